Background: an optimization exercise with open tools, aiming at small area. Do not read the settings as production practice.
Where RTL was checked, it was by simulation tests only, not by an equivalence proof against the original.
Runs are listed by start time; runs that overlapped did not see each other's results, and the first one shown may already differ from the original design.
Not every run is shown, and edits may drop behaviour that the tests do not exercise.
For runs 9 and 11, only the layout was checked, not whether the RTL still works.
No driver is modelled on the clock port, so clock power and skew are understated where the tree is cut down; a real chip needs a root buffer or a tree.

==> design.v <==
`timescale 1ns / 1ps
module clk_psc(
    input  logic clk,
    input  logic reset,
    output logic tick
);
    localparam int PSC_BIT = 6;
    logic [PSC_BIT:0] myreg;
    always_ff @(posedge clk)
        if (reset) myreg <= '0;
        else       myreg <= myreg + 1;
    assign tick = (myreg == {1'b0, {PSC_BIT{1'b1}}});
endmodule
`timescale 1ns / 1ps
module clock(
    input  logic       clk, reset,
    output logic [3:0] hora_d, hora_u, min_d, min_u
);
    localparam int TICKS_PER_SEC = 40;
    logic [5:0]  contador;    
    logic [5:0]  segundos;    
    logic [3:0]  mins_u;
    logic [3:0]  mins_d;
    logic [3:0]  horas_u;
    logic [3:0]  horas_d;
    always_ff @(posedge clk) begin
        if (reset) begin
            contador <= '0; segundos <= '0;
            mins_u <= '0; mins_d <= '0;
            horas_u <= '0; horas_d <= '0;
        end else begin
            if (contador == TICKS_PER_SEC - 1) begin
                contador <= '0;
                if (segundos == 59) begin
                    segundos <= 0;
                    if (mins_u == 9) begin
                        mins_u <= 0;
                        if (mins_d == 5) begin
                            mins_d <= 0;
                            if (horas_d == 2 && horas_u == 3) begin
                                horas_d <= 0; horas_u <= 0;  
                            end else if (horas_u == 9) begin
                                horas_u <= 0; horas_d <= horas_d + 1;
                            end else begin
                                horas_u <= horas_u + 1;
                            end
                        end else begin
                            mins_d <= mins_d + 1;
                        end
                    end else begin
                        mins_u <= mins_u + 1;
                    end
                end else begin
                    segundos <= segundos + 1;
                end
            end else begin
                contador <= contador + 1;
            end
        end
    end
    assign min_u  = mins_u;
    assign min_d  = mins_d;
    assign hora_u = horas_u;
    assign hora_d = horas_d;
endmodule
`timescale 1ns / 1ps
module debouncer(
  input  logic clk,
  input  logic reset,
  input  logic btn_raw,
  output logic btn_stable
);
  logic [5:0] cnt;
  logic sync0, sync1;
  always_ff @(posedge clk) begin
    if (reset) begin
      sync0 <= 1'b0;
      sync1 <= 1'b0;
      cnt <= '0;
      btn_stable <= 1'b0;
    end else begin
      sync0 <= btn_raw;
      sync1 <= sync0;
      if (sync1) begin
        if (&cnt) btn_stable <= 1'b1;
        else      cnt <= cnt + 1;
      end else begin
        if (&cnt) btn_stable <= 1'b0;
        else      cnt <= cnt + 1;
      end
    end
  end
endmodule
`timescale 1ns / 1ps
module one_pulse(
  input  logic clk,
  input  logic reset,
  input  logic din,
  output logic pulse
);
  logic d_ff;
  always_ff @(posedge clk) begin
    if (reset) begin
      pulse <= 1'b0;
      d_ff  <= 1'b0;
    end else begin
      pulse <= din & ~d_ff;
      d_ff  <= din;
    end
  end
endmodule
`timescale 1ns / 1ps
module display_7segments(
    input  logic       clk,
    input  logic       reset,
    input  logic [3:0] d3, d2, d1, d0,    
    output logic [3:0] enabled,      
    output logic [6:0] ag            
);
    localparam int REFRESH = 5;
    logic [2:0]  conteo;   
    logic [1:0]  fsm;
    logic [3:0]  display_number;
    always_ff @(posedge clk) begin
        if (reset) begin
            conteo <= '0;
            fsm    <= '0;
        end else if (conteo == REFRESH - 1) begin
            conteo <= 0;
            fsm    <= fsm + 1;
        end else begin
            conteo <= conteo + 1;
        end
    end
    always_comb begin
        case (fsm)
            2'b00: begin enabled = 4'b1110; display_number = d0; end  
            2'b01: begin enabled = 4'b1101; display_number = d1; end  
            2'b10: begin enabled = 4'b1011; display_number = d2; end  
            2'b11: begin enabled = 4'b0111; display_number = d3; end  
        endcase
    end
    always_comb begin
        unique case (display_number)
            4'd0: ag = 7'b1000000;
            4'd1: ag = 7'b1111001;
            4'd2: ag = 7'b0100100;
            4'd3: ag = 7'b0110000;
            4'd4: ag = 7'b0011001;
            4'd5: ag = 7'b0010010;
            4'd6: ag = 7'b0000010;
            4'd7: ag = 7'b1111000;
            4'd8: ag = 7'b0000000;
            4'd9: ag = 7'b0010000;
            default: ag = 7'b1111111;  
        endcase
    end
endmodule
`timescale 1ns / 1ps
module M1_Moore(
    input  logic clk,
    input  logic en,
    input  logic iT,
    input  logic iM,
    input  logic R,
    output logic T, V,
    output logic [1:0] D
);
    typedef enum logic [2:0] {S0, S1, S2, S3} statetype;
    statetype state, nextstate;
    always_ff @(posedge clk)
        if (R)       state <= S0;
        else if (en) state <= nextstate;
    always_comb begin
        nextstate = state;
        case (state)
            S0: if (iT) nextstate = S1;
            S1: if (iM) nextstate = S2;
            S2: if (iM) nextstate = S3;
            S3: if (R)  nextstate = S0;
        endcase
    end
    always_comb begin
        T=0; V=0; D=2'b00;
        case (state)
            S0: begin T=0; V=0; D=2'b00; end
            S1: begin T=1; V=0; D=2'b00; end
            S2: begin T=1; V=0; D=2'b01; end
            S3: begin T=1; V=1; D=2'b10; end
        endcase
    end
endmodule
`timescale 1ns / 1ps
module M2_Mealy(
    input  logic clk,
    input  logic en,
    input  logic R,     
    input  logic T,     
    input  logic V,     
    input  logic C,     
    output logic [1:0] TAL
);
    typedef enum logic [1:0] {S0, S1, S2, S3} statetype;
    statetype state, nextstate;
    typedef enum logic [1:0] {DOWN, UP_START, UP, DOWN_START} outtype;
    outtype tal;
    always_ff @(posedge clk) begin
        if (R)       state <= S0;
        else if (en) state <= nextstate;
    end
    always_comb begin
        nextstate = state;
        case (state)
            S0: if (T & V & C) nextstate = S1;
            S1: if (T & V & C) nextstate = S2;
            S2: if (!C)        nextstate = S3;
            S3: if (!C)        nextstate = S0;
        endcase
    end
    always_comb begin
        tal = DOWN;
        case (state)
            S0: tal = (T & V & C) ? UP_START : DOWN;
            S1: tal = (T & V & C) ? UP       : UP_START;
            S2: tal = (!C)        ? DOWN_START : UP;
            S3: tal = (!C)        ? DOWN       : DOWN_START;
        endcase
    end
    assign TAL = tal;
endmodule
`timescale 1ns / 1ps
module Top_FSM(
    input  logic clk,
    input  logic en,    
    input  logic R,
    input  logic iT,    
    input  logic iM,    
    input  logic C,     
    output logic T1, V1,            
    output logic [1:0] D1,          
    output logic [1:0] TAL2         
);
    logic V2;
    typedef enum logic [1:0] {DOWN, UP_START, UP, DOWN_START} tal_state_t;
    tal_state_t TAL_text;
    M1_Moore Maquina_sellado (
        .clk(clk),
        .en(en),
        .iT(iT),
        .iM(iM),
        .R(R),
        .T(T1),
        .V(V1),
        .D(D1)
    );
    assign V2 = V1;
    M2_Mealy Talanquera (
        .clk(clk),
        .en(en),
        .R(R),
        .T(~iT),
        .V(V2),
        .C(C),
        .TAL(TAL2)
    );
    always_comb begin
        case(TAL2)
            2'b00: TAL_text = DOWN;
            2'b01: TAL_text = UP_START;
            2'b10: TAL_text = UP;
            2'b11: TAL_text = DOWN_START;
            default: TAL_text = DOWN;
        endcase
    end
endmodule
`timescale 1ns / 1ps
module Top_basys3(
  input  logic        clk,       
  input  logic        btnC,      
  input  logic        btnU,      
  input  logic [2:0]  sw,        
  output logic [3:0]  an,        
  output logic [6:0]  seg,       
  output logic        dp         
);
  logic fsm_tick;
  clk_psc clock_div (
    .clk(clk),
    .reset(btnC),
    .tick(fsm_tick)          
  );
  logic T1, V1;
  logic [1:0] D1, TAL2;
  Top_FSM sistema (
    .clk(clk),
    .en(fsm_tick),
    .R(btnC),
    .iT(sw[0]),
    .iM(sw[1]),
    .C(sw[2]),
    .T1(T1),
    .V1(V1),
    .D1(D1),
    .TAL2(TAL2)
  );
  logic [3:0] hora_d, hora_u, min_d, min_u;
  clock reloj_inst(
    .clk   (clk),
    .reset (btnC),
    .hora_d(hora_d),
    .hora_u(hora_u),
    .min_d (min_d),
    .min_u (min_u)
  );
  logic btn_db, btn_pulse;
  logic show_clock;          
  debouncer db(.clk(clk), .reset(btnC), .btn_raw(btnU), .btn_stable(btn_db));
  one_pulse  op(.clk(clk), .reset(btnC), .din(btn_db), .pulse(btn_pulse));
  always_ff @(posedge clk) begin
    if (btnC) show_clock <= 1'b0;   
    else if (btn_pulse) show_clock <= ~show_clock;
  end
  logic [3:0] d3, d2, d1_bcd, d0_bcd;
  always_comb begin
    if (show_clock) begin
      d3 = hora_d;             
      d2 = hora_u;             
      d1_bcd = min_d;          
      d0_bcd = min_u;          
    end else begin
      d3 = {2'b00, TAL2};      
      d2 = 4'hF;               
      d1_bcd = 4'hF;           
      d0_bcd = {2'b00, D1};    
    end
  end
  display_7segments disp(
    .clk(clk),
    .reset(btnC),
    .d3 (d3),
    .d2 (d2),
    .d1 (d1_bcd),
    .d0 (d0_bcd),
    .enabled(an),
    .ag(seg)
  );
  assign dp = 1'b1;  
endmodule
==> run.sh <==
#!/bin/bash
# synth_recipe.tcl (not shown) runs the flow's synth.tcl, then flattens the netlist and writes it again
# the make line also repeats each setting of config.mk as NAME=value (left out here)
make -C /OpenROAD-flow-scripts/flow DESIGN_CONFIG=/design/flow/config.mk WORK_HOME=/design/flow/orfs CLKGATE_MAP_FILE= SYNTH_SCRIPT=/design/flow/synth_recipe.tcl finish
==> config.mk <==
export PLATFORM = sky130hd
export DESIGN_NAME = Top_basys3
export DESIGN_NICKNAME = Top_basys3
export VERILOG_FILES = /design/flow/design.v
export SDC_FILE = /design/flow/constraint.sdc
export NUM_CORES = 4
export LEC_CHECK = 0
export CAP_MARGIN = 20
export CORE_MARGIN = 2
export CORE_UTILIZATION = 40
export PLACE_DENSITY = 0.6
export SLEW_MARGIN = 20
==> constraint.sdc <==
create_clock -name core_clock -period 6.0 [get_ports {clk}]
set_input_delay 1.2000 -clock core_clock [delete_from_list [all_inputs] [get_ports {clk}]]
set_output_delay 1.2000 -clock core_clock [all_outputs]
set_load 0.01 [all_outputs]
==> impl_metrics.tcl, run 1 <==
set metrics [dict create \
    status "no timing/DRC/antenna violations" \
    vias_per_cell 5.07 \
    firstDrtPassIters 4 \
    totalWireLength_mm 5.43 \
    fill_cells 766 \
    dp_hpwl_mm 3.85 \
    syn_inst 358 \
    use_met1_pct 18.2 \
    worst_path_most_repeated_cell "clkdlybuf4s50_1" \
    gr-usage-all-layers_pct 13.5 \
    yosysSeqAreaShare_pct 36.4 \
    cts_buffers 5 \
    hp-class "reg2reg" \
    clk_latency_ns 0.30 \
    yosysWarnings 9 \
    drv_slew 0 \
    tns_ns 0 \
    diodes 0 \
    syn_area_um2 3080 \
    critical_path_required_ns 4.80 \
    start_kind "primary input" \
    yosys-top-cells-area "dfxtp_1, ha_1, nor2_1" \
    post-route-min-period_ns 5.27 \
    antenna_found_initial 0 \
    maxCapViolCount 0 \
    grt_max_degree 56 \
    drt-wirelength-per-cell_um 11.6 \
    nNetsFinal 402 \
    setup_violations 0 \
    rows 32 \
    place_congestion 0.751 \
    grt_util_met2_pct 22.5 \
    fp.dieArea_um2 8430 \
    cpPeakStageDelay_ns 0.55 \
    first_global_vias 2198 \
    busiest_layer "met2" \
    crit_start "sw[2]" \
    port_buffers 16 \
    worstMarginPinSlew_ns 0.990 \
    reg2reg_from "reloj_inst.contador[0]$_SDFF_PP0_" \
    drc_errors 0 \
    synth_flop_cell "dfxtp_1" \
    clk_pin_slew_ns 0.10 \
    core_area_um2 7610 \
    worstPathArrival_ns 4.07 \
    endpoint_kind "output port" \
    final.setup_skew_ns 0.00266 \
    hold_path.startpoint "op.d_ff$_SDFF_PP0_" \
    crit_type "in2out" \
    dieWidth_um 91.8 \
    cts_htree_levels 2 \
    ant_nets 0 \
    grt_pass1_wl_mm 9.68 \
    synth.largest_area_cell "dfxtp_1" \
    cts_buffer_depth 2 \
    drive_above_1_share_pct 4.09 \
    synth_edf_count 0 \
    rsz0062_at_grt "false" \
    avgSynthCellArea_um2 8.61 \
    area_delta_synth_final_pct 9.62 \
    ys_types 53 \
    clkSinkCount 56 \
    synth_top_area_share_pct 36.4 \
    synth-seq-cells 56 \
    cts_hold_buffers 0 \
    route.vias.total 2377 \
    cts_tree "built" \
    ios 18 \
    cts-root-buf "clkbuf_8" \
    overflow 0 \
    synth_fp_nets 394 \
    grt_util_met3_pct 2.96 \
    worstPathCellList "clkdlybuf4s50_1, mux2_2, a211oi_1, o2111ai_1, and2_1, inv_1, ha_1, nor3_1, nor2_1, a311o_1, clkdlybuf4s50_1" \
    maxSlewHeadroom_pct 34.0 \
    fin_crit_sh_pct 87.9 \
    hold_viol 0 \
    async_reset_ff_share_pct 0 \
    initial_utilization_pct 40.5 \
    fp.dieH_um 91.8 \
    max_freq_mhz 190 \
    slowest_stage "clkdlybuf4s50_1" \
    cp_max_fo 5 \
    post_cts_buffers 0 \
    drtIter0Drc 129 \
    post_cts_resized 0 \
    rrSetupSlack_ns 3.71 \
]
-- final timing paths --
path	cells past startpoint	end
worst max-delay path	11	seg[3]
worst min-delay path	1	op.pulse$_SDFF_PP0_
worst max register to register	6	reloj_inst.horas_d[3]$_SDFFE_PP0P_
worst min register to register	1	op.pulse$_SDFF_PP0_
-- metal layers --
metal | vias up | wire (um)
li1 | 1262 | -
met1 | 1087 | 2760
met2 | 26 | 2490
met3 | 2 | 162
met4 | 0 | 15
met5 | - | 0
-- cells in the final DEF (no fill, tap or decap), types with 5 or more instances in the layout --
| cell | n |
|---|---|
| xnor2_1 | 10 |
| xor2_1 | 8 |
| clkbuf_8 | 5 |
| or3_1 | 8 |
| ha_1 | 30 |
| mux2i_1 | 10 |
| nor2_1 | 39 |
| a21oi_1 | 24 |
| nor3_1 | 11 |
| nor2b_1 | 9 |
| nand3_1 | 16 |
| nand2_1 | 18 |
| clkdlybuf4s50_1 | 15 |
| dfxtp_1 | 56 |
| inv_1 | 21 |
| o21ai_0 | 17 |
| nand3b_1 | 5 |
| and3_1 | 5 |
-- critical path: cells and delay by family --
kind                       cells  cell delay (ns)
muxes                          1             0.35
adders and majority gates      1             0.24
and+or+nand+nor                3             0.47
AOI/OAI and AO/OA              3             0.70
buffers and inverters          3             1.11
-- synthesized netlist by cell type, types with 8 or more instances --
cell      count
inv_1        21
nor3_1       11
xor2_1        8
clkbuf_1      9
xnor2_1      10
nor2_1       39
or3_1         8
nand3_1      16
nand2_1      18
a21oi_1      24
o21ai_0      17
ha_1         30
dfxtp_1      56
mux2i_1      10
nor2b_1       9
-- kinds of logic after synthesis --
group	after synthesis	synth area share (%)
AND/OR/NAND/NOR	138	24.0
buffers and inverters	36	4.99
AO/OA/AOI/OAI	68	13.6
XOR/XNOR	18	5.11
flip-flops	56	36.4
multiplexers	11	3.61
adder cells (fa/ha/maj)	30	12.2
other	1	0.122
-- layout make-up --
type                            instances  area (um2)  area share (%)
Sequential cell                        56        1120            33.2
Clock buffer                            6        72.6            2.15
Tap cell                              102         128            3.78
Timing Repair Buffer                   16         155            4.59
Inverter                               21        78.8            2.33
Multi-Input combinational cell        266        1810            53.5
Clock inverter                          2        16.3           0.481
-- metrics by stage --
step	hold slack [ns]	util (%)	setup WS, ns	std cells	area (um2)
6_report	0.390	44.4	0.725	469	3380
5_1_grt	0.415	44.4	0.574	469	3380
4_1_cts	0.396	44.4	0.732	469	3380
3_5_place_dp	0.381	43.3	0.757	461	3290
3_3_place_gp	0.372	43.3	0.785	461	3290
2_1_floorplan	0.367	-	1.82	358	3080
-- flip-flops by register name, summed over array words and instances, names as in the netlist, 2 cells and up --
name                           count
reloj_inst.mins_d                  4
sistema.Maquina_sellado.state      2
disp.fsm                           2
disp.conteo                        3
clock_div.myreg                    7
reloj_inst.contador                6
db.cnt                             6
sistema.Talanquera.state           2
reloj_inst.segundos                6
reloj_inst.mins_u                  4
reloj_inst.horas_d                 4
reloj_inst.horas_u                 4
Power of run 1 is not shown: the default activity estimate is doubtful for this run.
==> inputs of run 2 (changes only) <==
==> design.v (replaced) <==
`timescale 1ns / 1ps
module Top_basys3(
  input  logic        clk,
  input  logic        btnC,
  input  logic        btnU,
  input  logic [2:0]  sw,
  output logic [3:0]  an,
  output logic [6:0]  seg,
  output logic        dp
);
  logic       rst;
  assign rst = btnC;
  logic [6:0] p;
  logic [2:0] r;
  logic [3:0] q;
  logic       r4, q14, p_hi, tick, mtick;
  assign r4    = r[2];                     
  assign q14   = q[3] & q[2] & q[1];       
  assign p_hi  = &p[5:1];                  
  assign tick  = p_hi & p[0] & ~p[6];      
  assign mtick = (&p[4:0]) & r4 & q14;     
  always_ff @(posedge clk) begin
    if (rst) begin
      p <= '0;
      r <= '0;
      q <= '0;
    end else begin
      p <= p + 7'd1;
      r <= r4 ? 3'd0 : r + 3'd1;
      if (r4) q <= q14 ? 4'd0 : q + 4'd1;
    end
  end
  logic [3:0] mu, hu;
  logic [2:0] md;
  logic [1:0] hd;
  logic       mu9, md5, hu9, h23;
  assign mu9 = mu[3] & mu[0];
  assign md5 = md[2] & md[0];
  assign hu9 = hu[3] & hu[0];
  assign h23 = hd[1] & hu[1] & hu[0];
  always_ff @(posedge clk) begin
    if (rst) begin
      mu <= '0; md <= '0; hu <= '0; hd <= '0;
    end else if (mtick) begin
      if (mu9) begin
        mu <= '0;
        if (md5) begin
          md <= '0;
          if (h23) begin
            hu <= '0; hd <= '0;
          end else if (hu9) begin
            hu <= '0; hd <= hd + 2'd1;
          end else begin
            hu <= hu + 4'd1;
          end
        end else begin
          md <= md + 3'd1;
        end
      end else begin
        mu <= mu + 4'd1;
      end
    end
  end
  logic [1:0] m1;
  logic       V1;
  logic [1:0] D1;
  assign V1 = m1[1] & m1[0];
  assign D1 = {V1, m1[1] & ~m1[0]};
  logic [1:0] m2, tal;
  logic       go, C;
  assign C  = sw[2];
  assign go = ~sw[0] & V1 & C;
  always_comb begin
    case (m2)
      2'd0: tal = go ? 2'd1 : 2'd0;
      2'd1: tal = go ? 2'd2 : 2'd1;
      2'd2: tal = C  ? 2'd2 : 2'd3;
      2'd3: tal = C  ? 2'd3 : 2'd0;
    endcase
  end
  always_ff @(posedge clk) begin
    if (rst) begin
      m1 <= 2'd0;
      m2 <= 2'd0;
    end else if (tick) begin
      case (m1)
        2'd0: if (sw[0]) m1 <= 2'd1;
        2'd1: if (sw[1]) m1 <= 2'd2;
        2'd2: if (sw[1]) m1 <= 2'd3;
        default: ;
      endcase
      m2 <= tal;
    end
  end
  logic sync0, sync1, sat, stable, dly, pulse, show_clock;
  always_ff @(posedge clk) begin
    sync0 <= btnU;
    sync1 <= sync0;
    dly   <= stable;
    if (rst) begin
      sat        <= 1'b0;
      stable     <= 1'b0;
      pulse      <= 1'b0;
      show_clock <= 1'b0;
    end else begin
      sat        <= sat | p_hi;           
      stable     <= sat & sync1;
      pulse      <= stable & ~dly;
      show_clock <= show_clock ^ pulse;
    end
  end
  logic [1:0] f;
  assign f = p[1:0] - r[1:0];
  logic [3:0] v;
  always_comb begin
    case (f)
      2'd0: v = show_clock ? mu           : {2'b00, D1};
      2'd1: v = show_clock ? {1'b0, md}   : 4'hF;
      2'd2: v = show_clock ? hu           : 4'hF;
      2'd3: v = show_clock ? {2'b00, hd}  : {2'b00, tal};
    endcase
  end
  always_comb begin
    case (f)
      2'd0: an = 4'b1110;
      2'd1: an = 4'b1101;
      2'd2: an = 4'b1011;
      2'd3: an = 4'b0111;
    endcase
  end
  always_comb begin
    case (v)
      4'd0: seg = 7'b1000000;
      4'd1: seg = 7'b1111001;
      4'd2: seg = 7'b0100100;
      4'd3: seg = 7'b0110000;
      4'd4: seg = 7'b0011001;
      4'd5: seg = 7'b0010010;
      4'd6: seg = 7'b0000010;
      4'd7: seg = 7'b1111000;
      4'd8: seg = 7'b0000000;
      4'd9: seg = 7'b0010000;
      default: seg = 7'b1111111;
    endcase
  end
  assign dp = 1'b1;
endmodule
==> run 2 against run 1 <==
Effect of this change: global-route usage grew 0.93 points; worst setup slack gained 0.053 ns; final area fell by 29%; non-clock buffer count rose by 1; sequential cell count shrank 18; largest cell class unchanged; highest routed layer unchanged.
==> impl_metrics.tcl, run 2 <==
set metrics [dict create \
    status "no timing/DRC/antenna violations" \
    vias_per_cell 5.08 \
    ys_top_cells_by_count "dfxtp_1, nand2_1, nor2_1" \
    drive_above_1_share_pct 5.41 \
    area_delta_synth_final_pct 13.0 \
    nNetsFinal 283 \
    worstPathCellList "clkdlybuf4s50_1, or4bb_1, and4_1, o32ai_2, nand2_1, ha_1, nor3_1, a211oi_1, clkdlybuf4s50_1" \
    worstMarginPinSlew_ns 0.574 \
    setup_violations 0 \
    maxSlewHeadroom_pct 61.7 \
    cts_buffer_depth 2 \
    ant_nets 0 \
    largest_reg_flops 7 \
    cts-root-buf "clkbuf_8" \
    synth_top_area_share_pct 35.6 \
    firstDrtPassIters 4 \
    clk_pin_slew_ns 0.06 \
    antenna_found_initial 0 \
    yosysMostFrequentCell "dfxtp_1" \
    drtIter0Drc 66 \
    post_cts_resized 0 \
    ys_types 49 \
    fill_cells 556 \
    cp_top_family "buffers and inverters" \
    route.vias.total 1671 \
    synth_flop_cell "dfxtp_1" \
    rsz0062_at_grt "false" \
    initial_utilization_pct 41.6 \
    fp.dieArea_um2 5940 \
    ff_latch_area_um2 761 \
    maxCapViolCount 0 \
    final_cell_mix "dfxtp_1, nand2_1, nor2_1" \
    syn_inst 247 \
    cts_tree "built" \
    tns_ns 0 \
    worst_path_most_repeated_cell "clkdlybuf4s50_1" \
    synth_fp_nets 272 \
    fp.dieH_um 77.1 \
    dieWidth_um 77.1 \
    clk_latency_ns 0.29 \
    cp_max_fo 5 \
    hp-class "reg2reg" \
    ios 18 \
    drt-wirelength-per-cell_um 12.2 \
    start_kind "primary input" \
    synth.largest_area_cell "dfxtp_1" \
    drv_slew 0 \
    multi_input_area_um2 1270 \
    max_freq_mhz 192 \
    overflow 0 \
    gr-usage-all-layers_pct 14.4 \
    yosysSeqAreaShare_pct 35.6 \
    final_common_cell "dfxtp_1" \
    drc_errors 0 \
    hold_viol 0 \
    async_reset_ff_share_pct 0 \
    first_global_vias 1585 \
    fin_crit_sh_pct 87.0 \
    grt_max_degree 36 \
    crit_type "in2out" \
    slowest_stage "clkdlybuf4s50_1" \
    avgSynthCellArea_um2 8.65 \
    critical_path_required_ns 4.80 \
    yosysWarnings 1 \
    cts_htree_levels 2 \
    dp_hpwl_mm 2.89 \
    synth-seq-cells 38 \
    post-route-min-period_ns 5.22 \
    endpoint_kind "output port" \
    worstPathArrival_ns 4.02 \
    port_buffers 16 \
    clkSinkCount 38 \
    final.setup_skew_ns 0.00842 \
    diodes 0 \
    cts_buffers 5 \
    post_cts_buffers 0 \
    syn_area_um2 2140 \
    cts_hold_buffers 0 \
    cpPeakStageDelay_ns 0.57 \
    synth_edf_count 0 \
    totalWireLength_mm 4.00 \
    place_congestion 0.775 \
    largest_register "p" \
    rows 26 \
    grt_pass1_wl_mm 7.12 \
    yosys-top-cells-area "dfxtp_1, ha_1, a21oi_1" \
    core_area_um2 5140 \
    crit_buf_inv 2 \
]
==> run 2: changes by cell type after synthesis, sizes merged, moves of 7 or more <==
cell   change
nand3     -12
o21ai      -9
nor2b      -7
ha        -11
dfxtp     -18
a21oi      -7
inv       -10
nor2      -18
==> run 2: cells by family after synthesis <==
logic type / Yosys count / synth area share (%)
xor+xnor: 12 / 5.56
compound gates: 50 / 15.5
buf+inv: 24 / 5.15
fa+ha+maj: 19 / 11.1
flops: 38 / 35.6
mux: 6 / 2.81
other cells: 1 / 0.175
simple gates: 97 / 24.1
==> run 2: area by class of cell <==
type / count / share of cell area, %
Inverter: 11 / 1.71
Clock inverter: 1 / 0.207
Multi-Input combinational cell: 185 / 52.4
Timing Repair Buffer: 17 / 6.94
Clock buffer: 7 / 3.58
Sequential cell: 38 / 31.5
Tap cell: 70 / 3.63
==> run 2: worst register-to-register path, cell delays in order (launching register included) <==
cell and delay [ns]:
dfxtp_1 0.48, ha_1 0.27, and3_1 0.17, ha_1 0.14, and2_1 0.16, nand4_2 0.24, nor3_1 0.52, a21oi_1 0.14
a311oi_1 0.25
==> run 2: final timing paths <==
path                            depth (start not counted)            start                  to  slack, ns
worst min register to register                          0    sync0$_DFF_P_       sync1$_DFF_P_       0.33
worst min-delay path                                    0    sync0$_DFF_P_       sync1$_DFF_P_       0.33
worst max-delay path                                    9            sw[2]              seg[3]       0.78
worst max register to register                          8  p[1]$_SDFF_PP0_  hd[1]$_SDFFE_PP0P_       3.55
==> run 2: metrics by stage <==
step,worst slack [ns],instances,util [%],hold slack [ns],instance area (um2)
2_1_floorplan,1.84,247,-,0.310,2140
3_3_place_gp,0.813,321,45.2,0.312,2320
3_5_place_dp,0.748,321,45.2,0.316,2320
4_1_cts,0.747,329,47.0,0.333,2410
5_1_grt,0.487,329,47.0,0.348,2410
6_report,0.778,329,47.0,0.330,2410
==> run 2: per-layer routing <==
layer  vias up  wire length, um  share of wire (%)  track usage, %
li1        887                -                  -               -
met1       754             2040                 51            19.2
met2        25             1770                 44            23.2
met3         5              137                3.4            3.53
met4         0               53                1.3            4.29
met5         -                0                  0               0
Power of run 2 is not shown: the default activity estimate is doubtful for this run.
==> inputs of run 3 (changes only) <==
--- a/config.mk
+++ b/config.mk
@@ -5,6 +5,7 @@
 export SDC_FILE = /design/flow/constraint.sdc
 export NUM_CORES = 4
 export LEC_CHECK = 0
+export ABC_AREA = 1
 export CAP_MARGIN = 20
 export CORE_MARGIN = 2
 export CORE_UTILIZATION = 40
==> run 3 against run 2 <==
Effect of this change: critical path type unchanged; highest routed layer unchanged; non-clock buffer count down 1; critical endpoint unchanged; die area grew 2.0%; clock-buffer cell count shrank 1; still clean; sequential cell count stayed put.
==> impl_metrics.tcl, run 3 <==
set metrics [dict create \
    r2r_end "hd[1]$_SDFFE_PP0P_" \
    ant_nets 0 \
    clk_latency_ns 0.29 \
    drt-wirelength-per-cell_um 10.0 \
    initial_utilization_pct 42.2 \
    antenna_found_initial 0 \
    yosysMostFrequentCell "nand2_1" \
    dp_hpwl_mm 3.06 \
    yosys-top-cells-area "dfxtp_1, nand2_1, ha_1" \
    cpPeakStageDelay_ns 0.52 \
    yosysWarnings 1 \
    post_cts_resized 0 \
    diodes 0 \
    fp.dieH_um 77.9 \
    largest_register "p" \
    maxCapViolCount 0 \
    area_delta_synth_final_pct 16.6 \
    core_area_um2 5170 \
    drc_errors 0 \
    slowest_stage "clkdlybuf4s50_1" \
    cp_max_fo 5 \
    synth_top_area_share_pct 34.9 \
    final.setup_skew_ns 0.00864 \
    crit_start "sw[2]" \
    drive_above_1_share_pct 9.63 \
    post-route-min-period_ns 4.69 \
    worstPathArrival_ns 3.49 \
    worstMarginPinSlew_ns 0.557 \
    first_global_vias 1681 \
    pre_cts_slack_ns 1.30 \
    maxSlewHeadroom_pct 62.8 \
    crit_end "seg[3]" \
    post_cts_buffers 0 \
    fill_cells 531 \
    worst_path_most_repeated_cell "nand2_1" \
    clk_pin_slew_ns 0.07 \
    ys_types 35 \
    cts_tree "built" \
    max_freq_mhz 213 \
    dieWidth_um 77.9 \
    ys_top_cells_by_count "nand2_1, inv_1, dfxtp_1" \
    async_reset_ff_share_pct 0 \
    crit_buf_inv 4 \
    firstDrtPassIters 4 \
    avgSynthCellArea_um2 7.20 \
    start_kind "primary input" \
    fp.dieArea_um2 6060 \
    gr-usage-all-layers_pct 14.5 \
    reg2reg_depth 13 \
    synth.largest_area_cell "dfxtp_1" \
    endpoint_kind "output port" \
    fin_area_um2 2540 \
    drtIter0Drc 67 \
    synth-seq-cells 38 \
    synth_edf_count 0 \
    synth_flop_cell "dfxtp_1" \
    vias_per_cell 4.65 \
    cts-root-buf "clkbuf_8" \
    critical_path_required_ns 4.80 \
    clkSinkCount 38 \
    nNetsFinal 346 \
    synth_fp_nets 328 \
    reg2reg_from "p[1]$_SDFF_PP0_" \
    final_util_pct 49.2 \
    drv_slew 0 \
    syn_inst 303 \
    cts_hold_buffers 0 \
    yosysSeqAreaShare_pct 34.9 \
    route.vias.total 1822 \
    worstPathCellList "clkdlybuf4s50_1, inv_1, nand2_1, nand2_1, nand3_1, nand2_1, nor2_1, o21ai_2, inv_1, ha_1, nand3b_1, nand3_1, nand2_1, clkdlybuf4s50_1" \
    syn_area_um2 2180 \
    rsz0062_at_grt "false" \
    setup_violations 0 \
    critical_path_depth 14 \
    cts_htree_levels 2 \
    place_congestion 0.848 \
    port_buffers 16 \
    status "no timing/DRC/antenna violations" \
    crit_type "in2out" \
    rows 26 \
    overflow 0 \
    cp_top_family "buffers and inverters" \
    hold_viol 0 \
    totalWireLength_mm 3.93 \
    cts_buffers 5 \
    hp-class "reg2reg" \
    grt_pass1_wl_mm 7.16 \
    final_common_cell "nand2_1" \
    place_area_um2 2400 \
    grt_max_degree 18 \
    largest_reg_flops 7 \
    fin_crit_sh_pct 78.2 \
    ios 18 \
    final_cell_mix "nand2_1, inv_1, dfxtp_1" \
    tns_ns 0 \
    rrSetupSlack_ns 3.90 \
    setup_slack_ns 1.31 \
    cts_buffer_depth 2 \
]
[run 3: through the flow]
step	hold WS [ns]	cells
detailed placement	0.316	384
global route	0.345	392
CTS	0.340	392
global placement	0.326	384
finish	0.333	392
floorplan	0.310	303
[run 3: cell families (layout without fill, tap and decap cells)]
group | count (synthesis) | in the layout | synth area share, %
simple gates | 154 | 154 | 33.1
buf+inv | 49 | 68 | 8.83
other cells | 1 | 1 | 0.172
fa+ha+maj | 19 | 19 | 10.9
flops | 38 | 38 | 34.9
xor+xnor | 5 | 5 | 2.01
compound gates | 37 | 37 | 10.1
[run 3: worst min-delay path by stage]
stage | startpoint | end | slack, ns | depth (start not counted)
after global routing | sync0$_DFF_P_ | sync1$_DFF_P_ | 0.35 | 0
final | sync0$_DFF_P_ | sync1$_DFF_P_ | 0.33 | 0
after global placement | sync0$_DFF_P_ | sync1$_DFF_P_ | 0.33 | 0
after detailed placement | sync0$_DFF_P_ | sync1$_DFF_P_ | 0.32 | 0
after floorplan | sync0$_DFF_P_ | sync1$_DFF_P_ | 0.31 | 0
after CTS | sync0$_DFF_P_ | sync1$_DFF_P_ | 0.34 | 0
[run 3: cell type report]
cell class                 instances  area (um2)  share of cell area [%]
clock buffer                       6        82.6                    3.24
clock inverter                     2        60.1                    2.36
inverter                          44         165                    6.49
multi-input combinational        216        1230                    48.3
sequential                        38         761                    29.9
tap                               70        87.6                    3.44
timing repair buffer              16         160                    6.29
[run 3: routing by layer]
metal | vias up | global-route usage (%) | wire length, um
met2 | 27 | 23.3 | 1680
met1 | 789 | 18.3 | 2040
met3 | 6 | 4.42 | 160
met4 | 0 | 5.18 | 57
met5 | - | 0 | 0
li1 | 1000 | - | -
[run 3: worst register-to-register path: cells and delay by family (launching register included)]
kind                       cells  cell delay (ns)
and+or+nand+nor               10             1.11
adders and majority gates      2             0.40
DFF                            1             0.42
AOI/OAI and AO/OA              1             0.05
Power of run 3 is not shown: the default activity estimate is doubtful for this run.
==> inputs of run 4 (changes only) <==
==> flow/run.sh (new file) <==
#!/bin/bash
cp standard.sh synth_recipe.tcl config.mk out/ 2>/dev/null
bash standard.sh > standard.log 2>&1
==> standard.sh (new file) <==
#!/bin/bash
# synth_recipe.tcl (not shown) runs the flow's synth.tcl, then flattens the netlist and writes it again
# the make line also repeats each setting of config.mk as NAME=value (left out here)
make -C /OpenROAD-flow-scripts/flow DESIGN_CONFIG=/design/flow/config.mk WORK_HOME=/design/flow/orfs CLKGATE_MAP_FILE= SYNTH_SCRIPT=/design/flow/synth_recipe.tcl "${@:-finish}"
--- a/config.mk
+++ b/config.mk
@@ -5,9 +5,9 @@
 export SDC_FILE = /design/flow/constraint.sdc
 export NUM_CORES = 4
 export LEC_CHECK = 0
-export ABC_AREA = 1
 export CAP_MARGIN = 20
 export CORE_MARGIN = 2
 export CORE_UTILIZATION = 40
+export CTS_BUF_LIST = sky130_fd_sc_hd__clkbuf_4
 export PLACE_DENSITY = 0.6
 export SLEW_MARGIN = 20
removed: run.sh
==> run 4 against run 3 <==
Effect of this change: still clean; critical path type unchanged; first-iteration DRC count increased by 21%; sequential cell count stayed put; worst setup slack lost 0.53 ns; largest cell class unchanged; cell count shrank 16%; via count shrank 7.2%; register-to-register slack worse by 0.36 ns; final area is 6.6% lower; global-route usage is 0.12 points lower; synthesized cell count decreased by 18%; utilization shrank 3.0 points; hold slack improved by 0.0050 ns.
==> impl_metrics.tcl, run 4 <==
set metrics [dict create \
    worstPathArrival_ns 4.02 \
    vias_per_cell 5.14 \
    antenna_found_initial 0 \
    grt_pass1_wl_mm 7.11 \
    hp-class "reg2reg" \
    first_global_vias 1579 \
    dp_hpwl_mm 2.89 \
    setup_violations 0 \
    avgSynthCellArea_um2 8.65 \
    clk_latency_ns 0.34 \
    final_common_cell "dfxtp_1" \
    cts_buffer_depth 2 \
    reg2reg_depth 8 \
    gr-usage-all-layers_pct 14.4 \
    synth-seq-cells 38 \
    maxCapViolCount 0 \
    clk_pin_slew_ns 0.10 \
    rows 26 \
    syn_area_um2 2140 \
    fp.dieH_um 77.1 \
    ios 18 \
    largest_reg_flops 7 \
    worst_path_most_repeated_cell "clkdlybuf4s50_1" \
    worstMarginPinSlew_ns 0.565 \
    largest_register "p" \
    synth_top_area_share_pct 35.6 \
    firstDrtPassIters 4 \
    fp.dieArea_um2 5940 \
    diodes 0 \
    yosys-top-cells-area "dfxtp_1, ha_1, a21oi_1" \
    final.setup_skew_ns 0.0141 \
    cts_buffers 5 \
    crit_buf_inv 2 \
    worstPathCellList "clkdlybuf4s50_1, or4bb_1, and4_1, o32ai_2, nand2_1, ha_1, nor3_1, a211oi_1, clkdlybuf4s50_1" \
    post_cts_resized 0 \
    cp_top_family "buffers and inverters" \
    final_cell_mix "dfxtp_1, nand2_1, nor2_1" \
    synth_edf_count 0 \
    synth.largest_area_cell "dfxtp_1" \
    syn_inst 247 \
    drtIter0Drc 81 \
    dieWidth_um 77.1 \
    overflow 0 \
    post_cts_buffers 0 \
    slowest_stage "clkdlybuf4s50_1" \
    totalWireLength_mm 4.00 \
    cts_htree_levels 2 \
    hold_viol 0 \
    drv_slew 0 \
    ant_nets 0 \
    critical_path_depth 9 \
    clkSinkCount 38 \
    critical_path_required_ns 4.80 \
    area_delta_synth_final_pct 11.2 \
    nNetsFinal 283 \
    yosysWarnings 1 \
    rsz0062_at_grt "false" \
    async_reset_ff_share_pct 0 \
    endpoint_kind "output port" \
    maxSlewHeadroom_pct 62.3 \
    ys_top_cells_by_count "dfxtp_1, nand2_1, nor2_1" \
    start_kind "primary input" \
    cts_tree "built" \
    ys_types 49 \
    cp_max_fo 5 \
    post-route-min-period_ns 5.22 \
    status "no timing/DRC/antenna violations" \
    drt-wirelength-per-cell_um 12.2 \
    grt_max_degree 36 \
    whs_path_depth 0 \
    tns_ns 0 \
    crit_type "in2out" \
    yosysSeqAreaShare_pct 35.6 \
    core_area_um2 5140 \
    synth_flop_cell "dfxtp_1" \
    synth_fp_nets 272 \
    drc_errors 0 \
    cts-root-buf "clkbuf_4" \
    place_congestion 0.775 \
    max_freq_mhz 192 \
    port_buffers 16 \
    yosysMostFrequentCell "dfxtp_1" \
    route.vias.total 1690 \
    drive_above_1_share_pct 5.41 \
    initial_utilization_pct 41.6 \
    cts_hold_buffers 0 \
    fin_crit_sh_pct 87.0 \
    fill_cells 565 \
    cpPeakStageDelay_ns 0.57 \
]
## run 4: layout make-up
cell class	instances	area, um2	share of cell area, %
clock inverters	2	8.76	0.368
repair buffers	17	168	7.05
flip-flops and latches	38	761	32.0
well taps	70	87.6	3.68
multi-input cells	185	1270	53.3
clock buffers	6	45.0	1.89
inverters	11	41.3	1.74
## run 4: worst paths after layout
kind	slack, ns	start	endpoint
worst max-delay path	0.78	sw[2]	seg[3]
worst min register to register	0.34	sync0$_DFF_P_	sync1$_DFF_P_
worst max register to register	3.54	p[1]$_SDFF_PP0_	hd[1]$_SDFFE_PP0P_
worst min-delay path	0.34	sync0$_DFF_P_	sync1$_DFF_P_
## run 4: cell families after synthesis
| group | synth area share (%) |
|---|---|
| other | 0.175 |
| AND/OR/NAND/NOR | 24.1 |
| adder cells (fa/ha/maj) | 11.1 |
| buffers and inverters | 5.15 |
| flip-flops | 35.6 |
| multiplexers | 2.81 |
| AO/OA/AOI/OAI | 15.5 |
| XOR/XNOR | 5.56 |
## run 4: metal layers
metal / wire, um / track usage, % / share of wire, %
met2: 1770 / 23.1 / 44
met5: 0 / 0 / 0
met3: 134 / 3.41 / 3.4
met1: 2040 / 19.2 / 51
met4: 57 / 4.29 / 1.4
## run 4: metrics by stage
step,hold WS (ns),setup WS (ns),cell area [um2],utilization (%),instances
after global routing,0.355,0.487,2380,46.3,329
after detailed placement,0.316,0.748,2320,45.2,321
after global placement,0.312,0.813,2320,45.2,321
final,0.338,0.779,2380,46.3,329
after floorplan,0.310,1.84,2140,-,247
after CTS,0.342,0.747,2380,46.3,329
Power of run 4 is not shown: the default activity estimate is doubtful for this run.
==> inputs of run 5 (changes only) <==
==> flow/run.sh (replaced) <==
#!/bin/bash
# Own flow: the standard synthesis, then an area re-mapping of its
# combinational logic (registers untouched), then the standard layout
# with minimum-size port buffers and small clock-tree buffers.
set -euo pipefail
HERE=$PWD
RES=$HERE/orfs/results/$FLOW_PLATFORM/Top_basys3/base
LIB=$FLOW_HOME/platforms/$FLOW_PLATFORM/lib/sky130_fd_sc_hd__tt_025C_1v80.lib
YOSYS=$(command -v yosys || echo $FLOW_HOME/../tools/install/yosys/bin/yosys)

bash standard.sh $RES/1_2_yosys.v > $HERE/std_synth.log 2>&1
cp $RES/1_2_yosys.v $HERE/std_netlist.v
sed -e "s|LIBFILE|$LIB|g" -e "s|NETIN|$HERE/std_netlist.v|" -e "s|NETOUT|$HERE/reopt_netlist.v|" \
    -e "s|ABCSCRIPT|$HERE/flow/reopt.abc|" flow/reopt.ys > $HERE/reopt_run.ys
$YOSYS -s $HERE/reopt_run.ys > $HERE/reopt_yosys.log 2>&1
cp $HERE/reopt_netlist.v $RES/1_2_yosys.v
touch $RES/1_2_yosys.v $RES/1_2_yosys.sdc
bash standard.sh "BUFFER_PORTS_ARGS=-buffer_cell sky130_fd_sc_hd__buf_1" finish > $HERE/std_layout.log 2>&1
==> flow/reopt.abc (new file) <==
strash; balance -l; resub -K 6 -l; rewrite -l; resub -K 6 -N 2 -l; refactor -l; resub -K 8 -l; balance -l; resub -K 8 -N 2 -l; rewrite -l; resub -K 10 -l; rewrite -z -l; resub -K 10 -N 2 -l; balance -l; resub -K 12 -l; refactor -z -l; resub -K 12 -N 2 -l; rewrite -z -l; balance -l; balance -l; resub -K 6 -l; rewrite -l; resub -K 6 -N 2 -l; refactor -l; resub -K 8 -l; balance -l; resub -K 8 -N 2 -l; rewrite -l; resub -K 10 -l; rewrite -z -l; resub -K 10 -N 2 -l; balance -l; resub -K 12 -l; refactor -z -l; resub -K 12 -N 2 -l; rewrite -z -l; balance -l; dch -f; amap
==> flow/reopt.ys (new file) <==
# Re-map the combinational logic of the standard synthesis for area.
# The flip-flops are kept as black boxes, so every register keeps its
# instance name and cell type.
read_liberty -ignore_miss_func LIBFILE
blackbox sky130_fd_sc_hd__dfxtp_1
read_verilog NETIN
hierarchy -top Top_basys3
flatten
opt -full
abc -liberty LIBFILE -dont_use sky130_fd_sc_hd__probe* -dont_use sky130_fd_sc_hd__lpflow* -script ABCSCRIPT
opt_clean -purge
hilomap -singleton -hicell sky130_fd_sc_hd__conb_1 HI -locell sky130_fd_sc_hd__conb_1 LO
splitnets
opt_clean -purge
hierarchy -top Top_basys3
stat -liberty LIBFILE
write_verilog -noattr -nohex -nodec NETOUT
==> run 5 against run 4 <==
Effect of this change: final area decreased by 24%; die area decreased by 22%; non-clock buffer count decreased by 1; still clean on timing, DRC and antenna; synthesized cell count decreased by 10%.
==> impl_metrics.tcl, run 5 <==
set metrics [dict create \
    max_freq_mhz 191 \
    clk_pin_slew_ns 0.10 \
    cts_buffers 5 \
    hold_path.startpoint "sync0$_DFF_P_" \
    post_cts_resized 0 \
    ff_latch_area_um2 761 \
    place_congestion 0.825 \
    reg2reg_from "p[0]$_SDFF_PP0_" \
    yosysWarnings 1 \
    fp.dieH_um 67.9 \
    fill_cells 397 \
    initial_utilization_pct 41.1 \
    route.vias.total 1450 \
    drv_slew 0 \
    worstPathArrival_ns 4.03 \
    tns_ns 0 \
    antenna_found_initial 0 \
    syn_inst 222 \
    nNetsFinal 251 \
    ant_nets 0 \
    slowest_stage "o21ai_0" \
    avgSynthCellArea_um2 7.36 \
    gr-usage-all-layers_pct 15.0 \
    final.setup_skew_ns 0.00360 \
    diodes 0 \
    status "no timing/DRC/antenna violations" \
    post-route-min-period_ns 5.23 \
    drc_errors 0 \
    worstMarginPinSlew_ns 1.05 \
    core_area_um2 3970 \
    cp_max_fo 9 \
    final_cell_mix "nor2_1, dfxtp_1, clkinv_1" \
    clkSinkCount 38 \
    cpPeakStageDelay_ns 0.64 \
    syn_area_um2 1630 \
    grt_pass1_wl_mm 5.15 \
    fp.dieArea_um2 4610 \
    cts_tree "built" \
    rows 23 \
    multi_input_area_um2 768 \
    drt-wirelength-per-cell_um 10.4 \
    cts_htree_levels 2 \
    maxSlewHeadroom_pct 29.8 \
    grt_max_degree 22 \
    firstDrtPassIters 4 \
    cp_top_family "compound AO/OA/AOI/OAI gates" \
    totalWireLength_mm 3.07 \
    critical_path_required_ns 4.80 \
    synth_fp_nets 228 \
    setup_violations 0 \
    dieWidth_um 67.9 \
    crit_type "reg2out" \
    ios 18 \
    r2r_end "hd[1]$_SDFFE_PP0P_" \
    cts-root-buf "clkbuf_4" \
    clk_latency_ns 0.33 \
    vias_per_cell 4.92 \
    final_common_cell "nor2_1" \
    hold_viol 0 \
    whs_endpoint "sync1$_DFF_P_" \
    post_cts_buffers 0 \
    largest_reg_flops 7 \
    rrSetupSlack_ns 3.47 \
    fin_crit_sh_pct 87.2 \
    cts_hold_buffers 0 \
    whs_path_depth 0 \
    hp-class "reg2reg" \
    drtIter0Drc 85 \
    crit_buf_inv 5 \
    reg2reg_depth 13 \
    dp_hpwl_mm 2.33 \
    endpoint_kind "output port" \
    drive_above_1_share_pct 2.86 \
    worstPathCellList "clkinv_1, o21ai_0, clkinv_1, nor2_1, clkinv_1, a211oi_1, a21oi_1, o21ai_0, o21ai_0, nor2_1, a21oi_1, clkinv_1, o21ai_0, nor2b_1, a211oi_1, nand2b_1, buf_1" \
    area_delta_synth_final_pct 10.7 \
    rsz0062_at_grt "false" \
    maxCapViolCount 0 \
    largest_register "p" \
    cts_buffer_depth 2 \
    start_kind "register" \
    port_buffers 16 \
    overflow 0 \
    first_global_vias 1246 \
]
-- run 5: cell types whose count changed in the layout (fill, tap and decap cells not counted), moves of 5 or more --
cell	delta
clkinv_1	+27
nor3b_1	-6
clkdlybuf4s50_1	-16
buf_1	+16
mux2i_1	-6
nand2_1	-9
ha_1	-19
xnor2_1	-7
a21oi_1	-8
inv_1	-11
nor2_1	+42
o22ai_1	+5
-- run 5: cell type report --
| type | instances | share of cell area [%] |
|---|---|---|
| multi-input combinational | 156 | 42.5 |
| inverter | 28 | 5.81 |
| timing repair buffer | 16 | 3.32 |
| clock buffer | 7 | 2.90 |
| sequential | 38 | 42.0 |
| tap | 50 | 3.46 |
-- run 5: worst max path at each step --
stage | from | end | slack [ns] | cells after the start
after global routing | p[0]$_SDFF_PP0_ | seg[4] | 0.09 | 17
after global placement | sw[0] | seg[4] | 1.13 | 17
after floorplan | sw[0] | seg[4] | 0.91 | 15
after detailed placement | sw[0] | seg[4] | 1.03 | 17
after CTS | p[0]$_SDFF_PP0_ | seg[4] | 0.71 | 17
final | p[0]$_SDFF_PP0_ | seg[4] | 0.77 | 17
-- run 5: through the flow --
step	util, %	std cells	hold slack (ns)	instance area (um2)	setup slack [ns]
final	45.6	295	0.335	1810	0.767
after global routing	45.6	295	0.352	1810	0.0863
after CTS	45.6	295	0.338	1810	0.714
after detailed placement	44.2	288	0.314	1760	1.03
after global placement	44.2	288	0.311	1760	1.13
after floorplan	-	222	0.310	1630	0.913
-- run 5: layer usage --
layer  share of wire, %  up-vias  GRT usage [%]
li1                   -      801              -
met1                 53      616           18.5
met2                 41       26           24.5
met3                5.0        7           4.61
met4                1.8        0           6.00
met5                  0        -              0
Power of run 5 is not shown: the default activity estimate is doubtful for this run.
==> inputs of run 6 (changes only) <==
--- a/flow/run.sh
+++ b/flow/run.sh
@@ -15,4 +15,4 @@
 $YOSYS -s $HERE/reopt_run.ys > $HERE/reopt_yosys.log 2>&1
 cp $HERE/reopt_netlist.v $RES/1_2_yosys.v
 touch $RES/1_2_yosys.v $RES/1_2_yosys.sdc
-bash standard.sh "BUFFER_PORTS_ARGS=-buffer_cell sky130_fd_sc_hd__buf_1" finish > $HERE/std_layout.log 2>&1
+bash standard.sh "BUFFER_PORTS_ARGS=-buffer_cell sky130_fd_sc_hd__buf_1" "CTS_ARGS=-buf_list sky130_fd_sc_hd__clkbuf_4 -sink_clustering_enable -sink_clustering_size 20 -sink_clustering_max_diameter 300 -dont_use_dummy_load -repair_clock_nets" finish > $HERE/std_layout.log 2>&1
==> run 6 against run 5 <==
Effect of this change: first-iteration DRC count is 1.2% higher; largest cell class unchanged; area after synthesis unchanged; worst setup slack lost 0.038 ns; still clean.
==> impl_metrics.tcl, run 6 <==
set metrics [dict create \
    final.setup_skew_ns 0.00596 \
    ant_nets 0 \
    drt-wirelength-per-cell_um 10.5 \
    maxSlewHeadroom_pct 30.0 \
    avgSynthCellArea_um2 7.36 \
    final_common_cell "nor2_1" \
    critical_path_required_ns 4.80 \
    tns_ns 0 \
    diodes 0 \
    nNetsFinal 251 \
    crit_type "reg2out" \
    grt_pass1_wl_mm 5.13 \
    rrSetupSlack_ns 3.46 \
    status "no timing/DRC/antenna violations" \
    fill_cells 397 \
    totalWireLength_mm 3.08 \
    ff_latch_area_um2 761 \
    route.vias.total 1459 \
    fp.dieArea_um2 4610 \
    dieWidth_um 67.9 \
    worstPathCellList "clkinv_1, o21ai_0, clkinv_1, nor2_1, clkinv_1, a211oi_1, a21oi_1, o21ai_0, o21ai_0, nor2_1, a21oi_1, clkinv_1, o21ai_0, nor2b_1, a211oi_1, nand2b_1, buf_1" \
    clkSinkCount 38 \
    maxCapViolCount 0 \
    ios 18 \
    drtIter0Drc 86 \
    port_buffers 16 \
    cpPeakStageDelay_ns 0.67 \
    antenna_found_initial 0 \
    hold_viol 0 \
    final_cell_mix "nor2_1, dfxtp_1, clkinv_1" \
    cts_hold_buffers 0 \
    post-route-min-period_ns 5.27 \
    slowest_stage "o21ai_0" \
    cts_htree_levels 2 \
    cp_max_fo 9 \
    worstPathArrival_ns 4.07 \
    synth_fp_nets 228 \
    grt_max_degree 22 \
    first_global_vias 1239 \
    rsz0062_at_grt "false" \
    cts-root-buf "clkbuf_4" \
    dp_hpwl_mm 2.33 \
    drive_above_1_share_pct 2.06 \
    initial_utilization_pct 41.1 \
    syn_inst 222 \
    worstMarginPinSlew_ns 1.05 \
    post_cts_resized 0 \
    gr-usage-all-layers_pct 14.9 \
    overflow 0 \
    drv_slew 0 \
    fin_crit_sh_pct 87.9 \
    place_congestion 0.825 \
    start_kind "register" \
    area_delta_synth_final_pct 9.80 \
    core_area_um2 3970 \
    max_freq_mhz 190 \
    vias_per_cell 4.98 \
    endpoint_kind "output port" \
    rows 23 \
    firstDrtPassIters 4 \
    multi_input_area_um2 768 \
    cts_buffers 5 \
    largest_reg_flops 7 \
    cts_buffer_depth 2 \
    hp-class "reg2reg" \
    clk_pin_slew_ns 0.10 \
    fp.dieH_um 67.9 \
    setup_violations 0 \
    final_util_pct 45.2 \
    clk_latency_ns 0.33 \
    syn_area_um2 1630 \
    post_cts_buffers 0 \
    largest_register "p" \
    cts_tree "built" \
    hold_ws_ns 0.335 \
    yosysWarnings 1 \
    drc_errors 0 \
]
run 6: through the flow:
step / cells / setup WS, ns / cell area (um2)
after floorplan: 222 / 0.913 / 1630
after global placement: 288 / 1.13 / 1760
after detailed placement: 288 / 1.03 / 1760
after CTS: 293 / 0.713 / 1790
after global routing: 293 / 0.0883 / 1790
final: 293 / 0.729 / 1790
run 6: critical path, delay by kind of cell, from the launching register on:
kind | cells | cell delay (ns)
simple gates | 4 | 0.77
buf+inv | 5 | 0.89
compound gates | 8 | 1.72
flops | 1 | 0.37
run 6: routing by layer:
| layer | global-route usage (%) | share of wire [%] | wire length (um) |
|---|---|---|---|
| met5 | 0 | 0 | 0 |
| met4 | 5.25 | 1.4 | 43 |
| met2 | 24.3 | 41 | 1270 |
| met1 | 18.6 | 51 | 1580 |
| met3 | 4.61 | 5.8 | 177 |
run 6: worst paths after layout:
check	start	end	cells after the start
worst min-delay path	sync0$_DFF_P_	sync1$_DFF_P_	0
worst max register to register	p[0]$_SDFF_PP0_	hd[1]$_SDFFE_PP0P_	13
worst max-delay path	p[0]$_SDFF_PP0_	seg[4]	17
worst min register to register	sync0$_DFF_P_	sync1$_DFF_P_	0
run 6: cell type report:
type                       instances  share of cell area (%)
multi-input combinational        156                    42.8
inverter                          28                    5.86
tap                               50                    3.49
timing repair buffer              16                    3.35
sequential                        38                    42.4
clock buffer                       5                    2.09
Power of run 6 is not shown: the default activity estimate is doubtful for this run.
==> inputs of run 7 (changes only) <==
--- a/flow/run.sh
+++ b/flow/run.sh
@@ -15,4 +15,4 @@
 $YOSYS -s $HERE/reopt_run.ys > $HERE/reopt_yosys.log 2>&1
 cp $HERE/reopt_netlist.v $RES/1_2_yosys.v
 touch $RES/1_2_yosys.v $RES/1_2_yosys.sdc
-bash standard.sh "BUFFER_PORTS_ARGS=-buffer_cell sky130_fd_sc_hd__buf_1" "CTS_ARGS=-buf_list sky130_fd_sc_hd__clkbuf_4 -sink_clustering_enable -sink_clustering_size 20 -sink_clustering_max_diameter 300 -dont_use_dummy_load -repair_clock_nets" finish > $HERE/std_layout.log 2>&1
+bash standard.sh "BUFFER_PORTS_ARGS=-buffer_cell sky130_fd_sc_hd__buf_1" "CTS_ARGS=-buf_list sky130_fd_sc_hd__clkbuf_8 -root_buf sky130_fd_sc_hd__clkbuf_8 -sink_clustering_enable -sink_clustering_size 40 -sink_clustering_max_diameter 300 -dont_use_dummy_load -repair_clock_nets" finish > $HERE/std_layout.log 2>&1
==> run 7 against run 6 <==
Effect of this change: still clean on timing, DRC and antenna; synthesized cell count stayed put; register-to-register slack is essentially flat; via count is 0.82% lower; critical endpoint unchanged; highest routed layer unchanged.
==> impl_metrics.tcl, run 7 <==
set metrics [dict create \
    cp_max_fo 9 \
    drtIter0Drc 102 \
    fp.dieH_um 67.9 \
    slowest_stage "o21ai_0" \
    drive_above_1_share_pct 2.06 \
    maxCapViolCount 0 \
    initial_utilization_pct 41.1 \
    cts_buffer_depth 2 \
    nNetsFinal 251 \
    firstDrtPassIters 4 \
    syn_area_um2 1630 \
    start_kind "register" \
    hold_viol 0 \
    drt-wirelength-per-cell_um 10.8 \
    crit_type "reg2out" \
    final.setup_skew_ns 0.00262 \
    fin_crit_sh_pct 86.2 \
    cpPeakStageDelay_ns 0.64 \
    post_cts_resized 0 \
    worstPathArrival_ns 3.97 \
    post_cts_buffers 0 \
    dp_hpwl_mm 2.33 \
    syn_inst 222 \
    area_delta_synth_final_pct 11.7 \
    worstPathCellList "clkinv_1, o21ai_0, clkinv_1, nor2_1, clkinv_1, a211oi_1, a21oi_1, o21ai_0, o21ai_0, nor2_1, a21oi_1, clkinv_1, o21ai_0, nor2b_1, a211oi_1, nand2b_1, buf_1" \
    first_global_vias 1239 \
    grt_pass1_wl_mm 5.24 \
    overflow 0 \
    diodes 0 \
    clkSinkCount 38 \
    drc_errors 0 \
    max_freq_mhz 193 \
    hp-class "reg2reg" \
    route.vias.total 1447 \
    cts_hold_buffers 0 \
    final_common_cell "nor2_1" \
    crit_buf_inv 5 \
    clk_latency_ns 0.28 \
    status "no timing/DRC/antenna violations" \
    vias_per_cell 4.94 \
    dieWidth_um 67.9 \
    setup_violations 0 \
    ios 18 \
    yosysWarnings 1 \
    totalWireLength_mm 3.16 \
    final_cell_mix "nor2_1, dfxtp_1, clkinv_1" \
    rsz0062_at_grt "false" \
    endpoint_kind "output port" \
    fp.dieArea_um2 4610 \
    cts_tree "built" \
    cts-root-buf "clkbuf_8" \
    maxSlewHeadroom_pct 29.5 \
    clk_pin_slew_ns 0.07 \
    tns_ns 0 \
    synth_fp_nets 228 \
    avgSynthCellArea_um2 7.36 \
    cts_buffers 5 \
    place_congestion 0.825 \
    ant_nets 0 \
    cts_htree_levels 2 \
    critical_path_required_ns 4.80 \
    core_area_um2 3970 \
    worstMarginPinSlew_ns 1.06 \
    port_buffers 16 \
    grt_max_degree 22 \
    cp_top_family "compound AO/OA/AOI/OAI gates" \
    largest_register "p" \
    antenna_found_initial 0 \
    post-route-min-period_ns 5.17 \
    largest_reg_flops 7 \
    rows 23 \
    drv_slew 0 \
    gr-usage-all-layers_pct 15.2 \
]
run 7: worst paths after layout:
| kind | start | to | slack (ns) | cells after the start |
|---|---|---|---|---|
| worst max-delay path | p[0]$_SDFF_PP0_ | seg[4] | 0.83 | 17 |
| worst min-delay path | sync0$_DFF_P_ | sync1$_DFF_P_ | 0.33 | 0 |
| worst max register to register | p[0]$_SDFF_PP0_ | hd[1]$_SDFFE_PP0P_ | 3.45 | 13 |
| worst min register to register | sync0$_DFF_P_ | sync1$_DFF_P_ | 0.33 | 0 |
run 7: layout make-up:
cell class / instances / area (um2)
Clock buffer: 5 / 68.8
Fill cell: 395 / 2150
Inverter: 28 / 105
Tap cell: 50 / 62.6
Multi-Input combinational cell: 156 / 768
Sequential cell: 38 / 761
Timing Repair Buffer: 16 / 60.1
run 7: routing by layer:
layer | global-route usage (%) | part of all wire [%]
met5 | 0 | 0
met4 | 6.00 | 2.1
met3 | 4.61 | 4.1
met2 | 24.6 | 41
met1 | 19.0 | 53
run 7: stage by stage:
step / instances / worst slack (ns) / utilization [%] / hold slack [ns] / cell area [um2]
floorplan: 222 / 0.913 / - / 0.310 / 1630
global placement: 288 / 1.13 / 44.2 / 0.311 / 1760
detailed placement: 288 / 1.03 / 44.2 / 0.314 / 1760
CTS: 293 / 0.776 / 46.0 / 0.330 / 1830
global route: 293 / 0.162 / 46.0 / 0.344 / 1830
finish: 293 / 0.827 / 46.0 / 0.327 / 1830
Power of run 7 is not shown: the default activity estimate is doubtful for this run.
==> inputs of run 8 (changes only) <==
==> flow/run.sh (replaced) <==
#!/bin/bash
# Own flow: the standard synthesis, then an area re-mapping of its
# combinational logic (registers untouched, several ABC runs, smallest
# kept), then the standard layout with minimum-size port buffers and a
# small clock tree without dummy loads.
set -euo pipefail
HERE=$PWD
RES=$HERE/orfs/results/$FLOW_PLATFORM/Top_basys3/base
LIB=$FLOW_HOME/platforms/$FLOW_PLATFORM/lib/sky130_fd_sc_hd__tt_025C_1v80.lib
YOSYS=$(command -v yosys || echo $FLOW_HOME/../tools/install/yosys/bin/yosys)

bash standard.sh $RES/1_2_yosys.v > $HERE/std_synth.log 2>&1
cp $RES/1_2_yosys.v $HERE/std_netlist.v

mkdir -p $HERE/reopt
run_one() {
  local n=$1 script=$2
  echo "$script" > $HERE/reopt/r$n.abc
  sed -e "s|LIBFILE|$LIB|g" -e "s|NETIN|$HERE/std_netlist.v|" -e "s|NETOUT|$HERE/reopt/r$n.v|" \
      -e "s|ABCSCRIPT|$HERE/reopt/r$n.abc|" -e "s|AREAFILE|$HERE/reopt/r$n.area|" \
      flow/reopt.ys > $HERE/reopt/r$n.ys
  timeout 600 $YOSYS -s $HERE/reopt/r$n.ys > $HERE/reopt/r$n.log 2>&1 || true
}
i=0
for S in 1 2 3 4; do
  for M in "amap" "map -a"; do
    i=$((i+1))
    run_one $i "strash; &get -n; &deepsyn -T 20 -S $S; &put; dch -f; $M" &
    if (( i % 4 == 0 )); then wait; fi
  done
done
wait
best=""; bestA=1e18
for a in $HERE/reopt/r*.area; do
  A=$(grep -oP "Chip area for module .*: \K[0-9.]+" $a || true)
  [[ -z "$A" ]] && continue
  if python3 -c "import sys; sys.exit(0 if $A < $bestA else 1)"; then bestA=$A; best=${a%.area}.v; fi
done
echo "best: $best $bestA" | tee $HERE/reopt/choice.txt
[[ -n "$best" ]] || exit 1
cp $best $RES/1_2_yosys.v
touch $RES/1_2_yosys.v $RES/1_2_yosys.sdc
bash standard.sh "BUFFER_PORTS_ARGS=-buffer_cell sky130_fd_sc_hd__buf_1" \
  "CTS_ARGS=-buf_list sky130_fd_sc_hd__clkbuf_4 -sink_clustering_enable -sink_clustering_size 20 -sink_clustering_max_diameter 300 -dont_use_dummy_load -repair_clock_nets" \
  finish > $HERE/std_layout.log 2>&1
--- a/flow/reopt.ys
+++ b/flow/reopt.ys
@@ -13,5 +13,5 @@
 splitnets
 opt_clean -purge
 hierarchy -top Top_basys3
-stat -liberty LIBFILE
+tee -o AREAFILE stat -liberty LIBFILE
 write_verilog -noattr -nohex -nodec NETOUT
removed: flow/reopt.abc
==> run 8 against run 7 <==
Effect of this change: utilization rose by 0.30 points; sequential cell count did not move; cell count fell by 7.2%; clock-buffer cell count did not move; area after synthesis fell by 4.4%; critical path depth fell by 6; non-clock buffer count did not move; worst setup slack improved by 0.52 ns; hold slack improved by 0.0068 ns; sequential share of layout area rose by 2.6 points; first-iteration DRC count fell by 26%; largest cell class is now sequential cells.
==> impl_metrics.tcl, run 8 <==
set metrics [dict create \
    status "no timing/DRC/antenna violations" \
    cts_hold_buffers 0 \
    drt-wirelength-per-cell_um 11.4 \
    route.vias.total 1398 \
    critical_path_required_ns 4.80 \
    avgSynthCellArea_um2 7.69 \
    first_global_vias 1243 \
    totalWireLength_mm 3.11 \
    post_cts_resized 0 \
    gr-usage-all-layers_pct 16.6 \
    largest_reg_flops 7 \
    antenna_found_initial 0 \
    reg2reg_from "p[0]$_SDFF_PP0_" \
    cts_htree_levels 2 \
    drc_errors 0 \
    fp.dieArea_um2 4420 \
    crit_start "p[0]$_SDFF_PP0_" \
    dp_hpwl_mm 2.37 \
    drtIter0Drc 75 \
    grt_pass1_wl_mm 5.44 \
    worstMarginPinSlew_ns 0.864 \
    crit_type "reg2out" \
    hold_path.startpoint "sync0$_DFF_P_" \
    cts-root-buf "clkbuf_4" \
    grt_max_degree 20 \
    fin_crit_sh_pct 77.5 \
    ant_nets 0 \
    clk_pin_slew_ns 0.08 \
    port_buffers 16 \
    diodes 0 \
    rows 22 \
    setup_violations 0 \
    hp-class "reg2reg" \
    syn_inst 203 \
    cp_max_fo 8 \
    cpPeakStageDelay_ns 0.64 \
    final.setup_skew_ns 0.0300 \
    core_area_um2 3720 \
    syn_area_um2 1560 \
    slowest_stage "o21ai_0" \
    vias_per_cell 5.14 \
    use_met1_pct 19.3 \
    clkSinkCount 38 \
    worst_path_most_repeated_cell "o21ai_0" \
    max_freq_mhz 215 \
    fill_cells 403 \
    worstPathArrival_ns 3.45 \
    cts_buffers 5 \
    endpoint_kind "output port" \
    maxCapViolCount 0 \
    drv_slew 0 \
    hold_viol 0 \
    final_cell_mix "nor2_1, dfxtp_1, clkinv_1" \
    nNetsFinal 232 \
    rsz0062_at_grt "false" \
    area_delta_synth_final_pct 10.1 \
    drive_above_1_share_pct 2.23 \
    clk_latency_ns 0.35 \
    start_kind "register" \
    firstDrtPassIters 4 \
    synth_fp_nets 209 \
    yosysWarnings 1 \
    final_common_cell "nor2_1" \
    tns_ns 0 \
    post_cts_buffers 0 \
    initial_utilization_pct 42.0 \
    worstPathCellList "clkinv_1, o21ai_0, o22ai_1, o32ai_1, nor2_1, a22oi_1, o21ai_0, o21ai_0, clkinv_1, o22ai_1, buf_1" \
    busiest_layer "met2" \
    cts_buffer_depth 2 \
    largest_register "p" \
    grt_util_met3_pct 5.57 \
    maxSlewHeadroom_pct 42.4 \
    cts_tree "built" \
    post-route-min-period_ns 4.65 \
    overflow 0 \
    grt_util_met2_pct 27.6 \
    place_congestion 0.797 \
    ios 18 \
    dieWidth_um 66.5 \
    fp.dieH_um 66.5 \
]
run 8: cell count changes in the layout (fill, tap and decap cells not counted), sizes merged, moves of 2 or more:
cell,before,now
a211oi,7,3
and2,0,2
and3,5,8
nor2,63,48
o22ai,5,7
a31oi,4,0
nand3,3,1
nor2b,5,2
o21ai,12,15
a21oi,10,5
a221oi,1,3
run 8: path summary, 6_finish.rpt:
kind / endpoint / slack, ns / cells past startpoint
setup / recovery: seg[1] / 1.35 / 11
hold / removal: sync1$_DFF_P_ / 0.33 / 0
setup reg to reg: hu[2]$_SDFFE_PP0P_ / 3.59 / 10
hold reg to reg: sync1$_DFF_P_ / 0.33 / 0
run 8: worst max-delay path: cells and delay by family, from the launching register on:
| kind | cells | cell delay (ns) |
|---|---|---|
| AO/OA/AOI/OAI | 7 | 2.04 |
| AND/OR/NAND/NOR | 1 | 0.16 |
| flip-flops | 1 | 0.46 |
| buffers and inverters | 3 | 0.47 |
run 8: layout make-up:
class / count / area [um2] / area share [%]
clock buffers: 5 / 37.5 / 2.18
inverters: 27 / 101 / 5.90
multi-input cells: 138 / 699 / 40.7
flip-flops and latches: 38 / 761 / 44.3
well taps: 48 / 60.1 / 3.49
repair buffers: 16 / 60.1 / 3.49
run 8: per-layer routing:
metal | vias to the layer above | wire [um]
li1 | 739 | -
met1 | 627 | 1530
met2 | 26 | 1380
met3 | 6 | 144
met4 | 0 | 60
met5 | - | 0
run 8: per-stage QoR:
| stage | utilization, % | setup slack [ns] | cells | hold slack, ns | area, um2 |
|---|---|---|---|---|---|
| floorplan | - | 1.77 | 203 | 0.310 | 1560 |
| global placement | 45.3 | 1.68 | 267 | 0.311 | 1680 |
| detailed placement | 45.3 | 1.59 | 267 | 0.316 | 1680 |
| CTS | 46.3 | 1.31 | 272 | 0.337 | 1720 |
| global route | 46.3 | 0.903 | 272 | 0.350 | 1720 |
| finish | 46.3 | 1.35 | 272 | 0.334 | 1720 |
Power of run 8 is not shown: the default activity estimate is doubtful for this run.
==> inputs of run 9 (changes only) <==
--- a/design.v
+++ b/design.v
@@ -30,28 +30,27 @@
       if (r4) q <= q14 ? 4'd0 : q + 4'd1;
     end
   end
-  logic [3:0] mu, hu;
+  logic [3:0] mu, hx;
   logic [2:0] md;
-  logic [1:0] hd;
-  logic       mu9, md5, hu9, h23;
+  logic       h10;
+  logic       mu9, md5, hx9, h2x;
   assign mu9 = mu[3] & mu[0];
   assign md5 = md[2] & md[0];
-  assign hu9 = hu[3] & hu[0];
-  assign h23 = hd[1] & hu[1] & hu[0];
+  assign h2x = hx[3] & hx[2];              
+  assign hx9 = hx[3] & ~hx[2] & hx[0];     
   always_ff @(posedge clk) begin
     if (rst) begin
-      mu <= '0; md <= '0; hu <= '0; hd <= '0;
+      mu <= '0; md <= '0; hx <= '0; h10 <= 1'b0;
     end else if (mtick) begin
       if (mu9) begin
         mu <= '0;
         if (md5) begin
           md <= '0;
-          if (h23) begin
-            hu <= '0; hd <= '0;
-          end else if (hu9) begin
-            hu <= '0; hd <= hd + 2'd1;
+          if (hx9) begin
+            hx  <= h10 ? 4'd12 : 4'd0;
+            h10 <= ~h10;
           end else begin
-            hu <= hu + 4'd1;
+            hx <= hx + 4'd1;
           end
         end else begin
           md <= md + 3'd1;
@@ -61,11 +60,15 @@
       end
     end
   end
+  logic [3:0] hu;
+  logic [1:0] hd;
+  assign hu = {hx[3] & ~hx[2], hx[2] & ~hx[3], hx[1], hx[0]};
+  assign hd = {h2x, h10};
   logic [1:0] m1;
   logic       V1;
   logic [1:0] D1;
-  assign V1 = m1[1] & m1[0];
-  assign D1 = {V1, m1[1] & ~m1[0]};
+  assign V1 = m1[1] & ~m1[0];
+  assign D1 = {V1, m1[1] & m1[0]};
   logic [1:0] m2, tal;
   logic       go, C;
   assign C  = sw[2];
@@ -84,9 +87,9 @@
       m2 <= 2'd0;
     end else if (tick) begin
       case (m1)
-        2'd0: if (sw[0]) m1 <= 2'd1;
-        2'd1: if (sw[1]) m1 <= 2'd2;
-        2'd2: if (sw[1]) m1 <= 2'd3;
+        2'b00: if (sw[0]) m1 <= 2'b01;
+        2'b01: if (sw[1]) m1 <= 2'b11;
+        2'b11: if (sw[1]) m1 <= 2'b10;
         default: ;
       endcase
       m2 <= tal;
--- a/flow/run.sh
+++ b/flow/run.sh
@@ -22,8 +22,8 @@
   timeout 600 $YOSYS -s $HERE/reopt/r$n.ys > $HERE/reopt/r$n.log 2>&1 || true
 }
 i=0
-for S in 1 2 3 4; do
-  for M in "amap" "map -a"; do
+for S in 1 2 3 4 5 6 7 8; do
+  for M in "amap"; do
     i=$((i+1))
     run_one $i "strash; &get -n; &deepsyn -T 20 -S $S; &put; dch -f; $M" &
     if (( i % 4 == 0 )); then wait; fi
==> run 9 against run 8 <==
Effect of this change: maximum frequency increased by 0.45%; highest routed layer unchanged; cell count increased by 1.1%; sequential share of layout area decreased by 0.56 points; clock-buffer cell count unchanged; non-clock buffer count unchanged; clock skew about the same; global-route usage decreased by 0.61 points; hold slack improved by 0.0034 ns; sequential cell count decreased by 1; still clean on timing, DRC and antenna; synthesized cell count increased by 1.5%.
==> impl_metrics.tcl, run 9 <==
set metrics [dict create \
    drc_errors 0 \
    area_delta_synth_final_pct 10.3 \
    initial_utilization_pct 41.7 \
    final.setup_skew_ns 0.0302 \
    final_common_cell "nor2_1" \
    clk_latency_ns 0.34 \
    grt_util_met3_pct 6.47 \
    clk_pin_slew_ns 0.11 \
    yosysWarnings 1 \
    route.vias.total 1329 \
    hold_ws_ns 0.337 \
    place_area_um2 1660 \
    max_freq_mhz 216 \
    dp_hpwl_mm 2.29 \
    endpoint_kind "output port" \
    drt-wirelength-per-cell_um 10.6 \
    use_met1_pct 19.9 \
    drive_above_1_share_pct 2.20 \
    status "no timing/DRC/antenna violations" \
    worstPathArrival_ns 3.43 \
    port_buffers 16 \
    drtIter0Drc 51 \
    maxSlewHeadroom_pct 47.2 \
    post-route-min-period_ns 4.63 \
    ios 18 \
    fin_crit_sh_pct 77.2 \
    synth_fp_nets 212 \
    busiest_layer "met2" \
    syn_area_um2 1540 \
    grt_util_met2_pct 24.9 \
    totalWireLength_mm 2.93 \
    post_cts_resized 0 \
    critical_path_required_ns 4.80 \
    vias_per_cell 4.83 \
    post_cts_buffers 0 \
    crit_type "reg2out" \
    grt_pass1_wl_mm 5.21 \
    maxCapViolCount 0 \
    rrSetupSlack_ns 3.12 \
    nNetsFinal 235 \
    hp-class "reg2reg" \
    start_kind "register" \
    rows 22 \
    overflow 0 \
    dieWidth_um 66 \
    tns_ns 0 \
    fp.dieH_um 66 \
    cts_hold_buffers 0 \
    cts_buffers 5 \
    clkSinkCount 37 \
    firstDrtPassIters 4 \
    syn_inst 206 \
    grt_max_degree 18 \
    core_area_um2 3690 \
    ant_nets 0 \
    final_cell_mix "nor2_1, dfxtp_1, clkinv_1" \
    largest_reg_flops 7 \
    hold_path.startpoint "sync0$_DFF_P_" \
    setup_violations 0 \
    hold_viol 0 \
    first_global_vias 1208 \
    diodes 0 \
    cts_tree "built" \
    drv_slew 0 \
    cp_max_fo 6 \
    fin_area_um2 1700 \
    fp.dieArea_um2 4360 \
    antenna_found_initial 0 \
    largest_register "p" \
    cts-root-buf "clkbuf_4" \
    rsz0062_at_grt "false" \
    cts_buffer_depth 2 \
    crit_start "r[1]$_SDFF_PP0_" \
    worstMarginPinSlew_ns 0.792 \
    avgSynthCellArea_um2 7.46 \
    place_congestion 0.807 \
    reg2reg_from "p[0]$_SDFF_PP0_" \
    gr-usage-all-layers_pct 16.0 \
    cts_htree_levels 2 \
]
-- run 9: worst max-delay path: stages (launching register included) --
cell and delay [ns]:
dfxtp_1 0.36, clkinv_1 0.10, o22ai_1 0.35, clkinv_1 0.12
o22ai_1 0.39, nand2_1 0.19, a211oi_1 0.24, nor3_1 0.11
clkinv_1 0.07, nand2_1 0.06, o22ai_1 0.24, o21ai_0 0.17
nor2_1 0.13, nor2_1 0.06, or2_0 0.21, o21ai_0 0.14
buf_1 0.16
-- run 9: worst paths after layout --
check,endpoint,cells after the start
max,seg[1],16
min,sync1$_DFF_P_,0
max reg2reg,hx[3]$_SDFFE_PP0P_,17
min reg2reg,sync1$_DFF_P_,0
-- run 9: metrics by stage --
stage / instances / utilization (%) / setup WS (ns)
6_report: 275 / 46.0 / 1.37
5_1_grt: 275 / 46.0 / 0.928
4_1_cts: 275 / 46.0 / 1.39
3_5_place_dp: 270 / 44.9 / 1.57
3_3_place_gp: 270 / 44.9 / 1.64
2_1_floorplan: 206 / - / 1.66
-- run 9: area by class of cell --
cell class	instances	area, um2
fill	410	1990
multi-input combinational	138	681
sequential	37	741
inverter	31	116
timing repair buffer	16	60.1
clock buffer	5	37.5
tap	48	60.1
-- run 9: metal layers --
metal / up-vias / wire length, um
met2: 20 / 1240
met3: 6 / 128
met5: - / 0
li1: 740 / -
met1: 563 / 1490
met4: 0 / 65
Power of run 9 is not shown: the default activity estimate is doubtful for this run.
==> inputs of run 10 (changes only) <==
--- a/design.v
+++ b/design.v
@@ -19,15 +19,19 @@
   assign p_hi  = &p[5:1];                  
   assign tick  = p_hi & p[0] & ~p[6];      
   assign mtick = (&p[4:0]) & r4 & q14;     
+  logic unsat;
+  assign unsat = &q;
   always_ff @(posedge clk) begin
     if (rst) begin
       p <= '0;
       r <= '0;
-      q <= '0;
+      q <= 4'hF;
     end else begin
       p <= p + 7'd1;
       r <= r4 ? 3'd0 : r + 3'd1;
-      if (r4) q <= q14 ? 4'd0 : q + 4'd1;
+      if (unsat) begin
+        if (p_hi) q <= 4'd12;
+      end else if (r4) q <= q14 ? 4'd0 : q + 4'd1;
     end
   end
   logic [3:0] mu, hx;
@@ -95,19 +99,17 @@
       m2 <= tal;
     end
   end
-  logic sync0, sync1, sat, stable, dly, pulse, show_clock;
+  logic sync0, sync1, stable, dly, pulse, show_clock;
   always_ff @(posedge clk) begin
     sync0 <= btnU;
     sync1 <= sync0;
     dly   <= stable;
     if (rst) begin
-      sat        <= 1'b0;
       stable     <= 1'b0;
       pulse      <= 1'b0;
       show_clock <= 1'b0;
     end else begin
-      sat        <= sat | p_hi;           
-      stable     <= sat & sync1;
+      stable     <= ~unsat & sync1;
       pulse      <= stable & ~dly;
       show_clock <= show_clock ^ pulse;
     end
==> run 10 against run 9 <==
Effect of this change: still clean; non-clock buffer count is the same; sequential share of layout area shrank 0.90 points; first-iteration DRC count grew 20%; register-to-register slack lost 0.27 ns; via count grew 5.0%; hold slack lost 0.0038 ns; area after synthesis shrank 0.73%; clock-buffer cell count is the same; critical path depth shrank 2; synthesized cell count is the same; critical path type unchanged; highest routed layer unchanged.
==> impl_metrics.tcl, run 10 <==
set metrics [dict create \
    antenna_found_initial 0 \
    fill_cells 389 \
    ff_latch_area_um2 721 \
    drtIter0Drc 61 \
    drv_slew 0 \
    totalWireLength_mm 3.02 \
    ant_nets 0 \
    maxCapViolCount 0 \
    syn_area_um2 1530 \
    ios 18 \
    critical_path_required_ns 4.80 \
    vias_per_cell 5.07 \
    grt_util_met3_pct 4.09 \
    firstDrtPassIters 3 \
    place_congestion 0.800 \
    first_global_vias 1263 \
    cts_hold_buffers 0 \
    hp-class "reg2reg" \
    grt_pass1_wl_mm 5.29 \
    grt_max_degree 21 \
    clk_pin_slew_ns 0.11 \
    area_delta_synth_final_pct 10.3 \
    post-route-min-period_ns 4.74 \
    layout.cells.non_filler 275 \
    clkSinkCount 36 \
    drive_above_1_share_pct 2.20 \
    status "no timing/DRC/antenna violations" \
    multi_input_area_um2 686 \
    cts_buffer_depth 2 \
    cts_htree_levels 2 \
    max_freq_mhz 211 \
    setup_violations 0 \
    drc_errors 0 \
    largest_register "p" \
    overflow 0 \
    hold_path.startpoint "sync0$_DFF_P_" \
    rsz0062_at_grt "false" \
    cts_buffers 5 \
    dieWidth_um 65.8 \
    post_cts_buffers 0 \
    tns_ns 0 \
    hold_viol 0 \
    start_kind "register" \
    drt-wirelength-per-cell_um 11.0 \
    endpoint_kind "output port" \
    cp_max_fo 7 \
    final_common_cell "nor2_1" \
    gr-usage-all-layers_pct 16.2 \
    crit_start "p[1]$_SDFF_PP0_" \
    largest_reg_flops 7 \
    final.setup_skew_ns 0.0267 \
    cts_tree "built" \
    worstPathArrival_ns 3.54 \
    busiest_layer "met2" \
    crit_type "reg2out" \
    fp.dieH_um 65.8 \
    grt_util_met2_pct 26.3 \
    yosysWarnings 1 \
    worstMarginPinSlew_ns 0.914 \
    avgSynthCellArea_um2 7.41 \
    dp_hpwl_mm 2.32 \
    cts-root-buf "clkbuf_4" \
    nNetsFinal 235 \
    route.vias.total 1395 \
    hold_ws_ns 0.333 \
    diodes 0 \
    port_buffers 16 \
    fp.dieArea_um2 4330 \
    initial_utilization_pct 41.7 \
    dp.cells 270 \
    fin_crit_sh_pct 78.9 \
    synth_fp_nets 212 \
    syn_inst 206 \
    use_met1_pct 19.3 \
    maxSlewHeadroom_pct 39.1 \
    clk_latency_ns 0.34 \
    core_area_um2 3660 \
    post_cts_resized 0 \
    rows 22 \
    reg2reg_from "p[0]$_SDFF_PP0_" \
    final_cell_mix "nor2_1, dfxtp_1, clkinv_1" \
]
[run 10: worst max-delay path, cell delays in order, from the launching register on]
cell	delay, ns
dfxtp_1	0.39
clkinv_1	0.11
o22ai_1	0.29
clkinv_1	0.14
o22ai_1	0.46
o22ai_1	0.15
a31oi_1	0.36
nand2_1	0.12
a21oi_1	0.26
o21ai_0	0.17
nor2_1	0.13
nor2_1	0.06
or2_0	0.23
o21ai_0	0.16
buf_1	0.17
[run 10: layer usage]
layer,wire (um),part of all wire [%]
met4,78,2.6
met3,115,3.8
met1,1470,49
met2,1350,45
met5,0,0
[run 10: worst paths after layout]
kind,end,slack (ns),cells past startpoint
max reg2reg,hx[3]$_SDFFE_PP0P_,2.85,14
min reg2reg,sync1$_DFF_P_,0.33,0
max,seg[1],1.26,14
min,sync1$_DFF_P_,0.33,0
[run 10: layout make-up]
| class | instances | share of cell area [%] |
|---|---|---|
| Clock buffer | 5 | 2.23 |
| Inverter | 32 | 7.13 |
| Multi-Input combinational cell | 138 | 40.7 |
| Sequential cell | 36 | 42.8 |
| Tap cell | 48 | 3.57 |
| Timing Repair Buffer | 16 | 3.57 |
[run 10: through the flow]
stage / setup slack, ns / area, um2 / utilization (%)
2_1_floorplan: 1.42 / 1530 / -
4_1_cts: 1.27 / 1680 / 46.0
3_3_place_gp: 1.46 / 1650 / 45.0
6_report: 1.26 / 1680 / 46.0
3_5_place_dp: 1.36 / 1650 / 45.0
5_1_grt: 0.773 / 1680 / 46.0
Power of run 10 is not shown: the default activity estimate is doubtful for this run.
==> inputs of run 11 (changes only) <==
==> design.v (replaced) <==
`timescale 1ns / 1ps
module Top_basys3 (
  input  logic        clk,
  input  logic        btnC,
  input  logic        btnU,
  input  logic [2:0]  sw,
  output logic [3:0]  an,
  output logic [6:0]  seg,
  output logic        dp
);
  logic rst;
  assign rst = btnC;
  localparam logic [35:0] INV = 36'h1 << 20;      
  logic [6:0] p, p_n;
  logic [2:0] r, r_n;
  logic [3:0] q, q_n;
  logic [3:0] mu, mu_n, hx, hx_n;
  logic [2:0] md, md_n;
  logic       h10, h10_n;
  logic [1:0] m1, m1_n, m2, m2_n;
  logic       stable, stable_n, pulse, pulse_n, show_clock, show_n;
  logic       sync0, sync1, dly;
  logic [32:0] cur, nxt, st;
  localparam logic [32:0] RSTV = {7'd0, 3'd0, 4'hF, 4'd0, 3'd0, 4'd0, 1'b0, 2'b00, 2'b00, 1'b0, 1'b0, 1'b0};
  assign cur = st ^ INV[35:3];
  assign {p, r, q, mu, md, hx, h10, m1, m2, stable, pulse, show_clock} = cur;
  assign nxt = {p_n, r_n, q_n, mu_n, md_n, hx_n, h10_n, m1_n, m2_n, stable_n, pulse_n, show_n};
  logic [2:0] nr, nrq;
  assign {sync0, sync1, dly} = nr ^ INV[2:0];
  always_ff @(posedge clk) begin
    st <= (rst ? RSTV : nxt) ^ INV[35:3];
    nr <= {btnU, sync0, stable} ^ INV[2:0];
  end
  logic r4, q14, p_hi, tick, mtick, unsat;
  assign r4    = r[2];
  assign q14   = q[3] & q[2] & q[1];
  assign p_hi  = &p[5:1];
  assign tick  = p_hi & p[0] & ~p[6];
  assign mtick = (&p[4:0]) & r4 & q14;
  assign unsat = &q;
  always_comb begin
    p_n = p + 7'd1;
    r_n = r4 ? 3'd0 : r + 3'd1;
    q_n = q;
    if (unsat) begin
      if (p_hi) q_n = 4'd12;
    end else if (r4) q_n = q14 ? 4'd0 : q + 4'd1;
  end
  logic mu9, md5, hx9, h2x;
  assign mu9 = mu[3] & mu[0];
  assign md5 = md[2] & md[0];
  assign h2x = hx[3] & hx[2];
  assign hx9 = hx[3] & ~hx[2] & hx[0];
  always_comb begin
    mu_n = mu; md_n = md; hx_n = hx; h10_n = h10;
    if (mtick) begin
      if (mu9) begin
        mu_n = '0;
        if (md5) begin
          md_n = '0;
          if (hx9) begin
            hx_n  = h10 ? 4'd12 : 4'd0;
            h10_n = ~h10;
          end else hx_n = hx + 4'd1;
        end else md_n = md + 3'd1;
      end else mu_n = mu + 4'd1;
    end
  end
  logic [3:0] hu;
  logic [1:0] hd;
  assign hu = {hx[3] & ~hx[2], hx[2] & ~hx[3], hx[1], hx[0]};
  assign hd = {h2x, h10};
  logic       V1, go, C;
  logic [1:0] D1, tal;
  assign V1 = m1[1] & ~m1[0];
  assign D1 = {V1, m1[1] & m1[0]};
  assign C  = sw[2];
  assign go = ~sw[0] & V1 & C;
  always_comb begin
    case (m2)
      2'd0: tal = go ? 2'd1 : 2'd0;
      2'd1: tal = go ? 2'd2 : 2'd1;
      2'd2: tal = C  ? 2'd2 : 2'd3;
      2'd3: tal = C  ? 2'd3 : 2'd0;
    endcase
  end
  always_comb begin
    m1_n = m1; m2_n = m2;
    if (tick) begin
      case (m1)
        2'b00: if (sw[0]) m1_n = 2'b01;
        2'b01: if (sw[1]) m1_n = 2'b11;
        2'b11: if (sw[1]) m1_n = 2'b10;
        default: ;
      endcase
      m2_n = tal;
    end
  end
  assign stable_n = ~unsat & sync1;
  assign pulse_n  = stable & ~dly;
  assign show_n   = show_clock ^ pulse;
  logic [1:0] f;
  assign f = p[1:0] - r[1:0];
  logic [3:0] v;
  always_comb begin
    case (f)
      2'd0: v = show_clock ? mu           : {2'b00, D1};
      2'd1: v = show_clock ? {1'b0, md}   : 4'hF;
      2'd2: v = show_clock ? hu           : 4'hF;
      2'd3: v = show_clock ? {2'b00, hd}  : {2'b00, tal};
    endcase
  end
  always_comb begin
    case (f)
      2'd0: an = 4'b1110;
      2'd1: an = 4'b1101;
      2'd2: an = 4'b1011;
      2'd3: an = 4'b0111;
    endcase
  end
  always_comb begin
    case (v)
      4'd0: seg = 7'b1000000;
      4'd1: seg = 7'b1111001;
      4'd2: seg = 7'b0100100;
      4'd3: seg = 7'b0110000;
      4'd4: seg = 7'b0011001;
      4'd5: seg = 7'b0010010;
      4'd6: seg = 7'b0000010;
      4'd7: seg = 7'b1111000;
      4'd8: seg = 7'b0000000;
      4'd9: seg = 7'b0010000;
      default: seg = 7'b1111111;
    endcase
  end
  assign dp = 1'b1;
endmodule
--- a/flow/run.sh
+++ b/flow/run.sh
@@ -2,7 +2,8 @@
 # Own flow: the standard synthesis, then an area re-mapping of its
 # combinational logic (registers untouched, several ABC runs, smallest
 # kept), then the standard layout with minimum-size port buffers and a
-# small clock tree without dummy loads.
+# small clock tree without dummy loads whose root buffer is then
+# removed (flow/clock_tree.tcl).
 set -euo pipefail
 HERE=$PWD
 RES=$HERE/orfs/results/$FLOW_PLATFORM/Top_basys3/base
@@ -42,4 +43,5 @@
 touch $RES/1_2_yosys.v $RES/1_2_yosys.sdc
 bash standard.sh "BUFFER_PORTS_ARGS=-buffer_cell sky130_fd_sc_hd__buf_1" \
   "CTS_ARGS=-buf_list sky130_fd_sc_hd__clkbuf_4 -sink_clustering_enable -sink_clustering_size 20 -sink_clustering_max_diameter 300 -dont_use_dummy_load -repair_clock_nets" \
+  "POST_CTS_TCL=$HERE/flow/clock_tree.tcl" \
   finish > $HERE/std_layout.log 2>&1
==> flow/clock_tree.tcl (new file) <==
set block [ord::get_db_block]
set root [$block findInst clkbuf_0_clk]
set innet [[$root findITerm A] getNet]
set rootnet [[$root findITerm X] getNet]
set leaves {}
foreach it [$rootnet getITerms] {
  if {[$it getInst] eq $root} { continue }
  lappend leaves $it
}
if {[llength $leaves] <= 4} {
  foreach it $leaves {
    $it disconnect
    $it connect $innet
  }
  [$root findITerm A] disconnect
  [$root findITerm X] disconnect
  odb::dbInst_destroy $root
  odb::dbNet_destroy $rootnet
  if {[info exists ::env(CLK_LEAF_CELL)]} {
    foreach it $leaves { replace_cell [[$it getInst] getName] $::env(CLK_LEAF_CELL) }
  }
}
detailed_placement
estimate_parasitics -placement
report_clock_skew
==> run 11 against run 10 <==
Effect of this change: critical path type is now in2out; clock-buffer cell count down 1; hold slack better by 0.0048 ns; global-route usage fell by 1.2 points; cell count rose by 1.1%; maximum frequency grew 3.7%.
==> impl_metrics.tcl, run 11 <==
set metrics [dict create \
    status "no timing/DRC/antenna violations" \
    setup_violations 0 \
    tns_ns 0 \
    diodes 0 \
    dieWidth_um 66.2 \
    clkSinkCount 36 \
    rsz0062_at_grt "false" \
    reg2reg_depth 17 \
    antenna_found_initial 0 \
    synth_fp_nets 215 \
    nNetsFinal 238 \
    hp-class "reg2reg" \
    reg_top3 "st: 33 flops, nr: 3 flops" \
    largest_register "st" \
    worstPathArrival_ns 3.36 \
    drt-wirelength-per-cell_um 10.6 \
    syn_area_um2 1550 \
    yosysWarnings 1 \
    gr-usage-all-layers_pct 15.0 \
    critical_path_required_ns 4.80 \
    fin_area_um2 1700 \
    grt_pass1_wl_mm 5.03 \
    fp.dieH_um 66.2 \
    pre_cts_slack_ns 1.46 \
    fin_crit_sh_pct 76.1 \
    final.setup_skew_ns 0.0198 \
    largest_reg_flops 33 \
    drc_errors 0 \
    dp_hpwl_mm 2.23 \
    rows 22 \
    ios 18 \
    whs_path_depth 0 \
    drtIter0Drc 43 \
    vias_per_cell 4.87 \
    cp_max_fo 5 \
    clk_latency_ns 0.16 \
    start_kind "primary input" \
    overflow 0 \
    avgSynthCellArea_um2 7.40 \
    maxSlewHeadroom_pct 66.0 \
    final_cell_mix "nor2_1, dfxtp_1, clkinv_1" \
    syn_inst 209 \
    place_area_um2 1670 \
    maxCapViolCount 0 \
    layout.cells.non_filler 278 \
    totalWireLength_mm 2.94 \
    endpoint_kind "output port" \
    firstDrtPassIters 4 \
    final_common_cell "nor2_1" \
    port_buffers 16 \
    setup_slack_ns 1.44 \
    hold_viol 0 \
    drv_slew 0 \
    clk_pin_slew_ns 0.11 \
    ant_nets 0 \
    fp.dieArea_um2 4380 \
    max_freq_mhz 219 \
    place_congestion 0.767 \
    drive_above_1_share_pct 2.17 \
    first_global_vias 1180 \
    post-route-min-period_ns 4.56 \
    crit_type "in2out" \
    grt_max_degree 28 \
    dp.cells 274 \
    worstMarginPinSlew_ns 0.510 \
    core_area_um2 3690 \
    initial_utilization_pct 41.9 \
    area_delta_synth_final_pct 10.2 \
    route.vias.total 1355 \
]
[run 11: changes by cell type in the layout (fill, tap and decap cells not counted), sizes merged, moves of 3 or more]
cell    delta
a211oi     -3
nor2b      +6
o22ai      -4
a21oi      -8
o21ai      +5
[run 11: final timing paths]
| kind | slack (ns) | to | start |
|---|---|---|---|
| max reg2reg | 2.81 | st[11]$_SDFFE_PP0P_ | st[26]$_SDFF_PP0_ |
| min reg2reg | 0.34 | nr[1]$_DFF_P_ | nr[2]$_DFF_P_ |
| max | 1.44 | seg[1] | sw[0] |
| min | 0.34 | nr[1]$_DFF_P_ | nr[2]$_DFF_P_ |
[run 11: cell type report]
| cell class | instances | area (um2) |
|---|---|---|
| Tap cell | 48 | 60.1 |
| Clock buffer | 4 | 30.0 |
| Fill cell | 396 | 1980 |
| Multi-Input combinational cell | 143 | 713 |
| Timing Repair Buffer | 17 | 67.6 |
| Sequential cell | 36 | 721 |
| Inverter | 30 | 113 |
[run 11: critical path: stages]
cell	delay, ns
buf_1	0.08
or3_1	0.32
nor2_1	0.10
o22a_1	0.15
o211ai_1	0.10
o21ai_0	0.08
o21ai_0	0.19
nor2b_1	0.21
a21oi_1	0.15
o31ai_1	0.12
o21ai_0	0.24
clkinv_1	0.11
o21ai_0	0.15
buf_1	0.17
[run 11: stage by stage]
| step | hold slack, ns | util (%) |
|---|---|---|
| finish | 0.338 | 46.2 |
| detailed placement | 0.315 | 45.4 |
| floorplan | 0.310 | - |
| global route | 0.353 | 46.2 |
| global placement | 0.311 | 45.4 |
[run 11: layer usage]
layer / wire [um] / vias to the layer above / track usage (%)
met4: 49 / 0 / 6.89
met5: 0 / - / 0
met1: 1580 / 571 / 19.8
met3: 132 / 5 / 3.07
li1: - / 758 / -
met2: 1180 / 21 / 23.5
Power of run 11 is not shown: the default activity estimate is doubtful for this run.
==> inputs of run 12 (changes only) <==
==> design.v: back to that of run 10 <==
==> run 12 against run 11 <==
Effect of this change: final area decreased by 1.6%; clock-buffer cell count is the same; critical path depth is 1 higher; critical path type unchanged; still clean; worst setup slack lost 0.072 ns; non-clock buffer count shrank 1; maximum frequency down 1.6%; area after synthesis down 1.3%; synthesized cell count is 1.4% lower; via count is 2.0% higher.
==> impl_metrics.tcl, run 12 <==
set metrics [dict create \
    fp.dieH_um 65.8 \
    dieWidth_um 65.8 \
    worstMarginPinSlew_ns 0.917 \
    ant_nets 0 \
    area_delta_synth_final_pct 9.84 \
    clk_pin_slew_ns 0.09 \
    antenna_found_initial 0 \
    grt_pass1_wl_mm 5.22 \
    yosysWarnings 1 \
    firstDrtPassIters 4 \
    clk_latency_ns 0.17 \
    maxSlewHeadroom_pct 38.9 \
    cp_max_fo 4 \
    clkSinkCount 36 \
    synth_fp_nets 212 \
    drt-wirelength-per-cell_um 10.9 \
    grt_max_degree 21 \
    tns_ns 0 \
    worst_path_most_repeated_cell "clkinv_1" \
    cpPeakStageDelay_ns 0.34 \
    critical_path_required_ns 4.80 \
    rows 22 \
    syn_area_um2 1530 \
    nNetsFinal 234 \
    largest_reg_flops 7 \
    fin_crit_sh_pct 77.3 \
    maxCapViolCount 0 \
    setup_violations 0 \
    syn_inst 206 \
    initial_utilization_pct 41.7 \
    drive_above_1_share_pct 1.77 \
    rsz0062_at_grt "false" \
    first_global_vias 1242 \
    final_common_cell "nor2_1" \
    overflow 0 \
    totalWireLength_mm 2.98 \
    diodes 0 \
    dp_hpwl_mm 2.32 \
    gr-usage-all-layers_pct 15.6 \
    final.setup_skew_ns 0.0290 \
    post-route-min-period_ns 4.64 \
    slowest_stage "nor4_1" \
    endpoint_kind "output port" \
    drc_errors 0 \
    ios 18 \
    vias_per_cell 5.04 \
    cp_top_family "simple AND/OR/NAND/NOR gates" \
    start_kind "primary input" \
    worstPathCellList "buf_1, clkinv_1, nor3_1, a21oi_1, o221a_1, nor4_1, clkinv_1, nand2_1, a21oi_1, o211ai_1, clkinv_1, nor2_1, or2_0, o21ai_0, buf_1" \
    largest_register "p" \
    max_freq_mhz 216 \
    core_area_um2 3660 \
    crit_buf_inv 5 \
    route.vias.total 1382 \
    drtIter0Drc 48 \
    port_buffers 16 \
    worstPathArrival_ns 3.44 \
    status "no timing/DRC/antenna violations" \
    drv_slew 0 \
    final_cell_mix "nor2_1, dfxtp_1, clkinv_1" \
    hp-class "reg2reg" \
    fill_cells 388 \
    fp.dieArea_um2 4330 \
    hold_viol 0 \
    crit_type "in2out" \
    avgSynthCellArea_um2 7.41 \
    place_congestion 0.800 \
]
-- run 12: worst paths after layout --
path	startpoint	end	slack (ns)	cells after the start
worst max-delay path	sw[2]	seg[1]	1.36	15
worst min-delay path	sync0$_DFF_P_	sync1$_DFF_P_	0.33	0
worst max register to register	p[0]$_SDFF_PP0_	hx[3]$_SDFFE_PP0P_	2.85	14
worst min register to register	sync0$_DFF_P_	sync1$_DFF_P_	0.33	0
-- run 12: metal layers --
metal	track usage, %	up-vias	part of all wire, %
met5	0	-	0
met4	3.91	0	1.1
met3	4.60	5	4.0
met2	26.3	16	45
met1	19.3	614	50
li1	-	747	-
-- run 12: worst reg2reg max path: stages (launching register included) --
cell,delay [ns]
dfxtp_1,0.37
clkinv_1,0.13
nor2_1,0.20
nand2_1,0.12
nor4_1,0.41
nand2_1,0.17
nor2_1,0.18
nand2_1,0.12
nor2_1,0.29
and3_1,0.26
nor2_1,0.05
a311oi_1,0.31
and3_1,0.22
o21a_1,0.12
nor3_1,0.04
-- run 12: layout make-up --
| cell class | count | area [um2] | area share, % |
|---|---|---|---|
| Sequential cell | 36 | 721 | 43.0 |
| Multi-Input combinational cell | 138 | 686 | 40.9 |
| Inverter | 32 | 120 | 7.16 |
| Timing Repair Buffer | 16 | 60.1 | 3.58 |
| Tap cell | 48 | 60.1 | 3.58 |
| Clock buffer | 4 | 30.0 | 1.79 |
-- run 12: through the flow --
step / instances / hold WS [ns] / util [%] / worst slack, ns / instance area, um2
6_report: 274 / 0.333 / 45.8 / 1.36 / 1680
5_1_grt: 274 / 0.352 / 45.8 / 0.957 / 1680
3_5_place_dp: 270 / 0.315 / 45.0 / 1.36 / 1650
3_3_place_gp: 270 / 0.312 / 45.0 / 1.46 / 1650
2_1_floorplan: 206 / 0.310 / - / 1.42 / 1530
Power of run 12 is not shown: the default activity estimate is doubtful for this run.
==> inputs of run 13 (changes only) <==
==> flow/run.sh (replaced) <==
#!/bin/bash
# Own flow: the standard synthesis, then an area re-mapping of its
# combinational logic (registers untouched, three rounds of ABC runs,
# smallest kept), then the standard layout with minimum-size port buffers and a
# small clock tree without dummy loads whose root buffer is then
# removed (flow/clock_tree.tcl).
set -euo pipefail
HERE=$PWD
RES=$HERE/orfs/results/$FLOW_PLATFORM/Top_basys3/base
LIB=$FLOW_HOME/platforms/$FLOW_PLATFORM/lib/sky130_fd_sc_hd__tt_025C_1v80.lib
YOSYS=$(command -v yosys || echo $FLOW_HOME/../tools/install/yosys/bin/yosys)

bash standard.sh $RES/1_2_yosys.v > $HERE/std_synth.log 2>&1
cp $RES/1_2_yosys.v $HERE/std_netlist.v

mkdir -p $HERE/reopt
run_one() {
  local n=$1 script=$2 netin=$3
  echo "$script" > $HERE/reopt/r$n.abc
  sed -e "s|LIBFILE|$LIB|g" -e "s|NETIN|$netin|" -e "s|NETOUT|$HERE/reopt/r$n.v|" \
      -e "s|ABCSCRIPT|$HERE/reopt/r$n.abc|" -e "s|AREAFILE|$HERE/reopt/r$n.area|" \
      flow/reopt.ys > $HERE/reopt/r$n.ys
  timeout 600 $YOSYS -s $HERE/reopt/r$n.ys > $HERE/reopt/r$n.log 2>&1 || true
}
area_of() { grep -oP "Chip area for module .*: \K[0-9.]+" $1 2>/dev/null || true; }
# Three rounds of 8 ABC runs (deepsyn with different seeds); each round
# starts from the smallest netlist so far.
best=$HERE/std_netlist.v; bestA=1e18
for round in 1 2 3; do
  start=$best
  for S in 1 2 3 4 5 6 7 8; do
    run_one ${round}_$S "strash; &get -n; &deepsyn -T 20 -S $S; &put; dch -f; amap" $start &
    if (( S % 4 == 0 )); then wait; fi
  done
  wait
  for S in 1 2 3 4 5 6 7 8; do
    A=$(area_of $HERE/reopt/r${round}_$S.area)
    [[ -z "$A" ]] && continue
    if python3 -c "import sys; sys.exit(0 if $A < $bestA else 1)"; then bestA=$A; best=$HERE/reopt/r${round}_$S.v; fi
  done
  echo "round $round best: $best $bestA" | tee -a $HERE/reopt/choice.txt
done
[[ "$best" != "$HERE/std_netlist.v" ]] || exit 1
cp $best $RES/1_2_yosys.v
touch $RES/1_2_yosys.v $RES/1_2_yosys.sdc
bash standard.sh "BUFFER_PORTS_ARGS=-buffer_cell sky130_fd_sc_hd__buf_1" \
  "CTS_ARGS=-buf_list sky130_fd_sc_hd__clkbuf_4 -sink_clustering_enable -sink_clustering_size 20 -sink_clustering_max_diameter 300 -dont_use_dummy_load -repair_clock_nets" \
  "POST_CTS_TCL=$HERE/flow/clock_tree.tcl" \
  finish > $HERE/std_layout.log 2>&1
==> run 13 against run 12 <==
Effect of this change: sequential share of layout area rose by 0.29 points; register-to-register slack improved by 0.22 ns; utilization fell by 0.31 points; critical endpoint unchanged.
==> impl_metrics.tcl, run 13 <==
set metrics [dict create \
    fin_crit_sh_pct 75.9 \
    largest_reg_flops 7 \
    drtIter0Drc 88 \
    nNetsFinal 229 \
    ant_nets 0 \
    rsz0062_at_grt "false" \
    route.vias.total 1324 \
    fp.dieArea_um2 4300 \
    dieWidth_um 65.5 \
    dp_hpwl_mm 2.21 \
    tns_ns 0 \
    totalWireLength_mm 2.90 \
    maxSlewHeadroom_pct 46.0 \
    firstDrtPassIters 4 \
    core_area_um2 3660 \
    grt_max_degree 18 \
    hold_ws_ns 0.341 \
    crit_type "in2out" \
    clkSinkCount 36 \
    antenna_found_initial 0 \
    syn_area_um2 1520 \
    drive_above_1_share_pct 1.81 \
    max_freq_mhz 219 \
    drc_errors 0 \
    ios 18 \
    largest_register "p" \
    drt-wirelength-per-cell_um 10.8 \
    grt_pass1_wl_mm 5.23 \
    clk_pin_slew_ns 0.12 \
    diodes 0 \
    syn_inst 201 \
    maxCapViolCount 0 \
    endpoint_kind "output port" \
    final_cell_mix "dfxtp_1, nor2_1, clkinv_1" \
    hold_viol 0 \
    avgSynthCellArea_um2 7.54 \
    start_kind "primary input" \
    worstPathArrival_ns 3.36 \
    fp.dieH_um 65.5 \
    rows 22 \
    status "no timing/DRC/antenna violations" \
    final_common_cell "dfxtp_1" \
    overflow 0 \
    hp-class "reg2reg" \
    synth_fp_nets 207 \
    initial_utilization_pct 41.4 \
    port_buffers 16 \
    worstMarginPinSlew_ns 0.809 \
    clk_latency_ns 0.17 \
    gr-usage-all-layers_pct 15.7 \
    yosysWarnings 1 \
    cp_max_fo 4 \
    vias_per_cell 4.92 \
    place_congestion 0.797 \
    first_global_vias 1229 \
    area_delta_synth_final_pct 9.91 \
    post-route-min-period_ns 4.56 \
    final.setup_skew_ns 0.0288 \
    critical_path_required_ns 4.80 \
    drv_slew 0 \
    setup_violations 0 \
]
-- run 13: cell types whose count changed in the layout (fill, tap and decap cells not counted), moves of 2 or more --
cell,previous run,this run
a221o_1,0,2
nor2_1,44,35
o32ai_1,0,3
o22ai_1,8,6
a21oi_1,14,12
a211oi_1,6,4
a311oi_1,2,0
nand2_1,18,23
o21ai_0,13,16
nand3_1,3,6
a31oi_1,3,1
-- run 13: worst paths after layout --
check                       start            endpoint  slack, ns  depth (start not counted)
hold reg to reg     sync0$_DFF_P_       sync1$_DFF_P_       0.34                          0
setup reg to reg  p[0]$_SDFF_PP0_  hx[3]$_SDFFE_PP0P_       3.07                         16
hold / removal      sync0$_DFF_P_       sync1$_DFF_P_       0.34                          0
setup / recovery            sw[0]              seg[1]       1.44                         17
-- run 13: area by class of cell --
class,count,area (um2)
multi-input cells,134,678
flip-flops and latches,36,721
repair buffers,16,60.1
clock buffers,4,30.0
inverters,31,116
well taps,48,60.1
fillers,381,2000
-- run 13: through the flow --
step / instance area [um2] / worst slack, ns / cells / util (%)
2_1_floorplan: 1520 / 1.50 / 201 / -
3_3_place_gp: 1640 / 1.47 / 265 / 44.7
3_5_place_dp: 1640 / 1.43 / 265 / 44.7
5_1_grt: 1670 / 1.09 / 269 / 45.5
6_report: 1670 / 1.44 / 269 / 45.5
-- run 13: worst max-delay path, stage by stage --
cell and delay [ns]:
buf_1 0.10, nor2_1 0.05, nand3_1 0.08, o21ai_0 0.10, nand2_1 0.09, a21oi_1 0.08
o221a_1 0.21, nor4_1 0.34, clkinv_1 0.16, nand2_1 0.10, a21oi_1 0.10, o211ai_1 0.14
clkinv_1 0.11, nor2_1 0.13, or2_0 0.14, o21ai_0 0.07, buf_1 0.14
-- run 13: metal layers --
metal	wire, um	GRT usage [%]	part of all wire (%)
met5	0	0	0
met4	38	4.69	1.3
met3	114	4.11	3.9
met2	1200	26.3	41
met1	1550	19.8	53
Power of run 13 is not shown: the default activity estimate is doubtful for this run.
==> inputs of run 14 (changes only) <==
--- a/flow/run.sh
+++ b/flow/run.sh
@@ -1,6 +1,6 @@
 #!/bin/bash
 # Own flow: the standard synthesis, then an area re-mapping of its
-# combinational logic (registers untouched, three rounds of ABC runs,
+# combinational logic (registers untouched, five rounds of ABC runs,
 # smallest kept), then the standard layout with minimum-size port buffers and a
 # small clock tree without dummy loads whose root buffer is then
 # removed (flow/clock_tree.tcl).
@@ -23,10 +23,10 @@
   timeout 600 $YOSYS -s $HERE/reopt/r$n.ys > $HERE/reopt/r$n.log 2>&1 || true
 }
 area_of() { grep -oP "Chip area for module .*: \K[0-9.]+" $1 2>/dev/null || true; }
-# Three rounds of 8 ABC runs (deepsyn with different seeds); each round
+# Five rounds of 8 ABC runs (deepsyn with different seeds); each round
 # starts from the smallest netlist so far.
 best=$HERE/std_netlist.v; bestA=1e18
-for round in 1 2 3; do
+for round in 1 2 3 4 5; do
   start=$best
   for S in 1 2 3 4 5 6 7 8; do
     run_one ${round}_$S "strash; &get -n; &deepsyn -T 20 -S $S; &put; dch -f; amap" $start &
==> run 14 against run 13 <==
Effect of this change: still clean on timing, DRC and antenna; utilization up 0.14 points; die area decreased by 0.93%; sequential share of layout area increased by 0.20 points; register-to-register slack got worse by 0.36 ns; global-route usage shrank 0.10 points; sequential cell count unchanged; critical path type unchanged; highest routed layer unchanged.
==> impl_metrics.tcl, run 14 <==
set metrics [dict create \
    syn_area_um2 1500 \
    hp-class "reg2reg" \
    grt_max_degree 21 \
    first_global_vias 1226 \
    crit_type "in2out" \
    overflow 0 \
    fin_crit_sh_pct 86.9 \
    drv_slew 0 \
    hold_path.startpoint "sync0$_DFF_P_" \
    critical_path_required_ns 4.80 \
    vias_per_cell 5.09 \
    fp.dieH_um 65.2 \
    final_common_cell "nor2_1" \
    drt-wirelength-per-cell_um 11.3 \
    core_area_um2 3630 \
    clk_latency_ns 0.16 \
    initial_utilization_pct 41.3 \
    worstMarginPinSlew_ns 0.862 \
    post-route-min-period_ns 5.22 \
    largest_reg_flops 7 \
    reg2reg_depth 16 \
    setup_violations 0 \
    drtIter0Drc 72 \
    rows 22 \
    fill_cells 379 \
    maxCapViolCount 0 \
    antenna_found_initial 0 \
    firstDrtPassIters 4 \
    status "no timing/DRC/antenna violations" \
    avgSynthCellArea_um2 7.58 \
    ios 18 \
    reg2reg_from "p[0]$_SDFF_PP0_" \
    clkSinkCount 36 \
    nNetsFinal 227 \
    endpoint_kind "output port" \
    grt_pass1_wl_mm 5.17 \
    fp.dieArea_um2 4260 \
    syn_inst 198 \
    crit_start "sw[0]" \
    final.setup_skew_ns 0.0222 \
    place_congestion 0.798 \
    area_delta_synth_final_pct 10.5 \
    diodes 0 \
    maxSlewHeadroom_pct 41.0 \
    worstPathArrival_ns 4.02 \
    hold_viol 0 \
    dieWidth_um 65.2 \
    max_freq_mhz 192 \
    gr-usage-all-layers_pct 15.6 \
    whs_path_depth 0 \
    largest_register "p" \
    yosysWarnings 1 \
    hold_ws_ns 0.337 \
    synth_fp_nets 204 \
    drive_above_1_share_pct 2.28 \
    dp_hpwl_mm 2.26 \
    rsz0062_at_grt "false" \
    start_kind "primary input" \
    final_cell_mix "nor2_1, dfxtp_1, clkinv_1" \
    port_buffers 16 \
    route.vias.total 1358 \
    ant_nets 0 \
    drc_errors 0 \
    cp_max_fo 4 \
    totalWireLength_mm 3.02 \
    clk_pin_slew_ns 0.10 \
    tns_ns 0 \
]
[run 14: cell type report]
type	count	area, um2	area share [%]
Clock buffer	4	30.0	1.81
Inverter	28	105	6.34
Multi-Input combinational cell	134	674	40.7
Sequential cell	36	721	43.5
Tap cell	48	60.1	3.62
Timing Repair Buffer	17	67.6	4.08
[run 14: routing by layer]
| metal | track usage, % | wire [um] |
|---|---|---|
| met5 | 0 | 0 |
| met4 | 4.69 | 13 |
| met3 | 4.62 | 111 |
| met2 | 25.6 | 1330 |
| met1 | 19.8 | 1570 |
[run 14: critical path: stages]
cell	delay [ns]
buf_1	0.09
o41ai_1	0.22
o21ai_0	0.16
nor2_1	0.15
o22ai_1	0.11
nor2_1	0.13
a211oi_1	0.06
a2111oi_0	0.70
clkinv_1	0.20
nand2_1	0.11
a21oi_1	0.11
o211ai_1	0.15
clkinv_1	0.12
nor2_1	0.15
or2_0	0.15
o21ai_0	0.08
buf_1	0.14
[run 14: final timing paths]
kind	endpoint	slack [ns]
worst max-delay path	seg[1]	0.78
worst min-delay path	sync1$_DFF_P_	0.34
worst max register to register	hx[3]$_SDFFE_PP0P_	2.71
worst min register to register	sync1$_DFF_P_	0.34
[run 14: metrics by stage]
stage          worst slack, ns  cell area, um2  utilization, %  std cells
6_report                 0.784            1660            45.6        267
3_5_place_dp             0.832            1630            44.8        263
2_1_floorplan             1.05            1500               -        198
5_1_grt                  0.500            1660            45.6        267
3_3_place_gp             0.967            1630            44.8        263
Power of run 14 is not shown: the default activity estimate is doubtful for this run.
==> inputs of run 15 (changes only) <==
--- a/flow/run.sh
+++ b/flow/run.sh
@@ -1,7 +1,7 @@
 #!/bin/bash
 # Own flow: the standard synthesis, then an area re-mapping of its
-# combinational logic (registers untouched, five rounds of ABC runs,
-# smallest kept), then the standard layout with minimum-size port buffers and a
+# combinational logic (registers untouched, rounds of ABC runs, smallest
+# kept), then the standard layout with minimum-size port buffers and a
 # small clock tree without dummy loads whose root buffer is then
 # removed (flow/clock_tree.tcl).
 set -euo pipefail
@@ -23,13 +23,15 @@
   timeout 600 $YOSYS -s $HERE/reopt/r$n.ys > $HERE/reopt/r$n.log 2>&1 || true
 }
 area_of() { grep -oP "Chip area for module .*: \K[0-9.]+" $1 2>/dev/null || true; }
-# Five rounds of 8 ABC runs (deepsyn with different seeds); each round
-# starts from the smallest netlist so far.
-best=$HERE/std_netlist.v; bestA=1e18
-for round in 1 2 3 4 5; do
-  start=$best
+# Rounds of 8 ABC runs (deepsyn with seeds 1-8, or new seeds after a round
+# without a gain); each round starts
+# from the smallest netlist so far. Stop after 3 rounds without a gain,
+# or after 8 rounds.
+best=$HERE/std_netlist.v; bestA=1e18; stale=0
+for round in 1 2 3 4 5 6 7 8; do
+  start=$best; prevA=$bestA
   for S in 1 2 3 4 5 6 7 8; do
-    run_one ${round}_$S "strash; &get -n; &deepsyn -T 20 -S $S; &put; dch -f; amap" $start &
+    run_one ${round}_$S "strash; &get -n; &deepsyn -T 20 -S $(( stale * 8 + S )); &put; dch -f; amap" $start &
     if (( S % 4 == 0 )); then wait; fi
   done
   wait
@@ -39,6 +41,8 @@
     if python3 -c "import sys; sys.exit(0 if $A < $bestA else 1)"; then bestA=$A; best=$HERE/reopt/r${round}_$S.v; fi
   done
   echo "round $round best: $best $bestA" | tee -a $HERE/reopt/choice.txt
+  if [[ "$bestA" == "$prevA" ]]; then stale=$((stale+1)); else stale=0; fi
+  (( stale < 3 )) || break
 done
 [[ "$best" != "$HERE/std_netlist.v" ]] || exit 1
 cp $best $RES/1_2_yosys.v
--- a/config.mk
+++ b/config.mk
@@ -5,9 +5,9 @@
 export SDC_FILE = /design/flow/constraint.sdc
 export NUM_CORES = 4
 export LEC_CHECK = 0
-export CAP_MARGIN = 20
+export CAP_MARGIN = 0
 export CORE_MARGIN = 2
 export CORE_UTILIZATION = 40
 export CTS_BUF_LIST = sky130_fd_sc_hd__clkbuf_4
 export PLACE_DENSITY = 0.6
-export SLEW_MARGIN = 20
+export SLEW_MARGIN = 0
==> run 15 against run 14 <==
Effect of this change: clock-buffer cell count unchanged; critical path type unchanged; first-iteration DRC count unchanged; sequential cell count unchanged; worst setup slack unchanged; critical path depth unchanged; register-to-register slack about the same; non-clock buffer count unchanged; hold slack unchanged; clock skew unchanged; sequential share of layout area unchanged; global-route usage unchanged; routed wire length unchanged.
==> impl_metrics.tcl, run 15 <==
set metrics [dict create \
    status "no timing/DRC/antenna violations" \
    dieWidth_um 65.2 \
    worstPathArrival_ns 4.02 \
    cpPeakStageDelay_ns 0.70 \
    firstDrtPassIters 4 \
    fill_cells 379 \
    clk_pin_slew_ns 0.10 \
    fp.dieArea_um2 4260 \
    slowest_stage "a2111oi_0" \
    syn_area_um2 1500 \
    hold_viol 0 \
    place_congestion 0.798 \
    drt-wirelength-per-cell_um 11.3 \
    crit_type "in2out" \
    grt_pass1_wl_mm 5.17 \
    largest_register "p" \
    drc_errors 0 \
    rows 22 \
    max_freq_mhz 192 \
    totalWireLength_mm 3.02 \
    cp_top_family "compound AO/OA/AOI/OAI gates" \
    drive_above_1_share_pct 2.28 \
    final.setup_skew_ns 0.0222 \
    crit_buf_inv 4 \
    tns_ns 0 \
    route.vias.total 1358 \
    grt_max_degree 21 \
    initial_utilization_pct 41.3 \
    port_buffers 16 \
    ant_nets 0 \
    diodes 0 \
    fp.dieH_um 65.2 \
    rsz0062_at_grt "false" \
    maxSlewHeadroom_pct 41.0 \
    drv_slew 0 \
    cp_max_fo 4 \
    core_area_um2 3630 \
    critical_path_required_ns 4.80 \
    setup_slack_ns 0.784 \
    area_delta_synth_final_pct 10.5 \
    first_global_vias 1226 \
    setup_violations 0 \
    vias_per_cell 5.09 \
    nNetsFinal 227 \
    clk_latency_ns 0.16 \
    yosysWarnings 1 \
    gr-usage-all-layers_pct 15.6 \
    avgSynthCellArea_um2 7.58 \
    multi_input_area_um2 674 \
    pre_cts_slack_ns 0.832 \
    syn_inst 198 \
    fin_crit_sh_pct 86.9 \
    final_common_cell "nor2_1" \
    worst_path_most_repeated_cell "nor2_1" \
    ios 18 \
    endpoint_kind "output port" \
    overflow 0 \
    drtIter0Drc 72 \
    synth_fp_nets 204 \
    maxCapViolCount 0 \
    post-route-min-period_ns 5.22 \
    antenna_found_initial 0 \
    clkSinkCount 36 \
    final_cell_mix "nor2_1, dfxtp_1, clkinv_1" \
    largest_reg_flops 7 \
    start_kind "primary input" \
    hp-class "reg2reg" \
    worstPathCellList "buf_1, o41ai_1, o21ai_0, nor2_1, o22ai_1, nor2_1, a211oi_1, a2111oi_0, clkinv_1, nand2_1, a21oi_1, o211ai_1, clkinv_1, nor2_1, or2_0, o21ai_0, buf_1" \
    dp_hpwl_mm 2.26 \
    ff_latch_area_um2 721 \
    worstMarginPinSlew_ns 0.862 \
]
[run 15: path summary, 6_finish.rpt]
check	from	end	slack [ns]	cells after the start
max	sw[0]	seg[1]	0.78	17
min	sync0$_DFF_P_	sync1$_DFF_P_	0.34	0
max reg2reg	p[0]$_SDFF_PP0_	hx[3]$_SDFFE_PP0P_	2.71	16
min reg2reg	sync0$_DFF_P_	sync1$_DFF_P_	0.34	0
[run 15: layout make-up]
cell class	instances	share of cell area, %
clock buffer	4	1.81
inverter	28	6.34
multi-input combinational	134	40.7
sequential	36	43.5
tap	48	3.62
timing repair buffer	17	4.08
[run 15: layer usage]
| layer | vias to the layer above | GRT usage (%) | routed length (um) |
|---|---|---|---|
| met5 | - | 0 | 0 |
| met4 | 0 | 4.69 | 13 |
| met3 | 2 | 4.62 | 111 |
| met2 | 19 | 25.6 | 1330 |
| met1 | 598 | 19.8 | 1570 |
| li1 | 739 | - | - |
[run 15: per-stage QoR]
stage	utilization, %	hold slack (ns)	area [um2]	cells
after floorplan	-	0.310	1500	198
after global placement	44.8	0.310	1630	263
final	45.6	0.337	1660	267
after detailed placement	44.8	0.313	1630	263
after global routing	45.6	0.348	1660	267
[run 15: worst reg2reg max path: stages, from the launching register on]
cell and delay (ns):
dfxtp_1 0.42, clkinv_1 0.15, nor2_1 0.23, nand2_1 0.12, nor4_1 0.34, nand2_1 0.16
nor2_1 0.18, nand2_1 0.12, nor2_1 0.30, nand2_1 0.16, nor3_1 0.36, nand2_1 0.09
o21ai_0 0.08, a31oi_1 0.07, and3_1 0.21, o21a_1 0.10, nor3_1 0.11
Power of run 15 is not shown: the default activity estimate is doubtful for this run.
==> inputs of run 16 (changes only) <==
--- a/config.mk
+++ b/config.mk
@@ -5,9 +5,10 @@
 export SDC_FILE = /design/flow/constraint.sdc
 export NUM_CORES = 4
 export LEC_CHECK = 0
-export CAP_MARGIN = 0
+export CAP_MARGIN = 20
 export CORE_MARGIN = 2
 export CORE_UTILIZATION = 40
 export CTS_BUF_LIST = sky130_fd_sc_hd__clkbuf_4
+export GPL_TIMING_DRIVEN = 0
 export PLACE_DENSITY = 0.6
-export SLEW_MARGIN = 0
+export SLEW_MARGIN = 20
==> run 16 against run 15 <==
Effect of this change: non-clock buffer count down 1; maximum frequency up 2.3%; worst setup slack better by 0.12 ns; hold slack better by 0.0030 ns; global-route usage up 0.26 points; register-to-register slack better by 0.02 ns; utilization down 0.21 points; cell count down 0.37%; die area unchanged.
==> impl_metrics.tcl, run 16 <==
set metrics [dict create \
    clk_pin_slew_ns 0.11 \
    start_kind "primary input" \
    diodes 0 \
    largest_register "p" \
    cp_max_fo 4 \
    first_global_vias 1176 \
    critical_path_required_ns 4.80 \
    drv_slew 0 \
    ant_nets 0 \
    maxCapViolCount 0 \
    vias_per_cell 4.97 \
    fin_crit_sh_pct 85.0 \
    syn_area_um2 1500 \
    hold_ws_ns 0.340 \
    rsz0062_at_grt "false" \
    maxSlewHeadroom_pct 35.6 \
    setup_slack_ns 0.900 \
    clkSinkCount 36 \
    gr-usage-all-layers_pct 15.9 \
    max_freq_mhz 196 \
    area_delta_synth_final_pct 10.0 \
    synth_fp_nets 204 \
    fp.dieArea_um2 4260 \
    grt_pass1_wl_mm 5.16 \
    rows 22 \
    totalWireLength_mm 2.94 \
    worstMarginPinSlew_ns 0.967 \
    firstDrtPassIters 6 \
    drc_errors 0 \
    drt-wirelength-per-cell_um 11.1 \
    status "no timing/DRC/antenna violations" \
    pre_cts_slack_ns 0.906 \
    core_area_um2 3630 \
    ios 18 \
    post-route-min-period_ns 5.10 \
    final.setup_skew_ns 0.0270 \
    crit_type "in2out" \
    overflow 0 \
    port_buffers 16 \
    grt_max_degree 21 \
    final_common_cell "nor2_1" \
    largest_reg_flops 7 \
    clk_latency_ns 0.17 \
    hp-class "reg2reg" \
    tns_ns 0 \
    final_cell_mix "nor2_1, dfxtp_1, clkinv_1" \
    yosysWarnings 1 \
    fill_cells 402 \
    drive_above_1_share_pct 1.83 \
    drtIter0Drc 86 \
    route.vias.total 1321 \
    initial_utilization_pct 41.3 \
    dp_hpwl_mm 2.18 \
    antenna_found_initial 0 \
    worstPathArrival_ns 3.90 \
    hold_viol 0 \
    place_congestion 0.814 \
    endpoint_kind "output port" \
    avgSynthCellArea_um2 7.58 \
    dieWidth_um 65.2 \
    fp.dieH_um 65.2 \
    setup_violations 0 \
    syn_inst 198 \
    nNetsFinal 226 \
]
run 16: per-stage QoR:
step / utilization, % / instance area, um2 / instances
2_1_floorplan: - / 1500 / 198
3_3_place_gp: 44.6 / 1620 / 262
3_5_place_dp: 44.6 / 1620 / 262
6_report: 45.4 / 1650 / 266
5_1_grt: 45.4 / 1650 / 266
run 16: area by class of cell:
class                   count  area, um2  share of cell area [%]
repair buffers             16       60.1                    3.64
well taps                  48       60.1                    3.64
clock buffers               4       30.0                    1.82
inverters                  28        105                    6.37
multi-input cells         134        674                    40.9
flip-flops and latches     36        721                    43.7
run 16: worst paths after layout:
path                   startpoint                  to  slack [ns]  cells past startpoint
setup / recovery            sw[0]              seg[1]        0.90                     17
hold / removal      sync0$_DFF_P_       sync1$_DFF_P_        0.34                      0
setup reg to reg  p[0]$_SDFF_PP0_  hx[3]$_SDFFE_PP0P_        2.73                     16
hold reg to reg     sync0$_DFF_P_       sync1$_DFF_P_        0.34                      0
run 16: layer usage:
layer | routed length [um] | share of wire (%) | up-vias | global-route usage, %
li1 | - | - | 737 | -
met1 | 1550 | 53 | 563 | 20.8
met2 | 1270 | 43 | 19 | 24.5
met3 | 94 | 3.2 | 2 | 4.62
met4 | 23 | 0.78 | 0 | 6.51
met5 | 0 | 0 | - | 0
run 16: worst max-delay path, cell delays in order:
cell and delay (ns):
buf_1 0.08, o41ai_1 0.21, o21ai_0 0.16, nor2_1 0.14
o22ai_1 0.12, nor2_1 0.12, a211oi_1 0.07, a2111oi_0 0.61
clkinv_1 0.20, nand2_1 0.11, a21oi_1 0.11, o211ai_1 0.16
clkinv_1 0.12, nor2_1 0.13, or2_0 0.14, o21ai_0 0.08
buf_1 0.14
Power of run 16 is not shown: the default activity estimate is doubtful for this run.

==> port drivers added, routing unchanged <==
The flow's constraints put no driver on any port. The routed layouts listed below were extracted and timed again, unchanged, in two steps. Step 1, drivers: a clkbuf_16 drives clk and a buf_2 each remaining input, both assumed. Step 2, shift: input delay + t, output delay - t, t = (earliest + latest rising clock arrival at the registers) / 2. This alone moves slack from input paths to output paths. Three values: no drivers, after step 1, after step 2; two values: the first two.
| run | t, ns | slack for setup (ns) | worst data-port slew with drivers (ns) |
|---|---|---|---|
| run 1 | 0.328 | 0.725 / 0.702 / 0.702 | 0.03 |
| run 2 | 0.309 | 0.778 / 0.756 / 0.756 | 0.03 |
| run 3 | 0.313 | 1.308 / 1.284 / 1.284 | 0.03 |
| run 4 | 0.362 | 0.779 / 0.757 / 0.757 | 0.03 |
| run 5 | 0.352 | 0.767 / 0.744 / 1.011 | 0.03 |
| run 6 | 0.346 | 0.729 / 0.706 / 1.011 | 0.03 |
| run 7 | 0.301 | 0.827 / 0.802 / 1.011 | 0.03 |
| run 8 | 0.356 | 1.348 / 1.326 / 1.563 | 0.03 |
| run 9 | 0.353 | 1.369 / 1.345 / 1.546 | 0.03 |
| run 10 | 0.355 | 1.264 / 1.240 / 1.340 | 0.03 |
| run 11 | 0.199 | 1.435 / 1.416 / 1.416 | 0.03 |
| run 12 | 0.199 | 1.363 / 1.340 / 1.340 | 0.03 |
| run 13 | 0.199 | 1.443 / 1.421 / 1.421 | 0.03 |
| run 14 | 0.196 | 0.784 / 0.765 / 0.765 | 0.03 |
| run 15 | 0.196 | 0.784 / 0.765 / 0.765 | 0.03 |
| run 16 | 0.196 | 0.900 / 0.881 / 0.881 | 0.03 |
After both steps setup and hold are still met in every run listed. For run 3, which loses most, drivers alone change the setup slack by -0.024 ns; drivers and shift together by -0.024 ns.
